Background: an optimization exercise with open tools, aiming at small area. Do not read the settings as production practice. At most, simulation tests tie the RTL to the original design; equivalence was not proved. Runs are listed by start time; runs that overlapped did not see each other's results, and the first one shown may already differ from the original design. Not every run is shown, and edits may drop behaviour that the tests do not exercise. The RTL of runs 1 and 2 was laid out without a check of its function. The flow treats the clock pin as an ideal source, which a real chip does not have.

===== flow/design.v =====
`timescale 1ns / 1ps
module BREATH_LED #(
	parameter CLOCK_FRQ=1000000,  
	parameter PWM_FRQ=1000, 
	parameter BREATH_PERIOD=2, 
	parameter SET_COMPARE_FRQ=1000, 
	parameter PWM_COUNTER_MAX=CLOCK_FRQ/PWM_FRQ,
	parameter BREATH_COUNTER_MAX=CLOCK_FRQ*BREATH_PERIOD,
	parameter SET_COMPARE_COUNTER_MAX=CLOCK_FRQ/SET_COMPARE_FRQ,
	parameter COMPARE_VALUE_STEP=PWM_COUNTER_MAX/SET_COMPARE_FRQ
)
(
	input wire 		 CLK,
	input wire 		 RSTN,
	output wire [3:0] LED
);
reg [31:0] COUNTER_PWM;
reg [31:0] COUNTER_BREATH;
reg [31:0] COUNTER_COMPARE;
reg [31:0] COMPARE_VALUE;
reg PWM_PERIOD_CLK_VIEW;
reg BREATH_PERIOD_CLK_VIEW;
reg COMPARE_PERIOD_CLK_VIEW;
reg [3:0] LED_NUMBER;
reg LED_BREATH_VIEW;
reg BREATH_DIR;
reg [3:0] LED_REG;
assign LED = LED_REG;
always@(posedge CLK) begin
	if(RSTN == 0)LED_REG <= 0;
    else case (LED_NUMBER)
        8'b000 : LED_REG[0] <= LED_BREATH_VIEW;
        8'b001 : LED_REG[1] <= LED_BREATH_VIEW;
        8'b010 : LED_REG[2] <= LED_BREATH_VIEW;
        8'b011 : LED_REG[3] <= LED_BREATH_VIEW;
        default: LED_REG[0] <= LED_BREATH_VIEW;
    endcase
end
always @(posedge CLK or negedge RSTN)begin
	if(RSTN==0)begin
		COUNTER_PWM <= 0;
		PWM_PERIOD_CLK_VIEW <= 0;
		LED_BREATH_VIEW <= 0;
	end
	else begin
		COUNTER_PWM<=COUNTER_PWM+1;
        if(COUNTER_PWM < COMPARE_VALUE) LED_BREATH_VIEW <= 1;
        else 							LED_BREATH_VIEW <= 0;
        if(COUNTER_PWM > PWM_COUNTER_MAX-1) begin
            COUNTER_PWM <= 0;
            PWM_PERIOD_CLK_VIEW <= ~PWM_PERIOD_CLK_VIEW;
        end
	end
end
reg [3:0] LED_NUMBER_STATE;
always @(posedge CLK or negedge RSTN)begin
	if(RSTN==0) begin
		LED_NUMBER <= 0;
		COUNTER_BREATH <= 0;
		BREATH_PERIOD_CLK_VIEW <= 0;
		BREATH_DIR <= 0;
		LED_NUMBER_STATE <= 0;
	end
	else begin
		COUNTER_BREATH <= COUNTER_BREATH+1;
		if(COUNTER_BREATH > BREATH_COUNTER_MAX-1)begin
			COUNTER_BREATH <= 0;
			BREATH_PERIOD_CLK_VIEW <= ~BREATH_PERIOD_CLK_VIEW;
			BREATH_DIR <= ~BREATH_DIR;
			if(BREATH_DIR == 1)begin
				case (LED_NUMBER_STATE)
					0: begin       LED_NUMBER_STATE <= 1; LED_NUMBER <= 0; end
					1: begin       LED_NUMBER_STATE <= 2; LED_NUMBER <= 1; end
					2: begin       LED_NUMBER_STATE <= 3; LED_NUMBER <= 2; end
					3: begin       LED_NUMBER_STATE <= 4; LED_NUMBER <= 3; end
					4: begin       LED_NUMBER_STATE <= 5; LED_NUMBER <= 2; end
					5: begin       LED_NUMBER_STATE <= 6; LED_NUMBER <= 1; end
					6: begin       LED_NUMBER_STATE <= 0; LED_NUMBER <= 0; end
					default: begin LED_NUMBER_STATE <= 0; LED_NUMBER <= 0; end
				endcase
			end
		end
	end
end
always@(posedge CLK or negedge RSTN) begin
	if(RSTN == 0)begin
		COUNTER_COMPARE <= 0;
		COMPARE_PERIOD_CLK_VIEW <= 0;
		COMPARE_VALUE <= 0;
	end
	else begin
		COUNTER_COMPARE <= COUNTER_COMPARE+1;
		if(COUNTER_COMPARE > SET_COMPARE_COUNTER_MAX-1)begin
			COUNTER_COMPARE <= 0;
			if(BREATH_DIR == 0)begin
				if(COMPARE_VALUE < PWM_COUNTER_MAX) COMPARE_VALUE <= COMPARE_VALUE + COMPARE_VALUE_STEP;
		    end
			else if(BREATH_DIR == 1)begin
				if(COMPARE_VALUE > 0) COMPARE_VALUE <= COMPARE_VALUE - COMPARE_VALUE_STEP;
			end
			COMPARE_PERIOD_CLK_VIEW <= ~COMPARE_PERIOD_CLK_VIEW;
		end
	end
end
endmodule

===== flow/run.sh =====
#!/bin/bash
# synth_recipe.tcl (not shown) runs the flow's synth.tcl, then flattens the netlist and writes it again
# the make line also repeats each setting of config.mk as NAME=value (left out here)
make -C /OpenROAD-flow-scripts/flow DESIGN_CONFIG=/design/flow/config.mk WORK_HOME=/design/flow/orfs CLKGATE_MAP_FILE= SYNTH_SCRIPT=/design/flow/synth_recipe.tcl finish

===== flow/config.mk =====
export PLATFORM = sky130hd
export DESIGN_NAME = BREATH_LED
export DESIGN_NICKNAME = BREATH_LED
export VERILOG_FILES = /design/flow/design.v
export SDC_FILE = /design/flow/constraint.sdc
export NUM_CORES = 4
export LEC_CHECK = 0
export CAP_MARGIN = 20
export CORE_MARGIN = 2
export CORE_UTILIZATION = 40
export SLEW_MARGIN = 20

===== flow/constraint.sdc =====
create_clock -name core_clock -period 5.0 [get_ports {CLK}]
set_input_delay 1.0000 -clock core_clock [delete_from_list [all_inputs] [get_ports {CLK}]]
set_output_delay 1.0000 -clock core_clock [all_outputs]
set_load 0.01 [all_outputs]

==> results of run 1 <==
## final cells by class
cell class              instances  area [um^2]
well taps                     234        292.8
repair buffers                  9        81.33
clock inverters                13        190.2
clock buffers                  19        442.9
multi-input cells             629         4124
fillers                      1761         9991
inverters                      50        187.7
flip-flops and latches        139         3458
## worst max-delay path, cell delays in order, from the launching register on
cell	delay, ns
dfrtp_1	0.98
ha_1	0.48
a21oi_2	0.19
o21ai_1	0.11
a311oi_1	0.51
a21oi_4	0.15
a31oi_2	0.29
nor4_1	0.07
or4_1	0.49
## registers in the layout, indices dropped and copies added, names as in the netlist
name	cells
COUNTER_COMPARE	32
COUNTER_PWM	32
LED_NUMBER	2
BREATH_DIR	1
LED_BREATH_VIEW	1
COUNTER_BREATH	32
LED_NUMBER_STATE	3
LED_REG	4
COMPARE_VALUE	32
## cell usage after synthesis, types with 5 or more instances
library cell	number	area (um^2)
nor3_1	14	70.07
a211oi_1	8	60.06
or3_1	6	37.54
o31ai_1	6	45.04
nand4_1	22	137.6
o21ai_0	39	195.2
o21ai_1	10	50.05
o21a_1	6	45.04
ha_1	64	800.8
dfrtp_1	135	3378
xor2_1	29	254.0
o211ai_1	6	45.04
buf_2	5	25.02
nand2_1	69	259.0
or4_1	6	45.04
inv_1	49	183.9
clkbuf_1	9	33.78
a21o_1	20	150.1
a31oi_1	5	31.28
xnor2_1	26	227.7
a21oi_1	32	160.2
nor2_1	69	259.0
nor4_1	19	118.9
nand3_1	27	135.1
and3_1	8	50.05
and4_1	6	52.55
nand2b_1	8	50.05
nor2b_1	7	43.79
## kinds of logic (layout without fill, tap and decap cells)
kind of cell | after synthesis | in the layout | share of synthesized area [%]
AND/OR/NAND/NOR | 277 | 277 | 18.22
XOR/XNOR | 55 | 55 | 6.267
buffers and inverters | 70 | 91 | 3.988
other | 1 | 55 | 0.04879
multiplexers | 3 | 3 | 0.3907
adder cells (fa/ha/maj) | 65 | 65 | 10.68
AO/OA/AOI/OAI | 174 | 174 | 15.42
flip-flops | 139 | 139 | 44.99
## worst paths after layout
path,slack [ns],start,to,cells after the start
max,1.60,BREATH_DIR,COMPARE_VALUE[29],8
min,0.46,COUNTER_BREATH[0],COUNTER_BREATH[0],1
max reg2reg,1.60,BREATH_DIR,COMPARE_VALUE[29],8
min reg2reg,0.46,COUNTER_BREATH[0],COUNTER_BREATH[0],1
max in group asynchronous,3.23,RSTN,COUNTER_PWM[11],2
min in group asynchronous,0.62,RSTN,LED_NUMBER_STATE[0],1
## per-stage QoR
stage | area [um^2] | hold slack, ns | instances | setup slack [ns]
after global routing | 8777 | 0.4813 | 1093 | 1.314
after CTS | 8777 | 0.4631 | 1093 | 1.662
after floorplan | 7889 | 0.4329 | 838 | 1.920
final | 8777 | 0.4605 | 1093 | 1.599
after global placement | 8144 | 0.4529 | 1061 | 1.712
after detailed placement | 8144 | 0.4544 | 1061 | 1.653
## layer usage
metal	GRT usage, %	vias up
met2	26.01	80
li1	-	2892
met1	23.11	2624
met4	6.045	0
met5	0	-
met3	3.320	24
==> results.cfg, run 1 <==
[run_status]
status = finished clean

[detailed_routing]
wl_met3_um = 444
drt_iter0_markers = 222
drc = 0
highest-signal-layer = met4
vias_per_cell = 5.142
num_vias = 5620
drt-pass1-iter-count = 5
ant_nets = 0
wl_met2_um = 6935
wire_per_inst_um = 14.22
finalWirelength_um = 15540
wl_met1_um = 7888

[sta]
period_share_pct = 68.01
hold_viol_final = 0
setup_tns_ns = 0
drv_slew = 0
slew_headroom_pct = 32.93
finalCriticalPeriod_ns = 3.401
skew_ns = 0.008833
rsz0062_at_grt = false
max_freq_mhz = 294.1
setup_viol = 0
worstMarginPinSlew_ns = 1.006

[cts]
clk_latency_ns = 0.42
cts_resized = 0
htreeDepth = 4
hold_buffers = 0
clkSinkCount = 139
tritoncts = yes
cts_made_buffers = 17
root_buffer = clkbuf_16
clkTransAtPathRegs_ns = 0.06
post-cts-setup-buffer-count = 0
clockBufferDepth = 2

[setup_path]
worstPathMaxFanout = 27
cp.arrival_ns = 3.70
required_ns = 5.30
crit_path_end_kind = flip-flop
worstSetupPathType = flip-flop to flip-flop
cp-start-kind = flip-flop

[hold_path]
hold_class = flip-flop to flip-flop

[cells_and_area]
layout_common_cells = dfrtp_1 (135), nand2_1 (69), nor2_1 (69)
synthToLayoutAreaGrowth_pct = 14.20
drive_above_1_share_pct = 6.403
layout_commonest_cell = dfrtp_1
antennaDiodeCount = 0
post-route-util_pct = 46.77
final_nets = 913

[global_routing]
grt_pass1_wl_um = 26910
grt_pass1_vias = 5560
grt_antenna_before_repair = 0
grt_overflow_total = 0
grtUsageTotal_pct = 16.68
grt_max_degree = 103

[synth]
syn_inst = 784
async_flop_share_pct = 97.12
seq_area_frac_synth_pct = 44.99
synthesis.area_um2 = 7686
yosys_warnings = 1
ys_ff_latch = 139
ys_types = 75
synthFlopType = dfrtp_1
synth_edf_count = 0
syn_avg_cell_area_um2 = 9.804

[die]
core_um2 = 18770
rows = 50
die_area_um2 = 20340
die_x_um = 142.6
floorplan.initialDensity_pct = 40.95
die_y_um = 142.6
ios = 6

[run]
maxCapViolations = 0

[place]
gp_congestion = 0.8790
post-dp-hpwl_um = 11340
port_buffers = 5
Power of run 1 is not shown: the default activity estimate is doubtful for this run.
==> run 2: changes to the inputs <==
==> flow/design.v (replaced) <==
module BREATH_LED (
	input wire        CLK,
	input wire        RSTN,
	output wire [3:0] LED
);
reg [9:0]  P;       
reg [10:0] D;       
reg [20:0] B;       
reg        DIR;     
reg [2:0]  ST;      
wire wrapP = (P == 10'b0011010001);
wire wrapB = (B == 21'b110000001000011001000);
wire up  = wrapP & ~DIR & (D != 11'd0);
wire dnn = wrapP &  DIR & (D != 11'd1000);
wire [10:0] Y = {wrapP, 5'b0, wrapP, wrapP & ~up, up, up, ~wrapP | dnn | up};
wire [10:0] dn = D + Y;
always @(posedge CLK) begin
	if (!RSTN) begin
		P <= 10'b0001101000; D <= 11'd999; B <= 21'b111000000100001100100; DIR <= 1'b1; ST <= 3'd6;
	end else begin
		P <= {P[8:0], P[9] ^ P[6] ^ wrapP};
		D <= dn;
		B <= {B[19:0], B[20] ^ B[18] ^ wrapB};
		if (wrapB) begin
			DIR <= ~DIR;
			if (DIR) ST <= (ST == 3'd6) ? 3'd0 : ST + 3'd1;
		end
	end
end
wire on = D[10];
assign LED[0] = on & (ST == 3'd0 || ST == 3'd1);
assign LED[1] = on & (ST == 3'd2 || ST == 3'd6);
assign LED[2] = on & (ST == 3'd3 || ST == 3'd5);
assign LED[3] = on & (ST == 3'd4);
endmodule
==> run 2 against run 1 <==
Compared with the run above: first-iteration DRC count shrank 71%; sequential share of layout area grew 5.9 points; via count shrank 78%; fmax grew 24%; cell count shrank 77%; core utilization shrank 0.76 points; synthesized area shrank 76%.
==> results.cfg, run 2 <==
[run_status]
status = finished clean

[hold_path]
hold_class = flip-flop to flip-flop

[cells_and_area]
layout_common_cells = dfxtp_1 (46), nand2_1 (20), and2_1 (20)
largest_register_ffs = 21
final_nets = 207
synthToLayoutAreaGrowth_pct = 9.588
largest_registers = B x21, D x11, P x10
layout_commonest_cell = dfxtp_1
top_register = B
fill_cells = 421
drive_above_1_share_pct = 6.500
antennaDiodeCount = 0

[sta]
setup_viol = 0
skew_ns = 0.008567
setup_tns_ns = 0
drv_slew = 0
fin_hold_ws_ns = 0.4297
finalCriticalPeriod_ns = 2.735
max_freq_mhz = 365.7
worstMarginPinSlew_ns = 0.5366
period_share_pct = 54.70
hold_viol_final = 0
slew_headroom_pct = 63.95
rsz0062_at_grt = false

[die]
floorplan.initialDensity_pct = 41.98
die_x_um = 72.06
ios = 6
rows = 24
die_y_um = 72.06
core_um2 = 4414
die_area_um2 = 5193

[setup_path]
cpPeakStageDelay_ns = 0.55
required_ns = 5.20
cp-start-kind = flip-flop
cp.arrival_ns = 2.93
crit_path_end_kind = flip-flop
cp_common_cell = a21oi_1
crit_family = simple AND/OR/NAND/NOR gates
crit_buf_inv = 1
cpMaxStageDelayCell = or4b_4
worstSetupPathType = flip-flop to flip-flop
worstPathMaxFanout = 5
crit_chain = or4b_4 > nor4_4 > nand2_1 > inv_1 > ha_1 > a21oi_1 > o211ai_1 > a21oi_1 > o21ai_0 > o31a_1

[global_routing]
grt_pass1_vias = 1229
grt_overflow_total = 0
grt_pass1_wl_um = 5457
grt_antenna_before_repair = 0
grtUsageTotal_pct = 13.67
grt_max_degree = 47

[synth]
syn_inst = 192
seq_area_frac_synth_pct = 49.70
synth_top_cells_by_count = dfxtp_1 (46), and2_1 (20), nand2_1 (20)
syn_avg_cell_area_um2 = 9.651
synthTopCellsByArea = dfxtp_1 (50%), and2_1 (6.8%), nand2_1 (4.1%)
async_flop_share_pct = 0
yosysMostFrequentCell = dfxtp_1
synth_edf_count = 0
synthFlopType = dfxtp_1
ys_ff_latch = 46
yosysTopAreaCell = dfxtp_1
yosys_warnings = 1
synthesis.area_um2 = 1853
ys_types = 37
netlist.area_leader.share_pct = 49.70

[run]
maxCapViolations = 0

[place]
port_buffers = 5
gp_congestion = 0.7540
post-dp-hpwl_um = 2102

[detailed_routing]
drc = 0
wire_per_inst_um = 12.38
drt-pass1-iter-count = 4
num_vias = 1248
finalWirelength_um = 3119
drt_iter0_markers = 64
ant_nets = 0
vias_per_cell = 4.952

[cts]
clkSinkCount = 46
cts_made_buffers = 5
tritoncts = yes
hold_buffers = 0
htreeDepth = 2
post-cts-setup-buffer-count = 0
root_buffer = clkbuf_8
clk_latency_ns = 0.31
cts_resized = 0
clkTransAtPathRegs_ns = 0.09
clockBufferDepth = 2
==> run 2: cell types whose count changed in the layout (fill, tap and decap cells not counted), sizes merged, moves of 21 or more <==
cell | before | now
dfrtp | 135 | 0
nor2 | 70 | 7
ha | 64 | 5
conb | 55 | 0
nand2 | 69 | 20
dfxtp | 4 | 46
inv | 52 | 10
o21ai | 49 | 8
a21oi | 35 | 7
xor2 | 29 | 2
nand3 | 27 | 5
nand4 | 22 | 0
a21o | 21 | 0
==> run 2: metrics by stage <==
step | cells | utilization [%] | instance area (um^2) | worst slack [ns]
after global routing | 252 | 46.00 | 2031 | 1.926
after detailed placement | 244 | 43.91 | 1938 | 2.259
after floorplan | 192 | - | 1853 | 2.508
after global placement | 244 | 43.91 | 1938 | 2.346
final | 252 | 46.00 | 2031 | 2.265
after CTS | 252 | 46.00 | 2031 | 2.237
==> run 2: worst reg2reg max path, stage by stage, from the launching register on <==
cell,delay (ns)
dfxtp_1,0.32
or4b_4,0.55
nor4_4,0.35
nand2_1,0.16
inv_1,0.11
ha_1,0.23
a21oi_1,0.23
o211ai_1,0.14
a21oi_1,0.28
o21ai_0,0.14
o31a_1,0.11
==> run 2: cell families (layout without fill, tap and decap cells) <==
group | Yosys count | after routing | share of synthesized area [%]
and+or+nand+nor | 88 | 88 | 27.95
DFF | 46 | 46 | 49.70
AOI/OAI and AO/OA | 27 | 27 | 9.184
buffers and inverters | 15 | 23 | 3.848
xor gates and xnor gates | 8 | 8 | 3.781
adders and majority gates | 6 | 6 | 4.456
muxes | 2 | 2 | 1.080
==> run 2: metal layers <==
| layer | GRT usage [%] | up-vias | share of wire (%) |
|---|---|---|---|
| met4 | 7.757 | 0 | 2.5 |
| li1 | - | 656 | - |
| met2 | 20.80 | 18 | 44 |
| met5 | 0 | - | 0 |
| met3 | 4.306 | 8 | 3.4 |
| met1 | 17.09 | 566 | 50 |
==> run 2: final timing paths <==
check,from,to,slack (ns),cells past startpoint
worst min register to register,B[17],B[18],0.43,1
worst max-delay path,P[8],D[7],2.27,10
worst max register to register,P[8],D[7],2.27,10
worst min-delay path,B[17],B[18],0.43,1
==> run 2: cell type report <==
type                            instances  area, um^2  share of cell area (%)
Clock buffer                            5       68.82                   3.389
Multi-Input combinational cell        131       860.8                   42.39
Tap cell                               52       65.06                   3.204
Timing Repair Buffer                    6       57.56                   2.834
Inverter                                9       33.78                   1.664
Clock inverter                          3       23.77                   1.171
Sequential cell                        46       920.9                   45.35
Power of run 2 is not shown: the default activity estimate is doubtful for this run.
==> run 3: changes to the inputs <==
--- a/flow/design.v
+++ b/flow/design.v
@@ -8,19 +8,23 @@
 reg [20:0] B;       
 reg        DIR;     
 reg [2:0]  ST;      
-wire wrapP = (P == 10'b0011010001);
-wire wrapB = (B == 21'b110000001000011001000);
+localparam [9:0]  PINV = 10'b1010101010;
+localparam [20:0] BINV = 21'b010101010101010101010;
+wire [9:0]  p = P ^ PINV;
+wire [20:0] b = B ^ BINV;
+wire wrapP = (p == 10'b0011010001);
+wire wrapB = (b == 21'b110000001000011001000);
 wire up  = wrapP & ~DIR & (D != 11'd0);
 wire dnn = wrapP &  DIR & (D != 11'd1000);
 wire [10:0] Y = {wrapP, 5'b0, wrapP, wrapP & ~up, up, up, ~wrapP | dnn | up};
 wire [10:0] dn = D + Y;
 always @(posedge CLK) begin
 	if (!RSTN) begin
-		P <= 10'b0001101000; D <= 11'd999; B <= 21'b111000000100001100100; DIR <= 1'b1; ST <= 3'd6;
+		P <= 10'b0001101000 ^ PINV; D <= 11'd999; B <= 21'b111000000100001100100 ^ BINV; DIR <= 1'b1; ST <= 3'd6;
 	end else begin
-		P <= {P[8:0], P[9] ^ P[6] ^ wrapP};
+		P <= {~P[8:0], p[9] ^ p[6] ^ wrapP};
 		D <= dn;
-		B <= {B[19:0], B[20] ^ B[18] ^ wrapB};
+		B <= {~B[19:0], b[20] ^ b[18] ^ wrapB};
 		if (wrapB) begin
 			DIR <= ~DIR;
 			if (DIR) ST <= (ST == 3'd6) ? 3'd0 : ST + 3'd1;
--- a/flow/config.mk
+++ b/flow/config.mk
@@ -8,4 +8,7 @@
 export CAP_MARGIN = 20
 export CORE_MARGIN = 2
 export CORE_UTILIZATION = 40
+export CTS_BUF_LIST = sky130_fd_sc_hd__clkbuf_4
+export CTS_CLUSTER_DIAMETER = 200
+export CTS_CLUSTER_SIZE = 50
 export SLEW_MARGIN = 20
==> run 3 against run 2 <==
Compared with the run above: count of clock-buffer cells in the layout increased by 1; clock skew decreased by 0.0038 ns; fmax decreased by 3.8%; via count increased by 6.1%; flip-flop and latch count unchanged; synthesized cell count decreased by 3.6%; highest routed layer unchanged; still clean; setup slack got worse by 0.11 ns; cell count decreased by 2.4%; critical path type unchanged; core utilization decreased by 0.51 points.
==> results.cfg, run 3 <==
[synth]
synthFlopType = dfxtp_1
yosysMostFrequentCell = dfxtp_1
synthTopCellsByArea = dfxtp_1 (50%), nor2_1 (4.9%), nand2_1 (4.3%)
syn_avg_cell_area_um2 = 9.915
async_flop_share_pct = 0
syn_inst = 185
synth_edf_count = 0
ys_types = 46
ys_ff_latch = 46
seq_area_frac_synth_pct = 50.20
netlist.area_leader.share_pct = 50.20
synthesis.area_um2 = 1834
yosysTopAreaCell = dfxtp_1
yosys_warnings = 1
synth_top_cells_by_count = dfxtp_1 (46), nor2_1 (24), nand2_1 (21)

[sta]
hold_viol_final = 0
setup_ws_ns = 2.158
fin_hold_ws_ns = 0.3932
drv_slew = 0
skew_ns = 0.004789
slew_headroom_pct = 66.04
setup_viol = 0
max_freq_mhz = 351.8
rsz0062_at_grt = false
period_share_pct = 56.84
worstMarginPinSlew_ns = 0.5063
setup_tns_ns = 0
finalCriticalPeriod_ns = 2.842

[setup_path]
critPathLaunch = D[0]
cp-start-kind = flip-flop
cp.arrival_ns = 3.08
reg2reg_slack_ns = 2.16
r2r-end = D[6]
reg2regPathDepth = 9
reg2reg_from = D[0]
required_ns = 5.24
crit_path_end_kind = flip-flop
worstSetupPathType = flip-flop to flip-flop
worstPathMaxFanout = 5

[cts]
hold_buffers = 0
cts_made_buffers = 5
root_buffer = clkbuf_4
tritoncts = yes
post-cts-setup-buffer-count = 0
clk_latency_ns = 0.35
clkTransAtPathRegs_ns = 0.12
htreeDepth = 2
clkSinkCount = 46
cts_resized = 0
clockBufferDepth = 2

[detailed_routing]
wl_met3_um = 65
vias_per_cell = 5.382
wl_met2_um = 1587
drc = 0
highest-signal-layer = met4
finalWirelength_um = 3146
drt_iter0_markers = 58
num_vias = 1324
ant_nets = 0
drt-pass1-iter-count = 4
wl_met1_um = 1438
wire_per_inst_um = 12.79

[die]
die_y_um = 71.72
rows = 24
die_x_um = 71.72
core_um2 = 4384
floorplan.initialDensity_pct = 41.84
ios = 6
die_area_um2 = 5143

[hold_path]
hold_class = flip-flop to flip-flop
hold_depth = 1
hold_start = B[17]
min_to = B[18]

[place]
placed_area_um2 = 1942
port_buffers = 5
gp_congestion = 0.8745
post-dp-hpwl_um = 2249
place_ws_ns = 2.162

[cells_and_area]
fill_cells = 438
largest_registers = B x21, D x11, P x10
layout_commonest_cell = dfxtp_1
design_area_um2 = 1994
antennaDiodeCount = 0
final_nets = 202
synthToLayoutAreaGrowth_pct = 8.731
drive_above_1_share_pct = 10.31
largest_register_ffs = 21
top_register = B
layout_common_cells = dfxtp_1 (46), nor2_1 (24), nand2_1 (21)

[run_status]
status = finished clean

[global_routing]
grt_pass1_vias = 1321
grt_overflow_total = 0
grt_max_degree = 32
grtUsageTotal_pct = 14.45
grt_pass1_wl_um = 5775
grt_antenna_before_repair = 0

[run]
maxCapViolations = 0
run 3: worst max-delay path, stage by stage, from the launching register on:
cell	delay, ns
dfxtp_1	0.33
or4_1	0.51
nor2_1	0.15
a41oi_1	0.13
and2_1	0.23
fa_1	0.45
a21o_1	0.23
a221oi_2	0.43
xor2_1	0.21
nand2_1	0.07
run 3: worst max path at each step:
stage	cells past startpoint	slack, ns	endpoint
4_1_cts	9	2.17	D[6]
2_1_floorplan	9	2.40	D[10]
5_1_grt	10	1.90	D[8]
3_5_place_dp	5	2.16	B[0]
3_3_place_gp	5	2.21	B[0]
6_report	9	2.16	D[6]
run 3: per-layer routing:
layer  GRT usage [%]  vias up
met2           24.38       11
li1                -      680
met3           3.516        6
met4           7.338        0
met1           17.05      627
met5               0        -
run 3: metrics by stage:
| stage | utilization, % | instances |
|---|---|---|
| 6_report | 45.49 | 246 |
| 5_1_grt | 45.49 | 246 |
| 4_1_cts | 45.49 | 246 |
| 3_5_place_dp | 44.29 | 239 |
| 3_3_place_gp | 44.29 | 239 |
| 2_1_floorplan | - | 185 |
run 3: layout make-up:
class | instances | area (um^2) | area share [%]
clock buffer | 6 | 45.04 | 2.258
tap | 52 | 65.06 | 3.262
multi-input combinational | 131 | 883.3 | 44.29
inverter | 4 | 15.01 | 0.7528
timing repair buffer | 6 | 57.56 | 2.886
clock inverter | 1 | 7.507 | 0.3764
sequential | 46 | 920.9 | 46.17
run 3: cell families after synthesis:
family | share of synthesized area [%]
compound gates | 11.19
xor+xnor | 2.388
fa+ha+maj | 4.502
mux | 1.842
buf+inv | 1.637
flops | 50.20
simple gates | 28.24
Power of run 3 is not shown: the default activity estimate is doubtful for this run.
==> run 4: changes to the inputs <==
--- a/flow/config.mk
+++ b/flow/config.mk
@@ -8,7 +8,7 @@
 export CAP_MARGIN = 20
 export CORE_MARGIN = 2
 export CORE_UTILIZATION = 40
-export CTS_BUF_LIST = sky130_fd_sc_hd__clkbuf_4
+export CTS_BUF_LIST = sky130_fd_sc_hd__clkbuf_8
 export CTS_CLUSTER_DIAMETER = 200
 export CTS_CLUSTER_SIZE = 50
 export SLEW_MARGIN = 20
==> run 4 against run 3 <==
Compared with the run above: fmax is 0.40% higher; count of clock-buffer cells in the layout is 1 lower; worst hold slack worse by 0.010 ns.
==> results.cfg, run 4 <==
[cts]
hold_buffers = 0
clkTransAtPathRegs_ns = 0.08
post-cts-setup-buffer-count = 0
cts_made_buffers = 5
root_buffer = clkbuf_8
htreeDepth = 2
tritoncts = yes
clkSinkCount = 46
clk_latency_ns = 0.29
clockBufferDepth = 2
cts_resized = 0

[synth]
yosysMostFrequentCell = dfxtp_1
synth_fa_ha_area_share_pct = 4.502
synthFlopType = dfxtp_1
synth_compound_area_share_pct = 11.19
yosys_warnings = 1
netlist.area_leader.share_pct = 50.20
synthesis.area_um2 = 1834
syn_avg_cell_area_um2 = 9.915
synth_mux_area_share_pct = 1.842
ys_ff_latch = 46
async_flop_share_pct = 0
synthTopCellsByArea = dfxtp_1 (50%), nor2_1 (4.9%), nand2_1 (4.3%)
synth_xor_area_share_pct = 2.387
synthSimpleGateAreaFrac_pct = 28.24
synth_edf_count = 0
syn_inst = 185
synth_top_family_by_area = simple AND/OR/NAND/NOR gates
yosysTopAreaCell = dfxtp_1
seq_area_frac_synth_pct = 50.20
ys_types = 46
synth_top_cells_by_count = dfxtp_1 (46), nor2_1 (24), nand2_1 (21)

[cells_and_area]
final_nets = 202
synthToLayoutAreaGrowth_pct = 10.23
post-route-util_pct = 46.12
drive_above_1_share_pct = 9.794
top_register = B
largest_registers = B x21, D x11, P x10
design_area_um2 = 2022
layout_common_cells = dfxtp_1 (46), nor2_1 (24), nand2_1 (21)
largest_register_ffs = 21
layout_commonest_cell = dfxtp_1
antennaDiodeCount = 0

[sta]
drv_slew = 0
setup_viol = 0
slew_headroom_pct = 66.22
finalCriticalPeriod_ns = 2.831
hold_viol_final = 0
setup_tns_ns = 0
setup_ws_ns = 2.169
period_share_pct = 56.62
rsz0062_at_grt = false
worstMarginPinSlew_ns = 0.5035
max_freq_mhz = 353.2
skew_ns = 0.005204

[die]
die_area_um2 = 5143
ios = 6
rows = 24
die_x_um = 71.72
core_um2 = 4384
floorplan.initialDensity_pct = 41.84
die_y_um = 71.72

[setup_path]
crit_chain = or4_1 > nor2_1 > a41oi_1 > and2_1 > fa_1 > a21o_1 > a221oi_2 > xor2_1 > nand2_1
cp.arrival_ns = 3.01
cpMaxStageDelayCell = or4_1
cp-start-kind = flip-flop
cpPeakStageDelay_ns = 0.51
worstPathMaxFanout = 5
reg2reg_slack_ns = 2.17
crit_buf_inv = 0
crit_path_end_kind = flip-flop
crit_family = simple AND/OR/NAND/NOR gates
worstSetupPathType = flip-flop to flip-flop
required_ns = 5.18

[place]
placed_area_um2 = 1942
place_ws_ns = 2.162
post-dp-hpwl_um = 2249
gp_congestion = 0.8745
port_buffers = 5

[detailed_routing]
num_vias = 1318
vias_per_cell = 5.358
finalWirelength_um = 3157
drt-pass1-iter-count = 4
drc = 0
ant_nets = 0
drt_iter0_markers = 58
wire_per_inst_um = 12.83

[global_routing]
grtUsageTotal_pct = 14.57
grt_antenna_before_repair = 0
grt_pass1_vias = 1316
grt_pass1_wl_um = 5782
grt_overflow_total = 0
grt_max_degree = 32

[run_status]
status = finished clean

[run]
maxCapViolations = 0

[hold_path]
hold_class = flip-flop to flip-flop
[run 4: cell counts after synthesis]
No cell type changed its count.
[run 4: layer usage]
layer	wire length (um)	GRT usage, %
met1	1419	17.23
met2	1588	24.28
met3	84	3.516
met4	65	7.966
met5	0	0
[run 4: cells by family after synthesis]
group,Yosys count
buf+inv,8
fa+ha+maj,6
mux,3
compound gates,28
flops,46
xor+xnor,5
simple gates,89
[run 4: path summary, 6_finish.rpt]
check / from / endpoint / cells after the start
hold / removal: B[17] / B[18] / 1
setup reg to reg: D[0] / D[6] / 9
setup / recovery: D[0] / D[6] / 9
hold reg to reg: B[17] / B[18] / 1
[run 4: worst register-to-register path: cells and delay by family (launching register included)]
family	cells	cell delay [ns]
adders and majority gates	1	0.45
AOI/OAI and AO/OA	3	0.79
and+or+nand+nor	4	0.96
xor gates and xnor gates	1	0.21
DFF	1	0.32
[run 4: area by class of cell]
type                       count  area (um^2)
fill                         429         2362
sequential                    46        920.9
multi-input combinational    131        883.3
clock buffer                   5        68.82
tap                           52        65.06
timing repair buffer           6        57.56
inverter                       4        15.01
clock inverter                 2        11.26
[run 4: per-stage QoR]
step,cells,hold WS (ns)
floorplan,185,0.3527
global placement,239,0.3607
detailed placement,239,0.3689
CTS,246,0.3875
global route,246,0.4013
finish,246,0.3830
Power of run 4 is not shown: the default activity estimate is doubtful for this run.
==> run 5: changes to the inputs <==
--- a/flow/config.mk
+++ b/flow/config.mk
@@ -8,7 +8,4 @@
 export CAP_MARGIN = 20
 export CORE_MARGIN = 2
 export CORE_UTILIZATION = 40
-export CTS_BUF_LIST = sky130_fd_sc_hd__clkbuf_8
-export CTS_CLUSTER_DIAMETER = 200
-export CTS_CLUSTER_SIZE = 50
 export SLEW_MARGIN = 20
==> run 5 against run 4 <==
Compared with the run above: still clean; die area stayed put; synthesized area stayed put; cell area stayed put; highest routed layer unchanged.
==> results.cfg, run 5 <==
[run_status]
status = finished clean

[synth]
syn_avg_cell_area_um2 = 9.915
synthesis.area_um2 = 1834
synthFlopType = dfxtp_1
seq_area_frac_synth_pct = 50.20
synth_top_cells_by_count = dfxtp_1 (46), nor2_1 (24), nand2_1 (21)
netlist.area_leader.share_pct = 50.20
synthTopCellsByArea = dfxtp_1 (50%), nor2_1 (4.9%), nand2_1 (4.3%)
ys_types = 46
ys_ff_latch = 46
yosysTopAreaCell = dfxtp_1
yosys_warnings = 1
synth_edf_count = 0
syn_inst = 185
async_flop_share_pct = 0
yosysMostFrequentCell = dfxtp_1

[cts]
cts_made_buffers = 5
cts_resized = 0
tritoncts = yes
root_buffer = clkbuf_8
hold_buffers = 0
post-cts-setup-buffer-count = 0
clkTransAtPathRegs_ns = 0.08
clkSinkCount = 46
htreeDepth = 2
clk_latency_ns = 0.29
clockBufferDepth = 2

[setup_path]
cp-start-kind = flip-flop
required_ns = 5.18
crit_path_end_kind = flip-flop
cp.arrival_ns = 3.01
worstPathMaxFanout = 5
worstSetupPathType = flip-flop to flip-flop

[cells_and_area]
largest_registers = B x21, D x11, P x10
largest_register_ffs = 21
antennaDiodeCount = 0
layout_common_cells = dfxtp_1 (46), nor2_1 (24), nand2_1 (21)
top_register = B
final_nets = 202
design_area_um2 = 2022
stdcell_count = 246
layout_commonest_cell = dfxtp_1
drive_above_1_share_pct = 9.794
fill_cells = 429
regArea_um2 = 920.9
synthToLayoutAreaGrowth_pct = 10.23
multi_input_area_um2 = 883.3

[run]
maxCapViolations = 0

[detailed_routing]
drt_iter0_markers = 58
wire_per_inst_um = 12.84
vias_per_cell = 5.358
ant_nets = 0
finalWirelength_um = 3158
num_vias = 1318
drt-pass1-iter-count = 4
drc = 0

[place]
port_buffers = 5
post-dp-hpwl_um = 2249
dp.cells = 239
placed_area_um2 = 1942
gp_congestion = 0.8745

[sta]
max_freq_mhz = 353.2
slew_headroom_pct = 66.22
rsz0062_at_grt = false
setup_viol = 0
worstMarginPinSlew_ns = 0.5035
setup_tns_ns = 0
drv_slew = 0
finalCriticalPeriod_ns = 2.831
skew_ns = 0.005063
period_share_pct = 56.62
hold_viol_final = 0

[die]
die_area_um2 = 5143
ios = 6
die_y_um = 71.72
core_um2 = 4384
floorplan.initialDensity_pct = 41.84
die_x_um = 71.72
rows = 24

[global_routing]
grtUsageTotal_pct = 14.57
grt_pass1_wl_um = 5782
grt_pass1_vias = 1316
grt_antenna_before_repair = 0
grt_max_degree = 32
grt_overflow_total = 0

[hold_path]
hold_class = flip-flop to flip-flop
==> run 5: cell counts after synthesis <==
No cell type changed its count.
==> run 5: metal layers <==
layer / track usage [%] / up-vias / wire length (um)
met5: 0 / - / 0
met4: 7.966 / 0 / 65
met2: 24.28 / 13 / 1588
li1: - / 675 / -
met1: 17.23 / 623 / 1420
met3: 3.516 / 7 / 84
==> run 5: area by class of cell <==
class | instances | area share [%]
Tap cell | 52 | 3.218
Clock inverter | 1 | 0.3713
Multi-Input combinational cell | 131 | 43.69
Clock buffer | 6 | 3.589
Timing Repair Buffer | 6 | 2.847
Sequential cell | 46 | 45.54
Inverter | 4 | 0.7426
==> run 5: metrics by stage <==
stage	worst slack [ns]	utilization, %	hold WS, ns
after CTS	2.174	46.12	0.3875
after detailed placement	2.162	44.29	0.3689
after floorplan	2.399	-	0.3527
after global routing	1.904	46.12	0.4013
final	2.169	46.12	0.3830
after global placement	2.208	44.29	0.3607
==> run 5: critical path, stage by stage (launching register included) <==
cell and delay, ns:
dfxtp_1 0.32, or4_1 0.51, nor2_1 0.15, a41oi_1 0.13
and2_1 0.23, fa_1 0.45, a21o_1 0.23, a221oi_2 0.43
xor2_1 0.21, nand2_1 0.07
==> run 5: logic make-up (layout without fill, tap and decap cells) <==
| group | after synthesis | count (layout) | share of synthesized area (%) |
|---|---|---|---|
| AO/OA/AOI/OAI | 28 | 28 | 11.19 |
| XOR/XNOR | 5 | 5 | 2.388 |
| adder cells (fa/ha/maj) | 6 | 6 | 4.502 |
| buffers and inverters | 8 | 17 | 1.637 |
| flip-flops | 46 | 46 | 50.20 |
| multiplexers | 3 | 3 | 1.842 |
| AND/OR/NAND/NOR | 89 | 89 | 28.24 |
==> run 5: path summary, 6_finish.rpt <==
check / from / end / slack, ns / depth (start not counted)
max: D[0] / D[6] / 2.17 / 9
min: B[17] / B[18] / 0.38 / 1
max reg2reg: D[0] / D[6] / 2.17 / 9
min reg2reg: B[17] / B[18] / 0.38 / 1
Power of run 5 is not shown: the default activity estimate is doubtful for this run.
==> run 6: changes to the inputs <==
==> flow/flow/run.sh (new file) <==
#!/bin/bash
# Standard ORFS layout, with two changes:
#  - synthesis maps the logic with an area-oriented ABC script (flow/area.abc);
#    registers are mapped by the standard script before ABC runs, so they are
#    the same cells with the same names as in the standard synthesis
#  - port buffers use the smallest buffer cell
set -euo pipefail
export MY_ABC_SCRIPT=$PWD/flow/area.abc
bash standard.sh finish \
  SYNTH_SCRIPT=$PWD/flow/synth_area.tcl \
  "BUFFER_PORTS_ARGS=-buffer_cell sky130_fd_sc_hd__buf_1" \
  > make_finish.log 2>&1
==> flow/flow/area.abc (new file) <==
strash
&get -n
&deepsyn -T 30
&put
dch -f
amap
topo
==> flow/flow/synth_area.tcl (new file) <==
proc synth {args} { yosys synth -nofsm -noshare {*}$args }
set f [open $::env(SCRIPTS_DIR)/synth.tcl]
set s [read $f]
close $f
set n 0
set s [string map [list {log_cmd abc {*}$abc_args} "log_cmd abc -script $::env(MY_ABC_SCRIPT) {*}\$lib_args {*}\$lib_dont_use_args"] $s]
if { [string first $::env(MY_ABC_SCRIPT) $s] < 0 } { error "abc call not found in synth.tcl" }
uplevel #0 $s
# left out here: clear keep_hierarchy, flatten, clean up, hide names made inside functions, write 1_2_yosys.v
==> flow/standard.sh (new file) <==
#!/bin/bash
# synth_recipe.tcl (not shown) runs the flow's synth.tcl, then flattens the netlist and writes it again
# the make line also repeats each setting of config.mk as NAME=value (left out here)
make -C /OpenROAD-flow-scripts/flow DESIGN_CONFIG=/design/flow/config.mk WORK_HOME=/design/flow/orfs CLKGATE_MAP_FILE= SYNTH_SCRIPT=/design/flow/synth_recipe.tcl "${@:-finish}"
removed: flow/run.sh
==> run 6 against run 5 <==
Compared with the run above: count of clock-buffer cells in the layout is the same; synthesized cell count shrank 4.3%; wire length shrank 13%; highest routed layer unchanged; still clean; non-clock buffer count grew 1; cell area shrank 12%; cell count shrank 1.6%.
==> results.cfg, run 6 <==
[run_status]
status = finished clean

[global_routing]
grt_max_degree = 26
grt_overflow_total = 0
grtUsageTotal_pct = 14.76
grt_antenna_before_repair = 0
grt_pass1_vias = 1239
grt_pass1_wl_um = 4919

[place]
port_buffers = 5
post-dp-hpwl_um = 2008
place_ws_ns = 1.507
gp_congestion = 0.7493

[cells_and_area]
fill_cells = 376
post-route-util_pct = 45.35
final_nets = 199
synthToLayoutAreaGrowth_pct = 11.38
top_register = B
largest_register_ffs = 21
multi_input_area_um2 = 628.1
regArea_um2 = 920.9
antennaDiodeCount = 0
drive_above_1_share_pct = 4.688
largest_registers = B x21, D x11, P x10
layout_commonest_cell = dfxtp_1
layout_common_cells = dfxtp_1 (46), nor2_1 (36), nand2_1 (20)

[die]
core_um2 = 3943
die_x_um = 67.35
die_area_um2 = 4536
floorplan.initialDensity_pct = 40.72
die_y_um = 67.35
rows = 23
ios = 6

[synth]
ys_ff_latch = 46
syn_avg_cell_area_um2 = 9.069
synth_edf_count = 0
netlist.area_leader.share_pct = 57.37
synthTopCellsByArea = dfxtp_1 (57%), nor2_1 (8.4%), nand2_1 (4.7%)
syn_inst = 177
seq_area_frac_synth_pct = 57.37
yosysTopAreaCell = dfxtp_1
synthesis.area_um2 = 1605
synthFlopType = dfxtp_1
ys_types = 25
synth_top_cells_by_count = dfxtp_1 (46), nor2_1 (36), nand2_1 (20)
async_flop_share_pct = 0
yosys_warnings = 1
yosysMostFrequentCell = dfxtp_1

[detailed_routing]
num_vias = 1228
ant_nets = 0
finalWirelength_um = 2740
drc = 0
wire_per_inst_um = 11.32
vias_per_cell = 5.074
drt-pass1-iter-count = 4
drt_iter0_markers = 64

[sta]
slew_headroom_pct = 55.30
setup_viol = 0
max_freq_mhz = 288.2
skew_ns = 0.004266
setup_ws_ns = 1.530
worstMarginPinSlew_ns = 0.6664
drv_slew = 0
hold_viol_final = 0
setup_tns_ns = 0
period_share_pct = 69.39
rsz0062_at_grt = false
finalCriticalPeriod_ns = 3.470

[setup_path]
cp_common_cell = nor2_1
cpMaxStageDelayCell = nor3_1
worstPathMaxFanout = 4
r2r-end = D[10]
reg2regPathDepth = 20
reg2reg_from = P[6]
required_ns = 5.23
critPathLaunch = P[6]
cpPeakStageDelay_ns = 0.47
crit_path_end_kind = flip-flop
worstSetupPathType = flip-flop to flip-flop
reg2reg_slack_ns = 1.53
cp.arrival_ns = 3.70
cp-start-kind = flip-flop
crit_chain = clkinv_1 > nor2_1 > nand3_1 > nor4b_1 > buf_4 > clkinv_1 > nor3_1 > nor2_1 > o21ai_0 > ha_1 > fa_1 > a21oi_1 > nor2_1 > o21a_1 > nor2_1 > nor2_1 > clkinv_1 > nor3_1 > o21ai_0 > a21oi_1

[cts]
hold_buffers = 0
htreeDepth = 2
post-cts-setup-buffer-count = 0
cts_made_buffers = 5
cts_resized = 0
clk_latency_ns = 0.30
tritoncts = yes
clkTransAtPathRegs_ns = 0.08
clockBufferDepth = 2
root_buffer = clkbuf_8
clkSinkCount = 46

[hold_path]
min_to = B[2]
hold_class = flip-flop to flip-flop
hold_start = B[1]
hold_depth = 1

[run]
maxCapViolations = 0
-- run 6: cell count changes after synthesis, sizes merged, moves of 4 or more --
cell	change
nor3	+6
nand2b	-5
clkinv	+14
or2	+4
and3	-4
a21oi	+5
nor2	+12
-- run 6: critical path: cells and delay by family, from the launching register on --
family	cells	cell delay, ns
AO/OA/AOI/OAI	5	0.62
adder cells (fa/ha/maj)	2	0.44
AND/OR/NAND/NOR	9	1.54
buffers and inverters	4	0.47
flip-flops	1	0.34
-- run 6: cell type report --
type | count | area share [%]
clock inverters | 2 | 0.7698
inverters | 15 | 3.149
repair buffers | 7 | 1.889
well taps | 50 | 3.499
multi-input cells | 116 | 35.13
clock buffers | 6 | 4.059
flip-flops and latches | 46 | 51.50
-- run 6: through the flow --
stage               cells  instance area, um^2  hold slack [ns]
global route          242                 1788           0.3935
floorplan             177                 1605           0.3527
global placement      234                 1702           0.3587
finish                242                 1788           0.3831
detailed placement    234                 1702           0.3684
CTS                   242                 1788           0.3884
-- run 6: cells by family after synthesis --
logic type / after synthesis / synth area share, %
and+or+nand+nor: 83 / 23.38
buffers and inverters: 15 / 3.507
adders and majority gates: 6 / 5.144
AOI/OAI and AO/OA: 27 / 10.60
DFF: 46 / 57.37
-- run 6: worst max-delay path by stage --
stage | slack, ns | to | depth (start not counted)
2_1_floorplan | 1.80 | D[10] | 19
6_report | 1.53 | D[10] | 20
3_5_place_dp | 1.51 | D[10] | 20
5_1_grt | 1.08 | D[10] | 20
4_1_cts | 1.46 | D[10] | 20
3_3_place_gp | 1.65 | D[10] | 20
-- run 6: metal layers --
metal / GRT usage [%] / wire [um]
met1: 15.76 / 1221
met2: 25.37 / 1366
met3: 4.000 / 81
met4: 9.949 / 71
met5: 0 / 0
Power of run 6 is not shown: the default activity estimate is doubtful for this run.
==> run 7: changes to the inputs <==
--- a/flow/config.mk
+++ b/flow/config.mk
@@ -5,7 +5,8 @@
 export SDC_FILE = /design/flow/constraint.sdc
 export NUM_CORES = 4
 export LEC_CHECK = 0
-export CAP_MARGIN = 20
+export CAP_MARGIN = 0
 export CORE_MARGIN = 2
 export CORE_UTILIZATION = 40
-export SLEW_MARGIN = 20
+export GPL_TIMING_DRIVEN = 0
+export SLEW_MARGIN = 0
==> run 7 against run 6 <==
Compared with the run above: still clean on timing, DRC and antenna; setup slack got worse by 0.61 ns; synthesized cell count did not move; flip-flop and latch count unchanged; first-iteration DRC count shrank 13%; non-clock buffer count is 2 lower; via count shrank 1.1%; largest cell class unchanged.
==> results.cfg, run 7 <==
[global_routing]
top_usage_layer = met2
use_met3_pct = 4.000
grt_use_met1_pct = 17.05
grt_pass1_wl_um = 4802
grtUsageTotal_pct = 14.04
grt_max_degree = 26
grt_antenna_before_repair = 0
grt_pass1_vias = 1135
grt_overflow_total = 0
grt_use_met2_pct = 22.77

[detailed_routing]
wire_per_inst_um = 11.10
num_vias = 1214
finalWirelength_um = 2664
vias_per_cell = 5.058
drt-pass1-iter-count = 4
drt_iter0_markers = 56
ant_nets = 0
drc = 0

[sta]
rsz0062_at_grt = false
worstMarginPinSlew_ns = 0.9392
max_freq_mhz = 245.2
slew_headroom_pct = 36.51
period_share_pct = 81.56
setup_viol = 0
setup_tns_ns = 0
drv_slew = 0
hold_viol_final = 0
finalCriticalPeriod_ns = 4.078
skew_ns = 0.006186

[synth]
syn_inst = 177
syn_avg_cell_area_um2 = 9.069
synthTopCellsByArea = dfxtp_1 (57%), nor2_1 (8.4%), nand2_1 (4.7%)
synth_top_cells_by_count = dfxtp_1 (46), nor2_1 (36), nand2_1 (20)
yosysTopAreaCell = dfxtp_1
yosys_warnings = 1
synthFlopType = dfxtp_1
async_flop_share_pct = 0
synth_edf_count = 0
seq_area_frac_synth_pct = 57.37
yosysMostFrequentCell = dfxtp_1
ys_ff_latch = 46
netlist.area_leader.share_pct = 57.37
synthesis.area_um2 = 1605
ys_types = 25

[cts]
clk_latency_ns = 0.29
hold_buffers = 0
htreeDepth = 2
clockBufferDepth = 2
clkTransAtPathRegs_ns = 0.08
cts_made_buffers = 5
clkSinkCount = 46
post-cts-setup-buffer-count = 0
root_buffer = clkbuf_8
tritoncts = yes
cts_resized = 0

[cells_and_area]
largest_register_ffs = 21
synthToLayoutAreaGrowth_pct = 10.68
regArea_um2 = 920.9
largest_registers = B x21, D x11, P x10
fill_cells = 374
final_nets = 197
layout_commonest_cell = dfxtp_1
multi_input_area_um2 = 628.1
drive_above_1_share_pct = 4.211
layout_common_cells = dfxtp_1 (46), nor2_1 (36), nand2_1 (20)
top_register = B
antennaDiodeCount = 0
design_area_um2 = 1777

[setup_path]
cp-start-kind = flip-flop
crit_path_end_kind = flip-flop
required_ns = 5.23
reg2reg_from = P[6]
reg2reg_slack_ns = 0.92
worstSetupPathType = flip-flop to flip-flop
reg2regPathDepth = 19
worstPathMaxFanout = 4
r2r-end = D[10]
cp.arrival_ns = 4.30

[die]
core_um2 = 3943
die_area_um2 = 4536
rows = 23
die_x_um = 67.35
die_y_um = 67.35
floorplan.initialDensity_pct = 40.72
ios = 6

[place]
post-dp-hpwl_um = 1959
placed_area_um2 = 1687
port_buffers = 5
gp_congestion = 0.8149

[hold_path]
hold_start = P[8]
min_to = P[9]
hold_class = flip-flop to flip-flop
hold_depth = 1

[run_status]
status = finished clean

[run]
maxCapViolations = 0
run 7: cell counts after synthesis:
Identical to the previous run, type by type.
run 7: worst max-delay path by stage:
| stage | from | endpoint | slack [ns] |
|---|---|---|---|
| after floorplan | P[6] | D[10] | 1.80 |
| after global placement | P[6] | D[10] | 1.01 |
| after detailed placement | P[6] | D[10] | 0.91 |
| after CTS | P[6] | D[10] | 0.88 |
| after global routing | P[6] | D[10] | 0.26 |
| final | P[6] | D[10] | 0.92 |
run 7: metrics by stage:
stage	util [%]	instances	hold slack, ns	worst slack [ns]
3_3_place_gp	42.78	232	0.3579	1.009
6_report	45.07	240	0.3779	0.9218
3_5_place_dp	42.78	232	0.3599	0.9068
5_1_grt	45.07	240	0.3987	0.2643
4_1_cts	45.07	240	0.3798	0.8803
2_1_floorplan	-	177	0.3527	1.797
run 7: layout make-up:
type,instances,share of cell area [%]
sequential,46,51.83
multi-input combinational,116,35.35
clock buffer,5,3.873
tap,50,3.521
inverter,15,3.169
clock inverter,3,1.197
timing repair buffer,5,1.056
run 7: per-layer routing:
metal,wire [um],vias up,part of all wire (%)
met5,0,-,0
li1,-,634,-
met1,1282,560,48
met4,44,0,1.7
met2,1230,15,46
met3,106,5,4.0
run 7: cell families after synthesis:
| family | Yosys count | share of synthesized area (%) |
|---|---|---|
| compound gates | 27 | 10.60 |
| fa+ha+maj | 6 | 5.144 |
| simple gates | 83 | 23.38 |
| flops | 46 | 57.37 |
| buf+inv | 15 | 3.507 |
run 7: critical path, stage by stage (launching register included):
cell and delay [ns]:
dfxtp_1 0.35, clkinv_1 0.10, nor2_1 0.09, nand3_1 0.08
nor4b_1 0.78, clkinv_1 0.27, nor3_1 0.51, nor2_1 0.13
o21ai_0 0.12, ha_1 0.21, fa_1 0.22, a21oi_1 0.08
nor2_1 0.15, o21a_1 0.18, nor2_1 0.05, nor2_1 0.13
clkinv_1 0.09, nor3_1 0.19, o21ai_0 0.12, a21oi_1 0.16
Power of run 7 is not shown: the default activity estimate is doubtful for this run.
==> run 8: changes to the inputs <==
--- a/flow/flow/run.sh
+++ b/flow/flow/run.sh
@@ -9,4 +9,5 @@
 bash standard.sh finish \
   SYNTH_SCRIPT=$PWD/flow/synth_area.tcl \
   "BUFFER_PORTS_ARGS=-buffer_cell sky130_fd_sc_hd__buf_1" \
+  "CTS_ARGS=-sink_clustering_enable -repair_clock_nets -dont_use_dummy_load -buf_list sky130_fd_sc_hd__clkbuf_8 -root_buf sky130_fd_sc_hd__clkbuf_8 -sink_clustering_size 50 -sink_clustering_max_diameter 500" \
   > make_finish.log 2>&1
==> run 8 against run 7 <==
Compared with the run above: die area did not move; setup slack got worse by 0.020 ns; register-to-register slack got worse by 0.02 ns; global-route usage fell by 0.070 points; critical path type unchanged; largest cell class unchanged.
==> results.cfg, run 8 <==
[run_status]
status = finished clean

[setup_path]
required_ns = 5.21
crit_buf_inv = 3
worstSetupPathType = flip-flop to flip-flop
reg2regPathDepth = 19
crit_family = simple AND/OR/NAND/NOR gates
worstPathMaxFanout = 4
crit_path_end_kind = flip-flop
cp_common_cell = nor2_1
cpPeakStageDelay_ns = 0.79
cp.arrival_ns = 4.31
crit_chain = clkinv_1 > nor2_1 > nand3_1 > nor4b_1 > clkinv_1 > nor3_1 > nor2_1 > o21ai_0 > ha_1 > fa_1 > a21oi_1 > nor2_1 > o21a_1 > nor2_1 > nor2_1 > clkinv_1 > nor3_1 > o21ai_0 > a21oi_1
cp-start-kind = flip-flop
path_depth = 19
cpMaxStageDelayCell = nor4b_1

[synth]
seq_area_frac_synth_pct = 57.37
synthFlopType = dfxtp_1
syn_inst = 177
synthSimpleGateAreaFrac_pct = 23.38
synth_top_cells_by_count = dfxtp_1 (46), nor2_1 (36), nand2_1 (20)
ys_types = 25
synth_xor_area_share_pct = 0
syn_avg_cell_area_um2 = 9.069
synth_compound_area_share_pct = 10.60
synth_mux_area_share_pct = 0
yosysMostFrequentCell = dfxtp_1
synth_top_family_by_area = simple AND/OR/NAND/NOR gates
synthesis.area_um2 = 1605
yosys_warnings = 1
yosysTopAreaCell = dfxtp_1
netlist.area_leader.share_pct = 57.37
async_flop_share_pct = 0
ys_ff_latch = 46
synth_fa_ha_area_share_pct = 5.144
synthTopCellsByArea = dfxtp_1 (57%), nor2_1 (8.4%), nand2_1 (4.7%)
synth_edf_count = 0

[die]
die_y_um = 67.35
die_x_um = 67.35
floorplan.initialDensity_pct = 40.72
rows = 23
ios = 6
die_area_um2 = 4536
core_um2 = 3943

[global_routing]
grt_pass1_wl_um = 4774
grt_use_met2_pct = 22.65
grt_pass1_vias = 1130
grt_overflow_total = 0
grt_use_met1_pct = 16.94
grt_antenna_before_repair = 0
use_met3_pct = 4.000
top_usage_layer = met2
grt_max_degree = 26
grtUsageTotal_pct = 13.97

[cells_and_area]
final_nets = 197
synthToLayoutAreaGrowth_pct = 9.353
antennaDiodeCount = 0
regArea_um2 = 920.9
layout_common_cells = dfxtp_1 (46), nor2_1 (36), nand2_1 (20)
top_register = B
largest_registers = B x21, D x11, P x10
fill_cells = 375
layout_commonest_cell = dfxtp_1
largest_register_ffs = 21
drive_above_1_share_pct = 2.674
multi_input_area_um2 = 628.1

[sta]
slew_headroom_pct = 35.56
setup_tns_ns = 0
skew_ns = 0.01855
finalCriticalPeriod_ns = 4.098
hold_viol_final = 0
worstMarginPinSlew_ns = 0.9532
rsz0062_at_grt = false
max_freq_mhz = 244.0
period_share_pct = 81.96
drv_slew = 0
setup_viol = 0

[cts]
htreeDepth = 2
root_buffer = clkbuf_8
clkSinkCount = 46
tritoncts = yes
post-cts-setup-buffer-count = 0
clkTransAtPathRegs_ns = 0.07
cts_resized = 0
cts_made_buffers = 5
clockBufferDepth = 2
hold_buffers = 0
clk_latency_ns = 0.29

[hold_path]
hold_class = flip-flop to flip-flop
hold_depth = 1

[place]
gp_congestion = 0.8149
port_buffers = 5
post-dp-hpwl_um = 1959

[detailed_routing]
drt-pass1-iter-count = 4
vias_per_cell = 5.025
finalWirelength_um = 2689
num_vias = 1191
wire_per_inst_um = 11.35
drt_iter0_markers = 62
drc = 0
ant_nets = 0

[run]
maxCapViolations = 0
[run 8: cells by family after synthesis]
family / Yosys count
buf+inv: 15
fa+ha+maj: 6
flops: 46
compound gates: 27
simple gates: 83
[run 8: worst paths after layout]
check / slack, ns / from / to
worst max-delay path: 0.90 / P[6] / D[10]
worst max register to register: 0.90 / P[6] / D[10]
worst min-delay path: 0.38 / P[8] / P[9]
worst min register to register: 0.38 / P[8] / P[9]
[run 8: final cells by class]
class | count | area share, %
Timing Repair Buffer | 5 | 1.069
Tap cell | 50 | 3.564
Inverter | 15 | 3.207
Multi-Input combinational cell | 116 | 35.78
Clock buffer | 5 | 3.920
Sequential cell | 46 | 52.46
[run 8: layer usage]
metal / up-vias / share of wire, % / wire length (um)
met5: - / 0 / 0
met4: 0 / 1.6 / 44
met3: 4 / 3.9 / 106
met2: 13 / 45 / 1215
met1: 544 / 49 / 1322
li1: 630 / - / -
[run 8: metrics by stage]
| stage | area [um^2] | setup slack [ns] | hold WS, ns | std cells | utilization (%) |
|---|---|---|---|---|---|
| final | 1755 | 0.9019 | 0.3759 | 237 | 44.53 |
| after global routing | 1755 | 0.2572 | 0.3979 | 237 | 44.53 |
| after CTS | 1755 | 0.8751 | 0.3775 | 237 | 44.53 |
| after detailed placement | 1687 | 0.9068 | 0.3599 | 232 | 42.78 |
| after global placement | 1687 | 1.009 | 0.3579 | 232 | 42.78 |
| after floorplan | 1605 | 1.797 | 0.3527 | 177 | - |
Power of run 8 is not shown: the default activity estimate is doubtful for this run.
==> run 9: changes to the inputs <==
==> flow/design.v (replaced) <==
module BREATH_LED (
	input wire        CLK,
	input wire        RSTN,
	output wire [3:0] LED
);
reg [9:0]  P;
reg [9:0]  X;
reg        G;
reg [20:0] B;
reg        DIR;
reg [2:0]  ST;
localparam [9:0]  PM = 10'b1010101010;
localparam [9:0]  XM = 10'b0000000000;
localparam        GM = 1'b0;
localparam [20:0] BM = 21'b010101010101010101010;
localparam        DM = 1'b0;
localparam [2:0]  SM = 3'b000;
localparam [9:0]  S    = 10'b0011010001;   
localparam [9:0]  S999 = 10'b0001101000;   
localparam [9:0]  X999 = 10'b0000110100;   
localparam [20:0] BEND = 21'b110000001000011001000;   
localparam [20:0] B999 = 21'b111000000100001100100;   
wire [9:0]  p   = P ^ PM;
wire [9:0]  x   = X ^ XM;
wire        g   = G ^ GM;
wire [20:0] b   = B ^ BM;
wire        dir = DIR ^ DM;
wire [2:0]  st  = ST ^ SM;
wire wrapP = (p == S);
wire wrapB = (b == BEND);
wire x0    = (x == S);
wire x1000 = (x == S999);
wire fx = x[9] ^ x[6] ^ x0;
wire [9:0] x1 = {x[8:0], fx};
wire [9:0] x2 = {x[7:0], fx, x[8] ^ x[5]};
wire hold = wrapP & ~dir & ~x0;
wire dbl  = wrapP &  dir & ~x1000;
wire on   = g & ~x0;
reg [2:0] st_next;
always @(*) begin
	case (st)
		3'b000: st_next = 3'b100;
		3'b100: st_next = 3'b001;
		3'b001: st_next = 3'b010;
		3'b010: st_next = 3'b011;
		3'b011: st_next = 3'b110;
		3'b110: st_next = 3'b101;
		3'b101: st_next = 3'b000;
		default: st_next = 3'b000;
	endcase
end
always @(posedge CLK) begin
	if (!RSTN) begin
		P <= S999 ^ PM; X <= X999 ^ XM; G <= GM; B <= B999 ^ BM; DIR <= 1'b1 ^ DM; ST <= 3'b101 ^ SM;
	end else begin
		P <= {p[8:0], p[9] ^ p[6] ^ wrapP} ^ PM;
		X <= (hold ? x : dbl ? x2 : x1) ^ XM;
		G <= (wrapP | on) ^ GM;
		B <= {b[19:0], b[20] ^ b[18] ^ wrapB} ^ BM;
		if (wrapB) begin
			DIR <= ~DIR;
			if (dir) ST <= st_next ^ SM;
		end
	end
end
assign LED[0] = on & (st == 3'b000 | st == 3'b100);
assign LED[1] = on & (st == 3'b001 | st == 3'b101);
assign LED[2] = on & (st == 3'b010 | st == 3'b110);
assign LED[3] = on & (st == 3'b011);
endmodule
==> flow/flow/run.sh (replaced) <==
#!/bin/bash
# Standard ORFS layout (standard.sh), with these changes:
#  - synthesis maps the logic with an area-oriented ABC script (flow/area.abc);
#    registers are mapped by the standard script before ABC runs, so they are
#    the same cells with the same names as in the standard synthesis
#  - port buffers use the smallest buffer cell
#  - the clock reaches the flip-flops through 3 clock buffers, each driving
#    the flip-flops of one vertical strip (flow/cts_pre.tcl), instead of
#    TritonCTS's two-level H-tree
# make's full output goes to make_finish.log; each step's log is in orfs/logs.
set -euo pipefail
export MY_ABC_SCRIPT=$PWD/flow/area.abc
bash standard.sh finish \
  SYNTH_SCRIPT=$PWD/flow/synth_area.tcl \
  "BUFFER_PORTS_ARGS=-buffer_cell sky130_fd_sc_hd__buf_1" \
  PRE_CTS_TCL=$PWD/flow/cts_pre.tcl \
  > make_finish.log 2>&1
==> flow/flow/cts_pre.tcl (new file) <==
# Runs before clock_tree_synthesis (PRE_CTS_TCL). TritonCTS then skips the
# clock nets, which already have clock buffers.
# Manual clock distribution: split the flip-flops into NCLUST groups by
# position and drive each group from its own clock buffer fed by the clock port.
proc manual_cts { nclust bufcell } {
  set block [ord::get_db_block]
  set sinks {}
  foreach inst [$block getInsts] {
    set m [$inst getMaster]
    if { [$m isSequential] } {
      set loc [$inst getLocation]
      lappend sinks [list [lindex $loc 0] [lindex $loc 1] [$inst getName]]
    }
  }
  # sort by x then split into vertical strips, then sort each strip by y
  set sinks [lsort -integer -index 0 $sinks]
  set n [llength $sinks]
  set groups {}
  for { set g 0 } { $g < $nclust } { incr g } {
    set lo [expr { ($g * $n) / $nclust }]
    set hi [expr { (($g + 1) * $n) / $nclust - 1 }]
    lappend groups [lrange $sinks $lo $hi]
  }
  set k 0
  foreach grp $groups {
    set pins {}
    set sx 0; set sy 0
    foreach s $grp {
      lappend pins [get_pins "[lindex $s 2]/CLK"]
      set sx [expr { $sx + [lindex $s 0] }]
      set sy [expr { $sy + [lindex $s 1] }]
    }
    set cnt [llength $grp]
    set dbu [$block getDbUnitsPerMicron]
    set x [expr { double($sx) / $cnt / $dbu }]
    set y [expr { double($sy) / $cnt / $dbu }]
    insert_buffer -buffer_cell $bufcell -net CLK -load_pins $pins -location [list $x $y] -buffer_name clkbuf_m$k -net_name clknet_m$k
    incr k
  }
}

manual_cts 3 sky130_fd_sc_hd__clkbuf_8
==> run 9 against run 8 <==
Compared with the run above: still clean on timing, DRC and antenna; worst hold slack worse by 0.0023 ns; wire length down 4.4%; fmax up 36%; global-route usage down 1.0 points; register-to-register slack better by 1.2 ns; synthesized area down 6.5%; cell count down 6.8%; clock skew down 0.0057 ns; core utilization up 0.10 points; critical path depth down 12; setup slack better by 1.1 ns; largest cell class unchanged.
==> results.cfg, run 9 <==
[setup_path]
worstPathMaxFanout = 21
reg2reg_slack_ns = 2.14
cp.arrival_ns = 3.10
crit_path_end_kind = flip-flop
reg2regPathDepth = 9
critPathLaunch = RSTN
r2r-end = X[2]
reg2reg_from = X[6]
worstSetupPathType = input port to flip-flop
required_ns = 5.09
cp-start-kind = input port

[synth]
ys_types = 24
yosysTopAreaCell = dfxtp_1
synth_mux_area_share_pct = 0
yosys_warnings = 1
ys_ff_latch = 46
synth_top_cells_by_count = dfxtp_1 (46), nor2_1 (33), nand2_1 (26)
synthFlopType = dfxtp_1
synth_fa_ha_area_share_pct = 0
netlist.area_leader.share_pct = 61.33
syn_avg_cell_area_um2 = 9.100
synthTopCellsByArea = dfxtp_1 (61%), nor2_1 (8.3%), nand2_1 (6.5%)
synth_compound_area_share_pct = 11.08
async_flop_share_pct = 0
synthSimpleGateAreaFrac_pct = 24.33
yosysMostFrequentCell = dfxtp_1
synth_edf_count = 0
synth_top_family_by_area = simple AND/OR/NAND/NOR gates
synth_xor_area_share_pct = 0
seq_area_frac_synth_pct = 61.33
syn_inst = 165
synthesis.area_um2 = 1501

[detailed_routing]
drt-pass1-iter-count = 4
finalWirelength_um = 2572
wire_per_inst_um = 11.64
drt_iter0_markers = 51
ant_nets = 0
vias_per_cell = 5.127
num_vias = 1133
drc = 0

[sta]
period_share_pct = 60.15
worstMarginPinSlew_ns = 1.222
skew_ns = 0.01284
drv_slew = 0
slew_headroom_pct = 17.44
setup_tns_ns = 0
hold_viol_final = 0
setup_viol = 0
rsz0062_at_grt = false
max_freq_mhz = 332.5
finalCriticalPeriod_ns = 3.008

[cells_and_area]
antennaDiodeCount = 0
largest_register_ffs = 21
drive_above_1_share_pct = 1.734
layout_common_cells = dfxtp_1 (46), nor2_1 (33), nand2_1 (26)
layout_commonest_cell = dfxtp_1
post-route-util_pct = 44.63
final_nets = 177
synthToLayoutAreaGrowth_pct = 8.000
largest_registers = B x21, P x10, X x10
top_register = B

[place]
gp_congestion = 0.9026
port_buffers = 5
post-dp-hpwl_um = 1896

[die]
ios = 6
die_x_um = 65.27
rows = 22
die_area_um2 = 4260
die_y_um = 65.27
core_um2 = 3633
floorplan.initialDensity_pct = 41.32

[hold_path]
hold_depth = 1
hold_start = B[19]
hold_class = flip-flop to flip-flop
min_to = B[20]

[global_routing]
grt_pass1_vias = 1154
grt_overflow_total = 0
grtUsageTotal_pct = 12.97
grt_pass1_wl_um = 4705
grt_antenna_before_repair = 0
grt_max_degree = 22

[cts]
hold_buffers = 0
post-cts-setup-buffer-count = 0
clk_latency_ns = 0.15
clkTransAtPathRegs_ns = 0.10
cts_resized = 0

[run_status]
status = finished clean

[run]
maxCapViolations = 0
==> run 9: changes by cell type after synthesis, sizes merged, moves of 4 or more <==
| cell | change |
|---|---|
| nand2 | +6 |
| ha | -5 |
| o22ai | +4 |
| a21oi | -5 |
==> run 9: layout make-up, without the clock buffers <==
type,count,area (um^2)
multi-input combinational,106,531.8
timing repair buffer,5,18.77
sequential,46,920.9
inverter,13,48.80
tap,48,60.06
fill,370,2012
==> run 9: how the worst max path moves through the flow <==
stage	endpoint	slack, ns	depth (start not counted)
3_3_place_gp	X[5]	1.82	7
3_5_place_dp	X[5]	1.84	7
6_report	X[2]	1.99	7
2_1_floorplan	X[2]	2.70	8
5_1_grt	X[2]	1.75	7
4_1_cts	X[5]	1.83	7
==> run 9: kinds of logic after synthesis <==
| group | after synthesis |
|---|---|
| AND/OR/NAND/NOR | 82 |
| flip-flops | 46 |
| buffers and inverters | 13 |
| AO/OA/AOI/OAI | 24 |
==> run 9: critical path: stages <==
cell	delay (ns)
buf_1	0.64
nand4_1	0.39
nor2_1	0.43
nor2_1	0.18
clkinv_1	0.18
o22ai_1	0.11
a21oi_1	0.18
==> run 9: layer usage <==
layer	GRT usage, %	wire [um]	up-vias
met1	16.18	1252	536
met3	1.027	68	2
met4	1.042	19	0
met5	0	0	-
li1	-	-	584
met2	25.13	1232	11
==> run 9: through the flow <==
stage	cells	setup slack, ns	hold slack (ns)	cell area (um^2)
5_1_grt	221	1.754	0.4088	1622
4_1_cts	221	1.832	0.3667	1622
2_1_floorplan	165	2.704	0.3529	1501
3_5_place_dp	218	1.844	0.3667	1580
6_report	221	1.992	0.3736	1622
3_3_place_gp	218	1.818	0.3591	1580
Power of run 9 is not shown: the default activity estimate is doubtful for this run.
==> run 10: changes to the inputs <==
--- a/flow/design.v
+++ b/flow/design.v
@@ -10,7 +10,7 @@
 reg        DIR;
 reg [2:0]  ST;
 localparam [9:0]  PM = 10'b1010101010;
-localparam [9:0]  XM = 10'b0000000000;
+localparam [9:0]  XM = 10'b1010101010;
 localparam        GM = 1'b0;
 localparam [20:0] BM = 21'b010101010101010101010;
 localparam        DM = 1'b0;
@@ -39,19 +39,19 @@
 reg [2:0] st_next;
 always @(*) begin
 	case (st)
-		3'b000: st_next = 3'b100;
-		3'b100: st_next = 3'b001;
-		3'b001: st_next = 3'b010;
-		3'b010: st_next = 3'b011;
-		3'b011: st_next = 3'b110;
-		3'b110: st_next = 3'b101;
-		3'b101: st_next = 3'b000;
-		default: st_next = 3'b000;
+		3'b000: st_next = 3'b011;
+		3'b011: st_next = 3'b111;
+		3'b111: st_next = 3'b101;
+		3'b101: st_next = 3'b010;
+		3'b010: st_next = 3'b110;
+		3'b110: st_next = 3'b100;
+		3'b100: st_next = 3'b000;
+		default: st_next = 3'bxxx;
 	endcase
 end
 always @(posedge CLK) begin
 	if (!RSTN) begin
-		P <= S999 ^ PM; X <= X999 ^ XM; G <= GM; B <= B999 ^ BM; DIR <= 1'b1 ^ DM; ST <= 3'b101 ^ SM;
+		P <= S999 ^ PM; X <= X999 ^ XM; G <= GM; B <= B999 ^ BM; DIR <= 1'b1 ^ DM; ST <= 3'b100 ^ SM;
 	end else begin
 		P <= {p[8:0], p[9] ^ p[6] ^ wrapP} ^ PM;
 		X <= (hold ? x : dbl ? x2 : x1) ^ XM;
@@ -63,8 +63,8 @@
 		end
 	end
 end
-assign LED[0] = on & (st == 3'b000 | st == 3'b100);
-assign LED[1] = on & (st == 3'b001 | st == 3'b101);
-assign LED[2] = on & (st == 3'b010 | st == 3'b110);
-assign LED[3] = on & (st == 3'b011);
+assign LED[0] = on & (st == 3'b000 | st == 3'b011);
+assign LED[1] = on & (st == 3'b111 | st == 3'b100);
+assign LED[2] = on & (st == 3'b101 | st == 3'b110);
+assign LED[3] = on & (st == 3'b010);
 endmodule
==> flow/flow/run.sh (replaced) <==
#!/bin/bash
# Standard ORFS layout (standard.sh), with these changes:
#  - synthesis maps the logic with an area-oriented ABC script (flow/area.abc);
#    registers are mapped by the standard script before ABC runs, so they are
#    the same cells as in the standard synthesis. The standard synthesis is
#    run first and kept as ref_synth.v; flow/match_names.py then gives each
#    register the instance name the standard synthesis gives it (yosys numbers
#    some register names, and the numbers depend on the mapped logic).
#  - port buffers use the smallest buffer cell
#  - the clock reaches the flip-flops through 3 clock buffers, each driving
#    the flip-flops of one vertical strip (flow/cts_pre.tcl), instead of
#    TritonCTS's two-level H-tree
# Each tool's full output is in the log files named below (make's output) and
# in orfs/logs (each step's log).
set -euo pipefail
R=$PWD/orfs/results/sky130hd/BREATH_LED/base
L=$PWD/orfs/logs/sky130hd/BREATH_LED/base

# 1. the standard synthesis, for the register names
bash standard.sh synth > make_ref_synth.log 2>&1
cp $R/1_2_yosys.v ref_synth.v
cp $L/1_2_yosys.log ref_synth_yosys.log
rm -f $R/1_2_yosys.v $R/1_2_yosys.sdc $R/1_synth.odb $R/1_synth.sdc $R/1_synth.v

# 2. the area-oriented synthesis, with the standard register names
export MY_ABC_SCRIPT=$PWD/flow/area.abc
ARGS=(SYNTH_SCRIPT=$PWD/flow/synth_area.tcl
      "BUFFER_PORTS_ARGS=-buffer_cell sky130_fd_sc_hd__buf_1"
      PRE_CTS_TCL=$PWD/flow/cts_pre.tcl)
bash standard.sh $R/1_2_yosys.v "${ARGS[@]}" > make_area_synth.log 2>&1
python3 flow/match_names.py ref_synth.v $R/1_2_yosys.v > match_names.log 2>&1

# 3. the rest of the layout
bash standard.sh finish "${ARGS[@]}" > make_finish.log 2>&1
==> flow/flow/match_names.py (new file) <==
#!/usr/bin/env python3
# Give every flip-flop of the area-optimised synthesis (CUR) the instance name
# that the standard synthesis (REF) gives the flip-flop driving the same net.
# Yosys names most registers after their Q net, but some registers get numbered
# names (_NNN_) whose numbers depend on the rest of the netlist; this makes
# them equal to the standard synthesis's. Any other identifier that would clash
# with a new name is renamed first. Exits non-zero if the registers differ.
import re, sys

ref_path, cur_path = sys.argv[1], sys.argv[2]
ID = r'(\\\S+ |[A-Za-z_][A-Za-z0-9_$]*)'
INST = re.compile(r'\bsky130_fd_sc_hd__(\w+)\s+' + ID + r'\s*\((.*?)\);', re.S)

def flops(text):
    res = {}
    for m in INST.finditer(text):
        cell, inst, conns = m.group(1), m.group(2).strip(), m.group(3)
        if not cell.startswith('df'):
            continue
        q = re.search(r'\.Q\(\s*' + ID + r'\s*\)', conns)
        res[q.group(1).strip()] = (inst, cell)
    return res

ref_text = open(ref_path).read()
cur_text = open(cur_path).read()
ref, cur = flops(ref_text), flops(cur_text)
if set(ref) != set(cur):
    sys.exit('registers drive different nets: %s' % sorted(set(ref) ^ set(cur)))
for q in ref:
    if ref[q][1] != cur[q][1]:
        sys.exit('register on %s has cell %s, standard synthesis %s' % (q, cur[q][1], ref[q][1]))

renames = {cur[q][0]: ref[q][0] for q in cur if cur[q][0] != ref[q][0]}
if not renames:
    print('all %d register names already match' % len(cur))
    sys.exit(0)

def tok(name):
    if name.startswith('\\'):
        return re.escape(name) + r'(?= )'
    return r'(?<![\w$\\])' + re.escape(name) + r'(?![\w$])'

# identifiers in use, to avoid clashes
used = set(t.strip() for t in re.findall(ID, cur_text))
targets = set(renames.values())
n = 0
moves = {}
for t in targets:
    if t in used and t not in renames:
        while True:
            fresh = '_mn%d_' % n
            n += 1
            if fresh not in used:
                break
        moves[t] = fresh
# first move clashing identifiers out of the way, then rename registers via
# temporary names so that swaps work
for old, new in moves.items():
    cur_text = re.sub(tok(old), new, cur_text)
tmp = {}
for i, old in enumerate(renames):
    t = '_mntmp%d_' % i
    cur_text = re.sub(tok(old), t, cur_text)
    tmp[t] = renames[old]
for t, new in tmp.items():
    cur_text = re.sub(tok(t), new.replace('\\', '\\\\'), cur_text)

check = flops(cur_text)
for q in ref:
    if check[q][0] != ref[q][0]:
        sys.exit('rename failed for register on %s' % q)
open(cur_path, 'w').write(cur_text)
print('renamed %d registers, moved %d clashing names' % (len(renames), len(moves)))
==> run 10 against run 9 <==
Compared with the run above: still clean; wire length is 5.8% lower; cell count is 6.8% lower; flip-flop and latch count stayed put.
==> results.cfg, run 10 <==
[place]
port_buffers = 5
gp_congestion = 0.7975
post-dp-hpwl_um = 1732
dp.cells = 203

[run]
maxCapViolations = 0

[cells_and_area]
stdcell_count = 206
layout_commonest_cell = dfxtp_1
synthToLayoutAreaGrowth_pct = 8.177
drive_above_1_share_pct = 1.899
layout_common_cells = dfxtp_1 (46), nand2_1 (23), nor2_1 (23)
antennaDiodeCount = 0
final_nets = 162

[detailed_routing]
vias_per_cell = 5.204
ant_nets = 0
num_vias = 1072
drc = 0
wire_per_inst_um = 11.76
finalWirelength_um = 2422
drt-pass1-iter-count = 4
drt_iter0_markers = 140

[synth]
yosys_warnings = 1
syn_avg_cell_area_um2 = 9.793
synth_edf_count = 0
yosysMostFrequentCell = dfxtp_1
netlist.area_leader.share_pct = 62.69
ys_types = 23
yosysTopAreaCell = dfxtp_1
async_flop_share_pct = 0
synthTopCellsByArea = dfxtp_1 (63%), a222oi_1 (6.1%), nand2_1 (5.9%)
seq_area_frac_synth_pct = 62.69
synth_top_cells_by_count = dfxtp_1 (46), nand2_1 (23), nor2_1 (23)
synthFlopType = dfxtp_1
synthesis.area_um2 = 1469
ys_ff_latch = 46
syn_inst = 150

[run_status]
status = finished clean

[sta]
fin_hold_ws_ns = 0.3768
hold_viol_final = 0
worstMarginPinSlew_ns = 1.118
drv_slew = 0
skew_ns = 0.02119
finalCriticalPeriod_ns = 3.493
max_freq_mhz = 286.3
setup_viol = 0
setup_tns_ns = 0
rsz0062_at_grt = false
slew_headroom_pct = 24.87
period_share_pct = 69.87

[hold_path]
hold_class = flip-flop to flip-flop

[die]
die_area_um2 = 4173
core_um2 = 3606
ios = 6
rows = 22
floorplan.initialDensity_pct = 40.74
die_y_um = 64.60
die_x_um = 64.60

[cts]
clk_latency_ns = 0.16
cts_resized = 0
clkTransAtPathRegs_ns = 0.10
hold_buffers = 0
post-cts-setup-buffer-count = 0

[global_routing]
grtUsageTotal_pct = 12.25
grt_pass1_vias = 1027
grt_antenna_before_repair = 0
grt_max_degree = 21
grt_pass1_wl_um = 4326
grt_overflow_total = 0

[setup_path]
worstPathMaxFanout = 20
required_ns = 5.11
worstSetupPathType = input port to flip-flop
cp.arrival_ns = 3.60
crit_path_end_kind = flip-flop
cp-start-kind = input port
## run 10: cell type report, without the clock buffers
cell class              instances  area (um^2)
fillers                       359         2017
inverters                      14        52.55
multi-input cells              90        495.5
flip-flops and latches         46        920.9
well taps                      48        60.06
repair buffers                  5        18.77
## run 10: worst max-delay path, stage by stage
cell and delay [ns]:
buf_1 0.60, clkinv_1 0.73, nor3_1 0.98, a221o_1 0.28
## run 10: metrics by stage
stage                     setup WS, ns  utilization [%]  cell area [um^2]
after global routing             1.118            44.07              1589
after CTS                        1.324            44.07              1589
after detailed placement         1.335            42.92              1548
final                            1.507            44.07              1589
after global placement           1.364            42.92              1548
after floorplan                  2.541                -              1469
## run 10: routing by layer
| metal | GRT usage, % | up-vias | part of all wire [%] |
|---|---|---|---|
| met5 | 0 | - | 0 |
| met4 | 1.862 | 0 | 1.3 |
| met3 | 1.736 | 4 | 3.1 |
| met2 | 23.18 | 17 | 50 |
| met1 | 14.96 | 511 | 46 |
| li1 | - | 540 | - |
## run 10: final timing paths
kind	slack [ns]	end	start	depth (start not counted)
max	1.51	flip-flop	RSTN	4
min	0.38	B[9]	B[8]	1
max reg2reg	1.88	X[6]	P[6]	8
min reg2reg	0.38	B[9]	B[8]	1
## run 10: logic make-up (layout without fill, tap and decap cells)
logic type                Yosys count  count (layout)  synth area share, %
buffers and inverters              14              22                3.577
AOI/OAI and AO/OA                  20              20                11.24
DFF                                46              46                62.69
and+or+nand+nor                    69              69                21.89
xor gates and xnor gates            1               1               0.5964
Power of run 10 is not shown: the default activity estimate is doubtful for this run.
==> run 11: changes to the inputs <==
--- a/flow/flow/cts_pre.tcl
+++ b/flow/flow/cts_pre.tcl
@@ -39,4 +39,4 @@
   }
 }
 
-manual_cts 3 sky130_fd_sc_hd__clkbuf_8
+manual_cts 4 sky130_fd_sc_hd__clkbuf_4
--- a/flow/config.mk
+++ b/flow/config.mk
@@ -7,6 +7,6 @@
 export LEC_CHECK = 0
 export CAP_MARGIN = 0
 export CORE_MARGIN = 2
-export CORE_UTILIZATION = 40
+export CORE_UTILIZATION = 70
 export GPL_TIMING_DRIVEN = 0
 export SLEW_MARGIN = 0
==> run 11 against run 10 <==
Compared with the run above: still clean on timing, DRC and antenna; critical path depth rose by 2; cell area fell by 2.4%; sequential share of layout area rose by 1.4 points; largest cell class unchanged; highest routed layer unchanged.
==> results.cfg, run 11 <==
[setup_path]
worstPathMaxFanout = 20
crit_path_end_kind = flip-flop
r2r-end = X[6]
cp_common_cell = nor3_1
cp-start-kind = input port
critPathLaunch = RSTN
reg2regPathDepth = 8
cp.arrival_ns = 3.60
crit_chain = buf_1 > nand2_1 > nor3_1 > nor3_1 > a222oi_1 > clkinv_1
required_ns = 5.07
reg2reg_from = P[4]
critPathCapture = X[6]
worstSetupPathType = input port to flip-flop
reg2reg_slack_ns = 1.77
cpMaxStageDelayCell = nor3_1
cpPeakStageDelay_ns = 0.94

[cells_and_area]
final_nets = 163
antennaDiodeCount = 0
synthToLayoutAreaGrowth_pct = 5.622
layout_common_cells = dfxtp_1 (46), nand2_1 (23), nor2_1 (23)
stdcell_count = 186
drive_above_1_share_pct = 2.516
layout_commonest_cell = dfxtp_1
fill_cells = 132

[detailed_routing]
ant_nets = 0
drt-pass1-iter-count = 4
num_vias = 1100
wire_per_inst_um = 13.47
vias_per_cell = 5.914
finalWirelength_um = 2506
drc = 0
drt_iter0_markers = 58

[cts]
clkTransAtPathRegs_ns = 0.12
cts_resized = 0
hold_buffers = 0
post-cts-setup-buffer-count = 0
clk_latency_ns = 0.17

[sta]
skew_ns = 0.02039
slew_headroom_pct = 20.06
drv_slew = 0
fin_hold_ws_ns = 0.3703
setup_viol = 0
worstMarginPinSlew_ns = 1.190
period_share_pct = 70.75
max_freq_mhz = 282.7
hold_viol_final = 0
finalCriticalPeriod_ns = 3.538
setup_tns_ns = 0
rsz0062_at_grt = false

[hold_path]
hold_class = flip-flop to flip-flop
hold_start = P[8]

[die]
rows = 16
floorplan.initialDensity_pct = 74.87
core_um2 = 1962
ios = 6
die_y_um = 49.81
die_x_um = 49.81
die_area_um2 = 2481

[synth]
synthTopCellsByArea = dfxtp_1 (63%), a222oi_1 (6.1%), nand2_1 (5.9%)
seq_area_frac_synth_pct = 62.69
synthFlopType = dfxtp_1
yosysTopAreaCell = dfxtp_1
netlist.area_leader.share_pct = 62.69
ys_ff_latch = 46
yosysMostFrequentCell = dfxtp_1
async_flop_share_pct = 0
yosys_warnings = 1
syn_avg_cell_area_um2 = 9.793
synthesis.area_um2 = 1469
synth_top_cells_by_count = dfxtp_1 (46), nand2_1 (23), nor2_1 (23)
syn_inst = 150
synth_edf_count = 0
ys_types = 23

[run_status]
status = finished clean

[place]
port_buffers = 5
post-dp-hpwl_um = 1799
dp.cells = 182
gp_congestion = 0.7850

[global_routing]
grt_pass1_vias = 1108
grt_pass1_wl_um = 4519
grtUsageTotal_pct = 22.33
grt_antenna_before_repair = 0
grt_overflow_total = 0
grt_max_degree = 21

[run]
maxCapViolations = 0
run 11: area by class of cell, without the clock buffers:
type	count	area, um^2	area share [%]
Tap cell	27	33.78	2.177
Timing Repair Buffer	5	18.77	1.210
Sequential cell	46	920.9	59.35
Multi-Input combinational cell	90	495.5	31.94
Inverter	14	52.55	3.387
run 11: logic make-up after synthesis:
group                  after synthesis  synth area share, %
AO/OA/AOI/OAI                       20                11.24
XOR/XNOR                             1               0.5964
buffers and inverters               14                3.577
flip-flops                          46                62.69
AND/OR/NAND/NOR                     69                21.89
run 11: through the flow:
step	util [%]	setup slack [ns]	cell area, um^2
2_1_floorplan	-	2.541	1469
3_3_place_gp	77.55	1.465	1521
3_5_place_dp	77.55	1.327	1521
4_1_cts	79.08	1.330	1551
5_1_grt	79.08	1.205	1551
6_report	79.08	1.462	1551
run 11: layer usage:
metal / GRT usage, % / share of wire (%) / vias to the layer above
met5: 0 / 0 / -
li1: - / - / 550
met3: 1.818 / 3.3 / 8
met1: 26.51 / 43 / 520
met2: 43.56 / 52 / 22
met4: 4.167 / 2.1 / 0
run 11: how the worst min path moves through the flow:
| stage | end | slack (ns) | depth (start not counted) |
|---|---|---|---|
| floorplan | B[15] | 0.35 | 1 |
| global placement | B[9] | 0.36 | 1 |
| detailed placement | B[15] | 0.36 | 1 |
| CTS | B[15] | 0.36 | 1 |
| global route | P[9] | 0.40 | 1 |
| finish | P[9] | 0.37 | 1 |
run 11: worst max-delay path, delay by kind of cell:
family                 cells  cell delay [ns]
AO/OA/AOI/OAI              1             0.39
buffers and inverters      2             0.71
AND/OR/NAND/NOR            3             1.50
Power of run 11 is not shown: the default activity estimate is doubtful for this run.
==> run 12: changes to the inputs <==
--- a/flow/flow/cts_pre.tcl
+++ b/flow/flow/cts_pre.tcl
@@ -39,4 +39,4 @@
   }
 }
 
-manual_cts 4 sky130_fd_sc_hd__clkbuf_4
+manual_cts 4 sky130_fd_sc_hd__buf_4
--- a/flow/config.mk
+++ b/flow/config.mk
@@ -7,6 +7,6 @@
 export LEC_CHECK = 0
 export CAP_MARGIN = 0
 export CORE_MARGIN = 2
-export CORE_UTILIZATION = 70
+export CORE_UTILIZATION = 40
 export GPL_TIMING_DRIVEN = 0
 export SLEW_MARGIN = 0
==> run 12 against run 11 <==
Compared with the run above: clock skew down 0.0077 ns; synthesized cell count stayed put; critical path depth up 1; highest routed layer unchanged; still clean; register-to-register slack gained 0.13 ns; wire length grew 7.4%; first-iteration DRC count increased by 140%; worst hold slack better by 0.0058 ns; largest cell class unchanged; sequential share of layout area down 8.0 points; synthesized area did not move; fmax grew 7.1%.
==> results.cfg, run 12 <==
[run_status]
status = finished clean

[cells_and_area]
drive_above_1_share_pct = 11.36
layout_common_cells = dfxtp_1 (46), nand2_1 (23), nor2_1 (23)
synthToLayoutAreaGrowth_pct = 22.06
layout_commonest_cell = dfxtp_1
final_nets = 178
antennaDiodeCount = 0

[place]
post-dp-hpwl_um = 1732
port_buffers = 5
gp_congestion = 0.7975

[cts]
post-cts-setup-buffer-count = 0
tritoncts = yes
clk_latency_ns = 0.56
hold_buffers = 0
clkTransAtPathRegs_ns = 0.05
cts_resized = 0

[synth]
synth_top_cells_by_count = dfxtp_1 (46), nand2_1 (23), nor2_1 (23)
synth_mux_area_share_pct = 0
seq_area_frac_synth_pct = 62.69
synthesis.area_um2 = 1469
synth_edf_count = 0
synthSimpleGateAreaFrac_pct = 21.89
syn_inst = 150
yosysTopAreaCell = dfxtp_1
netlist.area_leader.share_pct = 62.69
synthTopCellsByArea = dfxtp_1 (63%), a222oi_1 (6.1%), nand2_1 (5.9%)
async_flop_share_pct = 0
yosysMostFrequentCell = dfxtp_1
synth_xor_area_share_pct = 0.5963
yosys_warnings = 1
synthFlopType = dfxtp_1
synth_fa_ha_area_share_pct = 0
synth_top_family_by_area = simple AND/OR/NAND/NOR gates
synth_compound_area_share_pct = 11.24
ys_types = 23
ys_ff_latch = 46
syn_avg_cell_area_um2 = 9.793

[detailed_routing]
wire_per_inst_um = 12.01
num_vias = 1149
vias_per_cell = 5.129
drt_iter0_markers = 138
ant_nets = 0
drt-pass1-iter-count = 6
drc = 0
finalWirelength_um = 2691

[sta]
max_freq_mhz = 302.6
skew_ns = 0.01265
finalCriticalPeriod_ns = 3.304
setup_tns_ns = 0
rsz0062_at_grt = false
drv_slew = 0
slew_headroom_pct = 25.60
period_share_pct = 66.09
worstMarginPinSlew_ns = 1.108
hold_viol_final = 0
setup_viol = 0

[setup_path]
cpPeakStageDelay_ns = 0.44
cp.arrival_ns = 2.30
cp-start-kind = flip-flop
crit_chain = clkinv_1 > nor4_1 > nor4b_1 > nand2b_1 > or2_0 > nor2_1 > buf_1
worstSetupPathType = flip-flop to output port
crit_buf_inv = 2
worstPathMaxFanout = 3
required_ns = 4.00
cpMaxStageDelayCell = nor4b_1
crit_family = simple AND/OR/NAND/NOR gates
crit_path_end_kind = output port

[global_routing]
grt_pass1_wl_um = 4629
grt_antenna_before_repair = 0
grt_max_degree = 21
grt_overflow_total = 0
grt_pass1_vias = 1147
grtUsageTotal_pct = 14.44

[die]
core_um2 = 3606
die_y_um = 64.60
die_area_um2 = 4173
ios = 6
rows = 22
die_x_um = 64.60
floorplan.initialDensity_pct = 40.74

[hold_path]
hold_class = flip-flop to flip-flop

[run]
maxCapViolations = 0
## run 12: changes by cell type in the layout (fill, tap and decap cells not counted), sizes merged
cell    previous run  this run
buf                5         9
clkbuf             4        16
clkinv            14        15
## run 12: worst paths after layout
check                               start      to  slack, ns  cells after the start
worst min-delay path                 B[1]    B[2]       0.38                      1
worst max register to register       P[6]    X[8]       1.90                      8
worst max-delay path            flip-flop  LED[0]       1.70                      7
worst min register to register       B[1]    B[2]       0.38                      1
## run 12: cell type report, without the clock buffers
class	instances	area (um^2)
Clock inverter	1	5.005
Timing Repair Buffer	5	18.77
Tap cell	48	60.06
Multi-Input combinational cell	90	495.5
Sequential cell	46	920.9
Fill cell	342	1813
Inverter	14	52.55
## run 12: per-stage QoR
step | cells | util (%) | area (um^2) | worst slack, ns | hold slack, ns
2_1_floorplan | 150 | - | 1469 | 2.541 | 0.3529
3_3_place_gp | 203 | 42.92 | 1548 | 1.364 | 0.3594
3_5_place_dp | 203 | 42.92 | 1548 | 1.335 | 0.3627
4_1_cts | 224 | 49.72 | 1793 | 1.675 | 0.3759
5_1_grt | 224 | 49.72 | 1793 | 1.393 | 0.3882
6_report | 224 | 49.72 | 1793 | 1.696 | 0.3761
## run 12: cells by family after synthesis
kind of cell / count (synthesis)
flops: 46
compound gates: 20
buf+inv: 14
simple gates: 69
xor+xnor: 1
## run 12: metal layers
metal	global-route usage [%]	up-vias	wire length, um
li1	-	574	-
met1	15.84	531	1158
met5	0	-	0
met3	6.944	9	136
met4	7.979	0	83
met2	22.92	35	1313
## run 12: worst register-to-register path, delay by kind of cell (launching register included)
family / cells / cell delay, ns
compound gates: 1 / 0.38
buf+inv: 1 / 0.10
flops: 1 / 0.36
simple gates: 6 / 2.13
Power of run 12 is not shown: the default activity estimate is doubtful for this run.
==> run 13: changes to the inputs <==
--- a/flow/flow/cts_pre.tcl
+++ b/flow/flow/cts_pre.tcl
@@ -39,4 +39,4 @@
   }
 }
 
-manual_cts 4 sky130_fd_sc_hd__buf_4
+manual_cts 3 sky130_fd_sc_hd__buf_6
==> run 13 against run 12 <==
Compared with the run above: worst hold slack lost 0.00081 ns; synthesized area did not move; synthesized cell count unchanged; die area unchanged; first-iteration DRC count up 2.9%; sequential share of layout area is 0.54 points higher; fmax decreased by 0.31%; core utilization down 0.52 points; flip-flop and latch count is the same; via count rose by 0.35%; register-to-register slack hardly changed.
==> results.cfg, run 13 <==
[setup_path]
required_ns = 4.00
worstSetupPathType = flip-flop to output port
cpPeakStageDelay_ns = 0.44
reg2reg_from = P[6]
crit_family = simple AND/OR/NAND/NOR gates
cpMaxStageDelayCell = nor4b_1
crit_buf_inv = 2
cp-start-kind = flip-flop
crit_path_end_kind = output port
crit_chain = clkinv_1 > nor4_1 > nor4b_1 > nand2b_1 > or2_0 > nor2_1 > buf_1
worstPathMaxFanout = 3
path_depth = 7
cp.arrival_ns = 2.31
reg2regPathDepth = 8

[sta]
period_share_pct = 66.29
hold_viol_final = 0
slew_headroom_pct = 25.20
drv_slew = 0
max_freq_mhz = 301.7
skew_ns = 0.01189
rsz0062_at_grt = false
worstMarginPinSlew_ns = 1.113
setup_viol = 0
finalCriticalPeriod_ns = 3.315
fin_hold_ws_ns = 0.3753
setup_ws_ns = 1.685
setup_tns_ns = 0

[cells_and_area]
stdcell_count = 222
layout_commonest_cell = dfxtp_1
synthToLayoutAreaGrowth_pct = 20.78
drive_above_1_share_pct = 10.34
final_nets = 174
layout_common_cells = dfxtp_1 (46), nand2_1 (23), nor2_1 (23)
antennaDiodeCount = 0

[detailed_routing]
finalWirelength_um = 2660
ant_nets = 0
vias_per_cell = 5.194
drt-pass1-iter-count = 6
drt_iter0_markers = 142
drc = 0
num_vias = 1153
wire_per_inst_um = 11.98

[die]
rows = 22
ios = 6
floorplan.initialDensity_pct = 40.74
die_area_um2 = 4173
core_um2 = 3606
die_y_um = 64.60
die_x_um = 64.60

[synth]
synthesis.area_um2 = 1469
seq_area_frac_synth_pct = 62.69
synthFlopType = dfxtp_1
synth_top_cells_by_count = dfxtp_1 (46), nand2_1 (23), nor2_1 (23)
yosysTopAreaCell = dfxtp_1
synthTopCellsByArea = dfxtp_1 (63%), a222oi_1 (6.1%), nand2_1 (5.9%)
ys_ff_latch = 46
yosysMostFrequentCell = dfxtp_1
yosys_warnings = 1
syn_avg_cell_area_um2 = 9.793
ys_types = 23
async_flop_share_pct = 0
synth_edf_count = 0
syn_inst = 150
netlist.area_leader.share_pct = 62.69

[global_routing]
grt_antenna_before_repair = 0
grt_pass1_vias = 1121
grt_overflow_total = 0
grt_pass1_wl_um = 4636
grtUsageTotal_pct = 14.48
grt_max_degree = 21

[cts]
clk_latency_ns = 0.57
tritoncts = yes
post-cts-setup-buffer-count = 0
cts_resized = 0
hold_buffers = 0
clkTransAtPathRegs_ns = 0.06

[hold_path]
hold_class = flip-flop to flip-flop
hold_depth = 1
hold_start = B[12]

[place]
dp.cells = 203
post-dp-hpwl_um = 1732
port_buffers = 5
place_ws_ns = 1.335
gp_congestion = 0.7975

[run_status]
status = finished clean

[run]
maxCapViolations = 0
[run 13: cell counts after synthesis]
No cell type changed its count.
[run 13: through the flow]
step	utilization [%]	area, um^2
5_1_grt	49.20	1774
3_5_place_dp	42.92	1548
4_1_cts	49.20	1774
3_3_place_gp	42.92	1548
6_report	49.20	1774
2_1_floorplan	-	1469
[run 13: cells by family (layout without fill, tap and decap cells)]
group	after synthesis	after routing	share of synthesized area, %
and+or+nand+nor	69	69	21.89
DFF	46	46	62.69
AOI/OAI and AO/OA	20	20	11.24
buffers and inverters	14	38	3.577
xor gates and xnor gates	1	1	0.5964
[run 13: final cells by class, without the clock buffers]
type                    instances  area [um^2]
fillers                       344         1832
flip-flops and latches         46        920.9
multi-input cells              90        495.5
well taps                      48        60.06
inverters                      14        52.55
repair buffers                  5        18.77
clock inverters                 2        10.01
[run 13: worst paths after layout]
| path | endpoint | slack (ns) |
|---|---|---|
| worst max-delay path | LED[0] | 1.69 |
| worst min register to register | B[13] | 0.38 |
| worst min-delay path | B[13] | 0.38 |
| worst max register to register | X[6] | 1.91 |
[run 13: worst reg2reg max path, cell delays in order, from the launching register on]
cell and delay, ns:
dfxtp_1 0.36, nand2_1 0.08, nor4_1 0.17, nor4bb_1 0.49, nand2_1 0.13, nor3_1 0.88
nor3_1 0.38, a222oi_1 0.38, clkinv_1 0.11
[run 13: metal layers]
metal / GRT usage (%) / part of all wire, % / up-vias
met5: 0 / 0 / -
li1: - / - / 570
met4: 8.777 / 3.8 / 0
met2: 23.31 / 48 / 29
met3: 6.076 / 4.6 / 10
met1: 15.84 / 44 / 544
Power of run 13 is not shown: the default activity estimate is doubtful for this run.
==> run 14: changes to the inputs <==
--- a/flow/flow/run.sh
+++ b/flow/flow/run.sh
@@ -7,9 +7,10 @@
 #    register the instance name the standard synthesis gives it (yosys numbers
 #    some register names, and the numbers depend on the mapped logic).
 #  - port buffers use the smallest buffer cell
-#  - the clock reaches the flip-flops through 3 clock buffers, each driving
+#  - the clock reaches the flip-flops through a few buffers, each driving
 #    the flip-flops of one vertical strip (flow/cts_pre.tcl), instead of
-#    TritonCTS's two-level H-tree
+#    TritonCTS's two-level H-tree (CTS_ARGS lists that buffer so that
+#    TritonCTS leaves those clock nets alone)
 # Each tool's full output is in the log files named below (make's output) and
 # in orfs/logs (each step's log).
 set -euo pipefail
@@ -26,7 +27,8 @@
 export MY_ABC_SCRIPT=$PWD/flow/area.abc
 ARGS=(SYNTH_SCRIPT=$PWD/flow/synth_area.tcl
       "BUFFER_PORTS_ARGS=-buffer_cell sky130_fd_sc_hd__buf_1"
-      PRE_CTS_TCL=$PWD/flow/cts_pre.tcl)
+      PRE_CTS_TCL=$PWD/flow/cts_pre.tcl
+      "CTS_ARGS=-sink_clustering_enable -repair_clock_nets -buf_list sky130_fd_sc_hd__buf_4")
 bash standard.sh $R/1_2_yosys.v "${ARGS[@]}" > make_area_synth.log 2>&1
 python3 flow/match_names.py ref_synth.v $R/1_2_yosys.v > match_names.log 2>&1
 
--- a/flow/flow/cts_pre.tcl
+++ b/flow/flow/cts_pre.tcl
@@ -39,4 +39,4 @@
   }
 }
 
-manual_cts 3 sky130_fd_sc_hd__buf_6
+manual_cts 4 sky130_fd_sc_hd__buf_4
==> run 14 against run 13 <==
Compared with the run above: core utilization decreased by 5.4 points; cell area decreased by 11%; synthesized cell count unchanged; die area unchanged; via count decreased by 5.9%; worst hold slack got worse by 0.0024 ns; clock skew increased by 0.0075 ns; highest routed layer unchanged; wire length decreased by 6.7%; synthesized area unchanged; sequential share of layout area increased by 6.5 points; first-iteration DRC count decreased by 1.4%; flip-flop and latch count unchanged.
==> results.cfg, run 14 <==
[run_status]
status = finished clean

[cells_and_area]
synthToLayoutAreaGrowth_pct = 7.410
layout_commonest_cell = dfxtp_1
layout_common_cells = dfxtp_1 (46), nand2_1 (23), nor2_1 (23)
fill_cells = 363
post-route-util_pct = 43.75
antennaDiodeCount = 0
drive_above_1_share_pct = 2.516
final_nets = 163

[global_routing]
grt_overflow_total = 0
grt_pass1_wl_um = 4347
grt_use_met2_pct = 23.31
use_met3_pct = 1.736
grt_pass1_vias = 1034
grt_max_degree = 21
grtUsageTotal_pct = 12.29
top_usage_layer = met2
grt_antenna_before_repair = 0
grt_use_met1_pct = 14.96

[detailed_routing]
drt-pass1-iter-count = 4
num_vias = 1085
vias_per_cell = 5.242
ant_nets = 0
wire_per_inst_um = 11.99
finalWirelength_um = 2482
drc = 0
drt_iter0_markers = 140

[run]
maxCapViolations = 0

[synth]
synth_fa_ha_area_share_pct = 0
synth_top_family_by_area = simple AND/OR/NAND/NOR gates
synth_mux_area_share_pct = 0
syn_avg_cell_area_um2 = 9.793
ys_types = 23
synth_edf_count = 0
yosysTopAreaCell = dfxtp_1
synth_top_cells_by_count = dfxtp_1 (46), nand2_1 (23), nor2_1 (23)
async_flop_share_pct = 0
yosys_warnings = 1
netlist.area_leader.share_pct = 62.69
synthesis.area_um2 = 1469
ys_ff_latch = 46
synth_compound_area_share_pct = 11.24
synthFlopType = dfxtp_1
synthSimpleGateAreaFrac_pct = 21.89
seq_area_frac_synth_pct = 62.69
synthTopCellsByArea = dfxtp_1 (63%), a222oi_1 (6.1%), nand2_1 (5.9%)
synth_xor_area_share_pct = 0.5963
syn_inst = 150
yosysMostFrequentCell = dfxtp_1

[place]
gp_congestion = 0.7975
post-dp-hpwl_um = 1732
port_buffers = 5

[sta]
worstMarginPinSlew_ns = 1.139
setup_viol = 0
max_freq_mhz = 282.3
drv_slew = 0
setup_tns_ns = 0
skew_ns = 0.01938
hold_viol_final = 0
rsz0062_at_grt = false
slew_headroom_pct = 23.49
period_share_pct = 70.85
finalCriticalPeriod_ns = 3.542

[cts]
clk_latency_ns = 0.15
cts_resized = 0
post-cts-setup-buffer-count = 0
clkTransAtPathRegs_ns = 0.11
hold_buffers = 0

[setup_path]
worstSetupPathType = input port to flip-flop
required_ns = 5.09
crit_path_end_kind = flip-flop
worstPathMaxFanout = 20
cp.arrival_ns = 3.64
cp-start-kind = input port
reg2reg_slack_ns = 1.86

[die]
die_y_um = 64.60
rows = 22
core_um2 = 3606
floorplan.initialDensity_pct = 40.74
die_x_um = 64.60
ios = 6
die_area_um2 = 4173

[hold_path]
hold_class = flip-flop to flip-flop
==> run 14: cell counts after synthesis <==
Identical to the previous run, type by type.
==> run 14: worst max-delay path, cell delays in order <==
cell	delay [ns]
buf_1	0.59
clkinv_1	0.74
nor3_1	1.00
a221o_1	0.29
==> run 14: layer usage <==
layer	share of wire, %	wire [um]	vias up
li1	-	-	544
met1	45	1114	512
met2	50	1237	25
met3	3.8	95	4
met4	1.4	34	0
met5	0	0	-
==> run 14: final timing paths <==
kind / from / end / cells after the start
worst max-delay path: RSTN / flip-flop / 4
worst min register to register: B[8] / B[9] / 1
worst max register to register: P[6] / X[6] / 8
worst min-delay path: B[8] / B[9] / 1
==> run 14: layout make-up, without the clock buffers <==
cell class	count	area [um^2]	area share, %
Sequential cell	46	920.9	58.37
Multi-Input combinational cell	90	495.5	31.40
Tap cell	48	60.06	3.807
Inverter	14	52.55	3.331
Timing Repair Buffer	5	18.77	1.190
==> run 14: logic make-up (layout without fill, tap and decap cells) <==
family                    after synthesis  count (layout)
and+or+nand+nor                        69              69
DFF                                    46              46
AOI/OAI and AO/OA                      20              20
buffers and inverters                  14              23
xor gates and xnor gates                1               1
==> run 14: metrics by stage <==
stage / std cells / setup slack, ns / area (um^2) / hold WS, ns
after floorplan: 150 / 2.541 / 1469 / 0.3529
after global placement: 203 / 1.364 / 1548 / 0.3594
after detailed placement: 203 / 1.335 / 1548 / 0.3627
after CTS: 207 / 1.324 / 1578 / 0.3663
after global routing: 207 / 1.115 / 1578 / 0.4004
final: 207 / 1.458 / 1578 / 0.3730
Power of run 14 is not shown: the default activity estimate is doubtful for this run.
==> run 15: changes to the inputs <==
--- a/flow/flow/run.sh
+++ b/flow/flow/run.sh
@@ -28,7 +28,7 @@
 ARGS=(SYNTH_SCRIPT=$PWD/flow/synth_area.tcl
       "BUFFER_PORTS_ARGS=-buffer_cell sky130_fd_sc_hd__buf_1"
       PRE_CTS_TCL=$PWD/flow/cts_pre.tcl
-      "CTS_ARGS=-sink_clustering_enable -repair_clock_nets -buf_list sky130_fd_sc_hd__buf_4")
+      "CTS_ARGS=-sink_clustering_enable -repair_clock_nets -buf_list sky130_fd_sc_hd__buf_6")
 bash standard.sh $R/1_2_yosys.v "${ARGS[@]}" > make_area_synth.log 2>&1
 python3 flow/match_names.py ref_synth.v $R/1_2_yosys.v > match_names.log 2>&1
 
--- a/flow/flow/cts_pre.tcl
+++ b/flow/flow/cts_pre.tcl
@@ -39,4 +39,4 @@
   }
 }
 
-manual_cts 4 sky130_fd_sc_hd__buf_4
+manual_cts 3 sky130_fd_sc_hd__buf_6
==> run 15 against run 14 <==
Compared with the run above: still clean on timing, DRC and antenna; first-iteration DRC count unchanged; cell count decreased by 0.48%; wire length decreased by 3.0%; critical path depth unchanged; cell area increased by 0.24%; largest cell class unchanged.
==> results.cfg, run 15 <==
[detailed_routing]
ant_nets = 0
num_vias = 1098
drc = 0
vias_per_cell = 5.330
drt_iter0_markers = 140
drt-pass1-iter-count = 5
finalWirelength_um = 2407
wire_per_inst_um = 11.68

[global_routing]
grtUsageTotal_pct = 12.25
grt_antenna_before_repair = 0
grt_pass1_wl_um = 4326
grt_use_met1_pct = 14.96
grt_pass1_vias = 1027
top_usage_layer = met2
grt_use_met2_pct = 23.18
use_met3_pct = 1.736
grt_overflow_total = 0
grt_max_degree = 21

[sta]
rsz0062_at_grt = false
period_share_pct = 70.31
max_freq_mhz = 284.5
worstMarginPinSlew_ns = 1.110
skew_ns = 0.01889
drv_slew = 0
finalCriticalPeriod_ns = 3.515
slew_headroom_pct = 25.43
hold_viol_final = 0
setup_tns_ns = 0
setup_viol = 0
fin_hold_ws_ns = 0.3788

[run_status]
status = finished clean

[synth]
synthFlopType = dfxtp_1
yosysMostFrequentCell = dfxtp_1
synth_edf_count = 0
async_flop_share_pct = 0
ys_types = 23
yosysTopAreaCell = dfxtp_1
ys_ff_latch = 46
synth_top_cells_by_count = dfxtp_1 (46), nand2_1 (23), nor2_1 (23)
synthTopCellsByArea = dfxtp_1 (63%), a222oi_1 (6.1%), nand2_1 (5.9%)
syn_avg_cell_area_um2 = 9.793
yosys_warnings = 1
netlist.area_leader.share_pct = 62.69
seq_area_frac_synth_pct = 62.69
synthesis.area_um2 = 1469
syn_inst = 150

[place]
gp_congestion = 0.7975
post-dp-hpwl_um = 1732
port_buffers = 5

[die]
core_um2 = 3606
rows = 22
ios = 6
die_x_um = 64.60
floorplan.initialDensity_pct = 40.74
die_area_um2 = 4173
die_y_um = 64.60

[cells_and_area]
antennaDiodeCount = 0
layout_common_cells = dfxtp_1 (46), nand2_1 (23), nor2_1 (23)
drive_above_1_share_pct = 1.899
layout_commonest_cell = dfxtp_1
post-route-util_pct = 43.86
final_nets = 162
synthToLayoutAreaGrowth_pct = 7.666

[setup_path]
crit_path_end_kind = flip-flop
worstPathMaxFanout = 20
crit_chain = buf_1 > clkinv_1 > nor3_1 > a221o_1
crit_buf_inv = 2
cp.arrival_ns = 3.59
cpPeakStageDelay_ns = 0.97
worstSetupPathType = input port to flip-flop
required_ns = 5.08
cp-start-kind = input port
crit_family = buffers and inverters
cpMaxStageDelayCell = nor3_1

[cts]
hold_buffers = 0
clk_latency_ns = 0.13
cts_resized = 0
post-cts-setup-buffer-count = 0
clkTransAtPathRegs_ns = 0.11

[run]
maxCapViolations = 0

[hold_path]
hold_class = flip-flop to flip-flop
-- run 15: worst reg2reg max path, delay by kind of cell (launching register included) --
family,cells,cell delay [ns]
simple gates,6,2.13
buf+inv,1,0.11
compound gates,1,0.39
flops,1,0.37
-- run 15: path summary, 6_finish.rpt --
path / startpoint / endpoint / slack (ns) / cells after the start
worst max-delay path: RSTN / flip-flop / 1.48 / 4
worst min-delay path: B[12] / B[13] / 0.38 / 1
worst max register to register: P[6] / X[6] / 1.91 / 8
worst min register to register: B[12] / B[13] / 0.38 / 1
-- run 15: final cells by class, without the clock buffers --
| type | instances | area [um^2] |
|---|---|---|
| fill | 359 | 2024 |
| inverter | 14 | 52.55 |
| multi-input combinational | 90 | 495.5 |
| sequential | 46 | 920.9 |
| tap | 48 | 60.06 |
| timing repair buffer | 5 | 18.77 |
-- run 15: per-layer routing --
metal | up-vias | part of all wire [%]
met3 | 6 | 4.5
met5 | - | 0
met1 | 520 | 44
met2 | 28 | 50
li1 | 544 | -
met4 | 0 | 1.7
-- run 15: kinds of logic (layout without fill, tap and decap cells) --
logic type	after synthesis	count (layout)	synth area share (%)
AO/OA/AOI/OAI	20	20	11.24
AND/OR/NAND/NOR	69	69	21.89
XOR/XNOR	1	1	0.5964
flip-flops	46	46	62.69
buffers and inverters	14	22	3.577
-- run 15: per-stage QoR --
| stage | instance area (um^2) | std cells | setup WS (ns) |
|---|---|---|---|
| CTS | 1582 | 206 | 1.325 |
| detailed placement | 1548 | 203 | 1.335 |
| global placement | 1548 | 203 | 1.364 |
| finish | 1582 | 206 | 1.485 |
| floorplan | 1469 | 150 | 2.541 |
| global route | 1582 | 206 | 1.099 |
Power of run 15 is not shown: the default activity estimate is doubtful for this run.
==> run 16: changes to the inputs <==
--- a/flow/flow/run.sh
+++ b/flow/flow/run.sh
@@ -28,7 +28,7 @@
 ARGS=(SYNTH_SCRIPT=$PWD/flow/synth_area.tcl
       "BUFFER_PORTS_ARGS=-buffer_cell sky130_fd_sc_hd__buf_1"
       PRE_CTS_TCL=$PWD/flow/cts_pre.tcl
-      "CTS_ARGS=-sink_clustering_enable -repair_clock_nets -buf_list sky130_fd_sc_hd__buf_6")
+      "CTS_ARGS=-sink_clustering_enable -repair_clock_nets -buf_list sky130_fd_sc_hd__buf_4")
 bash standard.sh $R/1_2_yosys.v "${ARGS[@]}" > make_area_synth.log 2>&1
 python3 flow/match_names.py ref_synth.v $R/1_2_yosys.v > match_names.log 2>&1
 
--- a/flow/flow/cts_pre.tcl
+++ b/flow/flow/cts_pre.tcl
@@ -12,14 +12,25 @@
       lappend sinks [list [lindex $loc 0] [lindex $loc 1] [$inst getName]]
     }
   }
-  # sort by x then split into vertical strips, then sort each strip by y
+  # split into vertical strips by x; with 4 groups, split into 2 strips by x
+  # and each strip into 2 by y
   set sinks [lsort -integer -index 0 $sinks]
   set n [llength $sinks]
   set groups {}
-  for { set g 0 } { $g < $nclust } { incr g } {
-    set lo [expr { ($g * $n) / $nclust }]
-    set hi [expr { (($g + 1) * $n) / $nclust - 1 }]
-    lappend groups [lrange $sinks $lo $hi]
+  if { $nclust == 4 } {
+    set half [expr { $n / 2 }]
+    foreach strip [list [lrange $sinks 0 [expr { $half - 1 }]] [lrange $sinks $half end]] {
+      set strip [lsort -integer -index 1 $strip]
+      set m [llength $strip]
+      set h2 [expr { $m / 2 }]
+      lappend groups [lrange $strip 0 [expr { $h2 - 1 }]] [lrange $strip $h2 end]
+    }
+  } else {
+    for { set g 0 } { $g < $nclust } { incr g } {
+      set lo [expr { ($g * $n) / $nclust }]
+      set hi [expr { (($g + 1) * $n) / $nclust - 1 }]
+      lappend groups [lrange $sinks $lo $hi]
+    }
   }
   set k 0
   foreach grp $groups {
@@ -39,4 +50,4 @@
   }
 }
 
-manual_cts 3 sky130_fd_sc_hd__buf_6
+manual_cts 4 sky130_fd_sc_hd__buf_4
==> run 16 against run 15 <==
Compared with the run above: setup slack lost 0.022 ns; sequential share of layout area grew 0.14 points; clock skew shrank 0.0065 ns; synthesized cell count is the same; flip-flop and latch count is the same; critical path type unchanged; cell count grew 0.49%; cell area shrank 0.24%; worst hold slack gained 0.0080 ns; first-iteration DRC count shrank 5.0%.
==> results.cfg, run 16 <==
[setup_path]
cp-start-kind = input port
path_depth = 4
crit_chain = buf_1 > clkinv_1 > nor3_1 > a221o_1
crit_family = buffers and inverters
cp.arrival_ns = 3.62
worstPathMaxFanout = 20
crit_path_end_kind = flip-flop
worstSetupPathType = input port to flip-flop
required_ns = 5.08
crit_buf_inv = 2
reg2regPathDepth = 8
cpMaxStageDelayCell = nor3_1
cpPeakStageDelay_ns = 1.00

[global_routing]
grt_pass1_vias = 1050
grt_overflow_total = 0
grt_max_degree = 21
grt_pass1_wl_um = 4374
grt_antenna_before_repair = 0
grtUsageTotal_pct = 12.40

[detailed_routing]
vias_per_cell = 5.266
drt-pass1-iter-count = 6
wl_met3_um = 80
highest-signal-layer = met4
drt_iter0_markers = 133
wl_met1_um = 1155
wl_met2_um = 1177
finalWirelength_um = 2454
wire_per_inst_um = 11.86
ant_nets = 0
num_vias = 1090
drc = 0

[cts]
clkTransAtPathRegs_ns = 0.10
post-cts-setup-buffer-count = 0
clk_latency_ns = 0.14
hold_buffers = 0
cts_resized = 0

[cells_and_area]
antennaDiodeCount = 0
layout_common_cells = dfxtp_1 (46), nand2_1 (23), nor2_1 (23)
final_nets = 163
synthToLayoutAreaGrowth_pct = 7.410
layout_commonest_cell = dfxtp_1
drive_above_1_share_pct = 2.516
stdcell_count = 207
fill_cells = 362

[synth]
synthFlopType = dfxtp_1
netlist.area_leader.share_pct = 62.69
seq_area_frac_synth_pct = 62.69
yosys_warnings = 1
synthesis.area_um2 = 1469
syn_avg_cell_area_um2 = 9.793
yosysTopAreaCell = dfxtp_1
async_flop_share_pct = 0
synthTopCellsByArea = dfxtp_1 (63%), a222oi_1 (6.1%), nand2_1 (5.9%)
synth_edf_count = 0
yosysMostFrequentCell = dfxtp_1
ys_types = 23
syn_inst = 150
ys_ff_latch = 46
synth_top_cells_by_count = dfxtp_1 (46), nand2_1 (23), nor2_1 (23)

[sta]
hold_viol_final = 0
slew_headroom_pct = 24.62
setup_viol = 0
setup_tns_ns = 0
period_share_pct = 70.74
max_freq_mhz = 282.7
drv_slew = 0
skew_ns = 0.01240
worstMarginPinSlew_ns = 1.122
finalCriticalPeriod_ns = 3.537
rsz0062_at_grt = false

[place]
post-dp-hpwl_um = 1732
port_buffers = 5
dp.cells = 203
gp_congestion = 0.7975

[die]
ios = 6
die_area_um2 = 4173
floorplan.initialDensity_pct = 40.74
die_x_um = 64.60
rows = 22
die_y_um = 64.60
core_um2 = 3606

[hold_path]
hold_class = flip-flop to flip-flop
hold_depth = 1

[run_status]
status = finished clean

[run]
maxCapViolations = 0
[run 16: cell count changes in the layout (fill, tap and decap cells not counted), sizes merged]
cell,previous run,this run
buf,8,9
[run 16: stage by stage]
step / utilization (%) / cell area (um^2) / worst slack, ns / hold WS (ns)
after floorplan: - / 1469 / 2.541 / 0.3529
after detailed placement: 42.92 / 1548 / 1.335 / 0.3627
after CTS: 43.75 / 1578 / 1.324 / 0.3663
after global routing: 43.75 / 1578 / 1.110 / 0.4054
after global placement: 42.92 / 1548 / 1.364 / 0.3594
final: 43.75 / 1578 / 1.463 / 0.3867
[run 16: cell families after synthesis]
kind of cell / Yosys count / share of synthesized area [%]
flip-flops: 46 / 62.69
AND/OR/NAND/NOR: 69 / 21.89
AO/OA/AOI/OAI: 20 / 11.24
buffers and inverters: 14 / 3.577
XOR/XNOR: 1 / 0.5964
[run 16: cell type report, without the clock buffers]
type                    count  area (um^2)  area share, %
flip-flops and latches     46        920.9          58.37
inverters                  14        52.55          3.331
multi-input cells          90        495.5          31.40
well taps                  48        60.06          3.807
repair buffers              5        18.77          1.190
[run 16: worst paths after layout]
kind                             endpoint  slack (ns)  startpoint
worst max-delay path            flip-flop        1.46        RSTN
worst min-delay path                 B[2]        0.39        B[1]
worst max register to register       X[6]        1.89        P[6]
worst min register to register       B[2]        0.39        B[1]
[run 16: worst register-to-register path, stage by stage, from the launching register on]
cell and delay (ns):
dfxtp_1 0.37, nand2_1 0.08, nor4_1 0.17, nor4bb_1 0.49
nand2_1 0.14, nor3_1 0.89, nor3_1 0.39, a222oi_1 0.38
clkinv_1 0.10
[run 16: per-layer routing]
layer  track usage [%]  vias to the layer above
li1                  -                      543
met1             15.62                      520
met2             22.53                       21
met3             1.215                        6
met4             3.457                        0
met5                 0                        -
Power of run 16 is not shown: the default activity estimate is doubtful for this run.

## re-timing with driven ports
In the flow no input, the clock included, has a driving cell. The finished layouts below were timed again as built, in two steps. Step 1 (the two cells are an assumption about what drives the block):
set clk [get_ports {CLK}]
set_driving_cell -lib_cell sky130_fd_sc_hd__clkbuf_16 $clk
set_driving_cell -lib_cell sky130_fd_sc_hd__buf_2 [delete_from_list [all_inputs] $clk]
Step 2 moves the port delays by t, midway between the first and last clock arrival at a register: inputs arrive t later, outputs are due t later. That takes back most of the time a late clock gives input paths. a / b / c = ideal ports / drivers / drivers and shift; a / b = the first two.
| run | t, ns | setup slack, ns | pins driven straight from the clock port |
|---|---|---|---|
| run 1 | 0.459 | 1.599 / 1.599 / 1.599 | 1 |
| run 2 | 0.329 | 2.265 / 2.265 / 2.265 | 1 |
| run 3 | 0.367 | 2.158 / 2.158 / 2.158 | 1 |
| run 4 | 0.314 | 2.169 / 2.169 / 2.169 | 1 |
| run 5 | 0.314 | 2.169 / 2.169 / 2.169 | 1 |
| run 6 | 0.320 | 1.530 / 1.530 / 1.530 | 1 |
| run 7 | 0.317 | 0.922 / 0.922 / 0.922 | 1 |
| run 8 | 0.312 | 0.902 / 0.902 / 0.902 | 1 |
| run 9 | 0.186 | 1.992 / 2.005 / 1.818 | 3 |
| run 10 | 0.189 | 1.507 / 1.520 / 1.332 | 3 |
| run 11 | 0.202 | 1.462 / 1.474 / 1.272 | 4 |
| run 12 | 0.579 | 1.696 / 1.672 / 1.283 | 1 |
| run 13 | 0.587 | 1.685 / 1.660 / 1.318 | 1 |
| run 14 | 0.177 | 1.458 / 1.471 / 1.294 | 4 |
| run 15 | 0.165 | 1.485 / 1.501 / 1.335 | 3 |
| run 16 | 0.181 | 1.463 / 1.482 / 1.300 | 4 |
After both steps setup and hold are still met in every run listed. For run 12, which loses most, drivers alone change the setup slack by -0.024 ns; drivers and shift together by -0.413 ns.
